Context: an optimization exercise on an open-source flow, tuned for small area. The choices shown serve that exercise and are no tape-out recipe. Where RTL was checked, it was by simulation tests only, not by an equivalence proof against the original. The runs stand in the order in which they began. Some may have run side by side, so a run need not build on the results above it, and the first need not be the original design. The series may have gaps, and a smaller design here may also do less where the tests do not look. Function not checked in run 11: the RTL went through the layout flow alone.

--- flow/design.v ---
module chip_to_symbol 
(
input logic         i_clk,
input logic         i_rst_n,
input logic         i_stream,
input logic         i_stream_valid,
output logic [3:0]  o_symbol,
output logic        o_symbol_valid       
);
logic [4:0] r_bit_counter;
logic [31:0] r_received_chip;
logic [5:0] s_ones_counter[15:0];
logic	[31:0]	chip_values [15:0];  
initial 
begin
	chip_values[0] 		=  32'b11011001110000110101001000101110;
	chip_values[8] 		=  32'b11101101100111000011010100100010;
	chip_values[4] 		=  32'b00101110110110011100001101010010;
	chip_values[12] 	=  32'b00100010111011011001110000110101;
	chip_values[2] 		=  32'b01010010001011101101100111000011;
	chip_values[10] 	=  32'b00110101001000101110110110011100;
	chip_values[6] 		=  32'b11000011010100100010111011011001;
	chip_values[14] 	=  32'b10011100001101010010001011101101;
	chip_values[1] 		=  32'b10001100100101100000011101111011;
	chip_values[9] 		=  32'b10111000110010010110000001110111;
	chip_values[5] 		=  32'b01111011100011001001011000000111;
	chip_values[13] 	=  32'b01110111101110001100100101100000;
	chip_values[3]		=  32'b00000111011110111000110010010110;
	chip_values[11]		=  32'b01100000011101111011100011001001;
	chip_values[7] 		=  32'b10010110000001110111101110001100;
	chip_values[15] 	=  32'b11001001011000000111011110111000;
end
always_ff@(posedge i_clk , negedge i_rst_n)
begin
    if(!i_rst_n)
    begin
        r_bit_counter <= 'd0;
    end
    else if(r_bit_counter=='d31) 
    begin
        r_bit_counter <= 'd0;
    end
    else if(i_stream_valid)
    begin
        r_bit_counter <= r_bit_counter + 'd1;
    end
end
always_ff@(posedge i_clk , negedge i_rst_n)
begin
    if(!i_rst_n)
    begin
        r_received_chip <= 'd0;
		for(int i = 0 ; i<16 ; i++)
        begin
			s_ones_counter[i] <= 'd0;
		end
    end
	else if (r_bit_counter==31)
	begin
		for(int i = 0 ; i<16 ; i++)
        begin
			s_ones_counter[i] <= 'd0;
		end
	end
    else if(i_stream_valid)
    begin
        r_received_chip[r_bit_counter]<= i_stream;
        for(int i = 0 ; i<16 ; i++)
        begin
            s_ones_counter[i] <= s_ones_counter[i] + (i_stream ~^ chip_values[i][r_bit_counter]);
        end
    end    
end
	always@(*)
		begin
			if((s_ones_counter[0]>=s_ones_counter[1]) && (s_ones_counter[0]>=s_ones_counter[2]) && (s_ones_counter[0]>=s_ones_counter[3]) && (s_ones_counter[0]>=s_ones_counter[4]) && (s_ones_counter[0]>=s_ones_counter[5]) && (s_ones_counter[0]>=s_ones_counter[6]) && (s_ones_counter[0]>=s_ones_counter[7]) && (s_ones_counter[0]>=s_ones_counter[8]) && (s_ones_counter[0]>=s_ones_counter[9]) && (s_ones_counter[0]>=s_ones_counter[10]) && (s_ones_counter[0]>=s_ones_counter[11]) && (s_ones_counter[0]>=s_ones_counter[12]) && (s_ones_counter[0]>=s_ones_counter[13]) && (s_ones_counter[0]>=s_ones_counter[14]) && (s_ones_counter[0]>=s_ones_counter[15]) ) 
			begin
				o_symbol = 'd0;
			end
			else if((s_ones_counter[1]>=s_ones_counter[0]) && (s_ones_counter[1]>=s_ones_counter[2]) && (s_ones_counter[1]>=s_ones_counter[3]) && (s_ones_counter[1]>=s_ones_counter[4]) && (s_ones_counter[1]>=s_ones_counter[5]) && (s_ones_counter[1]>=s_ones_counter[6]) && (s_ones_counter[1]>=s_ones_counter[7]) && (s_ones_counter[1]>=s_ones_counter[8]) && (s_ones_counter[1]>=s_ones_counter[9]) && (s_ones_counter[1]>=s_ones_counter[10]) && (s_ones_counter[1]>=s_ones_counter[11]) && (s_ones_counter[1]>=s_ones_counter[12]) && (s_ones_counter[1]>=s_ones_counter[13]) && (s_ones_counter[1]>=s_ones_counter[14]) && (s_ones_counter[1]>=s_ones_counter[15]) ) 
			begin
				o_symbol = 'd1;
			end
			else if((s_ones_counter[2]>=s_ones_counter[0]) && (s_ones_counter[2]>=s_ones_counter[1]) && (s_ones_counter[2]>=s_ones_counter[3]) && (s_ones_counter[2]>=s_ones_counter[4]) && (s_ones_counter[2]>=s_ones_counter[5]) && (s_ones_counter[2]>=s_ones_counter[6]) && (s_ones_counter[2]>=s_ones_counter[7]) && (s_ones_counter[2]>=s_ones_counter[8]) && (s_ones_counter[2]>=s_ones_counter[9]) && (s_ones_counter[2]>=s_ones_counter[10]) && (s_ones_counter[2]>=s_ones_counter[11]) && (s_ones_counter[2]>=s_ones_counter[12]) && (s_ones_counter[2]>=s_ones_counter[13]) && (s_ones_counter[2]>=s_ones_counter[14]) && (s_ones_counter[2]>=s_ones_counter[15]) ) 
			begin
				o_symbol = 'd2;
			end
			else if((s_ones_counter[3]>=s_ones_counter[0]) && (s_ones_counter[3]>=s_ones_counter[1]) && (s_ones_counter[3]>=s_ones_counter[2]) && (s_ones_counter[3]>=s_ones_counter[4]) && (s_ones_counter[3]>=s_ones_counter[5]) && (s_ones_counter[3]>=s_ones_counter[6]) && (s_ones_counter[3]>=s_ones_counter[7]) && (s_ones_counter[3]>=s_ones_counter[8]) && (s_ones_counter[3]>=s_ones_counter[9]) && (s_ones_counter[3]>=s_ones_counter[10]) && (s_ones_counter[3]>=s_ones_counter[11]) && (s_ones_counter[3]>=s_ones_counter[12]) && (s_ones_counter[3]>=s_ones_counter[13]) && (s_ones_counter[3]>=s_ones_counter[14]) && (s_ones_counter[3]>=s_ones_counter[15]) ) 
			begin
				o_symbol = 'd3;
			end
			else if((s_ones_counter[4]>=s_ones_counter[0]) && (s_ones_counter[4]>=s_ones_counter[1]) && (s_ones_counter[4]>=s_ones_counter[2]) && (s_ones_counter[4]>=s_ones_counter[3]) && (s_ones_counter[4]>=s_ones_counter[5]) && (s_ones_counter[4]>=s_ones_counter[6]) && (s_ones_counter[4]>=s_ones_counter[7]) && (s_ones_counter[4]>=s_ones_counter[8]) && (s_ones_counter[4]>=s_ones_counter[9]) && (s_ones_counter[4]>=s_ones_counter[10]) && (s_ones_counter[4]>=s_ones_counter[11]) && (s_ones_counter[4]>=s_ones_counter[12]) && (s_ones_counter[4]>=s_ones_counter[13]) && (s_ones_counter[4]>=s_ones_counter[14]) && (s_ones_counter[4]>=s_ones_counter[15]) ) 
			begin
				o_symbol = 'd4;
			end
			else if((s_ones_counter[5]>=s_ones_counter[0]) && (s_ones_counter[5]>=s_ones_counter[1]) && (s_ones_counter[5]>=s_ones_counter[2]) && (s_ones_counter[5]>=s_ones_counter[3]) && (s_ones_counter[5]>=s_ones_counter[4]) && (s_ones_counter[5]>=s_ones_counter[6]) && (s_ones_counter[5]>=s_ones_counter[7]) && (s_ones_counter[5]>=s_ones_counter[8]) && (s_ones_counter[5]>=s_ones_counter[9]) && (s_ones_counter[5]>=s_ones_counter[10]) && (s_ones_counter[5]>=s_ones_counter[11]) && (s_ones_counter[5]>=s_ones_counter[12]) && (s_ones_counter[5]>=s_ones_counter[13]) && (s_ones_counter[5]>=s_ones_counter[14]) && (s_ones_counter[5]>=s_ones_counter[15]) ) 
			begin
				o_symbol = 'd5;
			end
			else if((s_ones_counter[6]>=s_ones_counter[0]) && (s_ones_counter[6]>=s_ones_counter[1]) && (s_ones_counter[6]>=s_ones_counter[2]) && (s_ones_counter[6]>=s_ones_counter[3]) && (s_ones_counter[6]>=s_ones_counter[4]) && (s_ones_counter[6]>=s_ones_counter[5]) && (s_ones_counter[6]>=s_ones_counter[7]) && (s_ones_counter[6]>=s_ones_counter[8]) && (s_ones_counter[6]>=s_ones_counter[9]) && (s_ones_counter[6]>=s_ones_counter[10]) && (s_ones_counter[6]>=s_ones_counter[11]) && (s_ones_counter[6]>=s_ones_counter[12]) && (s_ones_counter[6]>=s_ones_counter[13]) && (s_ones_counter[6]>=s_ones_counter[14]) && (s_ones_counter[6]>=s_ones_counter[15]) ) 
			begin
				o_symbol = 'd6;
			end
			else if((s_ones_counter[7]>=s_ones_counter[0]) && (s_ones_counter[7]>=s_ones_counter[1]) && (s_ones_counter[7]>=s_ones_counter[2]) && (s_ones_counter[7]>=s_ones_counter[3]) && (s_ones_counter[7]>=s_ones_counter[4]) && (s_ones_counter[7]>=s_ones_counter[5]) && (s_ones_counter[7]>=s_ones_counter[6]) && (s_ones_counter[7]>=s_ones_counter[8]) && (s_ones_counter[7]>=s_ones_counter[9]) && (s_ones_counter[7]>=s_ones_counter[10]) && (s_ones_counter[7]>=s_ones_counter[11]) && (s_ones_counter[7]>=s_ones_counter[12]) && (s_ones_counter[7]>=s_ones_counter[13]) && (s_ones_counter[7]>=s_ones_counter[14]) && (s_ones_counter[7]>=s_ones_counter[15]) ) 
			begin
				o_symbol = 'd7;
			end
			else if((s_ones_counter[8]>=s_ones_counter[0]) && (s_ones_counter[8]>=s_ones_counter[1]) && (s_ones_counter[8]>=s_ones_counter[2]) && (s_ones_counter[8]>=s_ones_counter[3]) && (s_ones_counter[8]>=s_ones_counter[4]) && (s_ones_counter[8]>=s_ones_counter[5]) && (s_ones_counter[8]>=s_ones_counter[6]) && (s_ones_counter[8]>=s_ones_counter[7]) && (s_ones_counter[8]>=s_ones_counter[9]) && (s_ones_counter[8]>=s_ones_counter[10]) && (s_ones_counter[8]>=s_ones_counter[11]) && (s_ones_counter[8]>=s_ones_counter[12]) && (s_ones_counter[8]>=s_ones_counter[13]) && (s_ones_counter[8]>=s_ones_counter[14]) && (s_ones_counter[8]>=s_ones_counter[15]) ) 
			begin
				o_symbol = 'd8;
			end
			else if((s_ones_counter[9]>=s_ones_counter[0]) && (s_ones_counter[9]>=s_ones_counter[1]) && (s_ones_counter[9]>=s_ones_counter[2]) && (s_ones_counter[9]>=s_ones_counter[3]) && (s_ones_counter[9]>=s_ones_counter[4]) && (s_ones_counter[9]>=s_ones_counter[5]) && (s_ones_counter[9]>=s_ones_counter[6]) && (s_ones_counter[9]>=s_ones_counter[7]) && (s_ones_counter[9]>=s_ones_counter[8]) && (s_ones_counter[9]>=s_ones_counter[10]) && (s_ones_counter[9]>=s_ones_counter[11]) && (s_ones_counter[9]>=s_ones_counter[12]) && (s_ones_counter[9]>=s_ones_counter[13]) && (s_ones_counter[9]>=s_ones_counter[14]) && (s_ones_counter[9]>=s_ones_counter[15]) ) 
			begin
				o_symbol = 'd9;
			end
			else if((s_ones_counter[10]>=s_ones_counter[0]) && (s_ones_counter[10]>=s_ones_counter[1]) && (s_ones_counter[10]>=s_ones_counter[2]) && (s_ones_counter[10]>=s_ones_counter[3]) && (s_ones_counter[10]>=s_ones_counter[4]) && (s_ones_counter[10]>=s_ones_counter[5]) && (s_ones_counter[10]>=s_ones_counter[6]) && (s_ones_counter[10]>=s_ones_counter[7]) && (s_ones_counter[10]>=s_ones_counter[8]) && (s_ones_counter[10]>=s_ones_counter[9]) && (s_ones_counter[10]>=s_ones_counter[11]) && (s_ones_counter[10]>=s_ones_counter[12]) && (s_ones_counter[10]>=s_ones_counter[13]) && (s_ones_counter[10]>=s_ones_counter[14]) && (s_ones_counter[10]>=s_ones_counter[15]) ) 
			begin
				o_symbol = 'd10;
			end
			else if((s_ones_counter[11]>=s_ones_counter[0]) && (s_ones_counter[11]>=s_ones_counter[1]) && (s_ones_counter[11]>=s_ones_counter[2]) && (s_ones_counter[11]>=s_ones_counter[3]) && (s_ones_counter[11]>=s_ones_counter[4]) && (s_ones_counter[11]>=s_ones_counter[5]) && (s_ones_counter[11]>=s_ones_counter[6]) && (s_ones_counter[11]>=s_ones_counter[7]) && (s_ones_counter[11]>=s_ones_counter[8]) && (s_ones_counter[11]>=s_ones_counter[9]) && (s_ones_counter[11]>=s_ones_counter[10]) && (s_ones_counter[11]>=s_ones_counter[12]) && (s_ones_counter[11]>=s_ones_counter[13]) && (s_ones_counter[11]>=s_ones_counter[14]) && (s_ones_counter[11]>=s_ones_counter[15]) ) 
			begin
				o_symbol = 'd11;
			end
			else if((s_ones_counter[12]>=s_ones_counter[0]) && (s_ones_counter[12]>=s_ones_counter[1]) && (s_ones_counter[12]>=s_ones_counter[2]) && (s_ones_counter[12]>=s_ones_counter[3]) && (s_ones_counter[12]>=s_ones_counter[4]) && (s_ones_counter[12]>=s_ones_counter[5]) && (s_ones_counter[12]>=s_ones_counter[6]) && (s_ones_counter[12]>=s_ones_counter[7]) && (s_ones_counter[12]>=s_ones_counter[8]) && (s_ones_counter[12]>=s_ones_counter[9]) && (s_ones_counter[12]>=s_ones_counter[10]) && (s_ones_counter[12]>=s_ones_counter[11]) && (s_ones_counter[12]>=s_ones_counter[13]) && (s_ones_counter[12]>=s_ones_counter[14]) && (s_ones_counter[12]>=s_ones_counter[15]) ) 
			begin
				o_symbol = 'd12;
			end
			else if((s_ones_counter[13]>=s_ones_counter[0]) && (s_ones_counter[13]>=s_ones_counter[1]) && (s_ones_counter[13]>=s_ones_counter[2]) && (s_ones_counter[13]>=s_ones_counter[3]) && (s_ones_counter[13]>=s_ones_counter[4]) && (s_ones_counter[13]>=s_ones_counter[5]) && (s_ones_counter[13]>=s_ones_counter[6]) && (s_ones_counter[13]>=s_ones_counter[7]) && (s_ones_counter[13]>=s_ones_counter[8]) && (s_ones_counter[13]>=s_ones_counter[9]) && (s_ones_counter[13]>=s_ones_counter[10]) && (s_ones_counter[13]>=s_ones_counter[11]) && (s_ones_counter[13]>=s_ones_counter[12]) && (s_ones_counter[13]>=s_ones_counter[15]) && (s_ones_counter[13]>=s_ones_counter[14]) ) 
			begin
				o_symbol = 'd13;
			end
			else if((s_ones_counter[14]>=s_ones_counter[0]) && (s_ones_counter[14]>=s_ones_counter[1]) && (s_ones_counter[14]>=s_ones_counter[2]) && (s_ones_counter[14]>=s_ones_counter[3]) && (s_ones_counter[14]>=s_ones_counter[4]) && (s_ones_counter[14]>=s_ones_counter[5]) && (s_ones_counter[14]>=s_ones_counter[6]) && (s_ones_counter[14]>=s_ones_counter[7]) && (s_ones_counter[14]>=s_ones_counter[8]) && (s_ones_counter[14]>=s_ones_counter[9]) && (s_ones_counter[14]>=s_ones_counter[10]) && (s_ones_counter[14]>=s_ones_counter[11]) && (s_ones_counter[14]>=s_ones_counter[12]) && (s_ones_counter[14]>=s_ones_counter[13]) && (s_ones_counter[14]>=s_ones_counter[15]) ) 
			begin
				o_symbol = 'd14;
			end
			else
				begin
				o_symbol = 'd15;
				end
			end
assign o_symbol_valid = (r_bit_counter==31);  
endmodule
--- flow/run.sh ---
#!/bin/bash
# synth_recipe.tcl (not shown) runs the flow's synth.tcl, then flattens the netlist and writes it again
# the make line also repeats each setting of config.mk as NAME=value (left out here)
make -C /OpenROAD-flow-scripts/flow DESIGN_CONFIG=/design/flow/config.mk WORK_HOME=/design/flow/orfs CLKGATE_MAP_FILE= SYNTH_SCRIPT=/design/flow/synth_recipe.tcl finish
--- flow/config.mk ---
export PLATFORM = sky130hd
export DESIGN_NAME = chip_to_symbol
export DESIGN_NICKNAME = chip_to_symbol
export VERILOG_FILES = /design/flow/design.v
export SDC_FILE = /design/flow/constraint.sdc
export NUM_CORES = 4
export LEC_CHECK = 0
export CAP_MARGIN = 20
export CORE_MARGIN = 2
export CORE_UTILIZATION = 40
export SLEW_MARGIN = 20
--- flow/constraint.sdc ---
create_clock -name core_clock -period 10.0 [get_ports {i_clk}]
set_input_delay 2.0000 -clock core_clock [delete_from_list [all_inputs] [get_ports {i_clk}]]
set_output_delay 2.0000 -clock core_clock [all_outputs]
set_load 0.01 [all_outputs]
==> implementation parameters, run 1 <==
Parameter                              Value

Status
  Run status ... no timing/DRC/antenna violations

Yosys
  Ranking of synthesized cells by area ... ha_1 (40%), dfrtp_1 (11%), a21oi_1 (6.0%), o21ai_0 (3.4%), nor2_1 (3.0%)
  Synthesized netlist cell count ... 2887
  Netlist Area Pre-Place ... 23800 sq um
  Number of register bits inferred by synthesis ... approximately 100
  Count of cell types in the netlist ... 72
  Sequential area share after synthesis ... 10.6%
  Yosys top cell area share ... 40.0%
  Synthesized area per cell ... 8.26 sq um
  Synth warnings ... 2
  Proportion of register bits with asynchronous set or reset after synthesis ... 100%
  Number of enable-type register cells in the synthesized netlist ... 0
  Nets in the synthesized netlist ... 3652
  Most area-hungry cell type in the Yosys netlist ... ha_1
  Leading register cell type out of synthesis ... dfrtp_1

STA
  RSZ-0062 raised after global routing ... no
  Total negative setup slack ... 0 ns
  Post-route fraction of the period consumed by the critical path ... 71.6%
  Final worst clock skew ... 0.0115 ns
  Count of final hold-check violations ... 0
  Setup-failing EPs final ... 0
  Final critical delay including setup and external delays ... roughly 7 ns
  Max-slew headroom at the worst pin ... between 20% and 30%
  Pins Over Slew Limit ... 0
  Achievable clock frequency ... 140 MHz
  Slew at the pin closest to its max-slew limit ... between 1 and 1.5 ns

Floorplanning
  Row Count ... 89
  Die width ... 248 um
  Boundary pin count ... 9
  Floorplan core area ... between 50000 and 60000 sq um
  Total Die Area ... 61600 sq um
  Die span in y ... around 250 um
  Effective utilization at floorplan ... 40.5%

Cells and area
  Commonest cells after routing, fill and taps aside ... ha_1 (760), a21oi_1 (285), nor2_1 (189), inv_1 (178), nand2_1 (172)
  Share of cells above drive strength 1 ... under 10%
  Final layout net count ... 3689
  Multi-input gate area in the final layout ... 20500 sq um
  Most common cell after layout, fill and taps aside ... ha_1
  Count of filler cells inserted in the layout ... 5774
  FF/Latch Area ... 2530 sq um
  Area delta synth->final ... 6.78%

GRT
  Pin count of the biggest net entering global routing ... between 60 and 70
  Number of antenna violations at the first check in global routing ... 1
  Overall fraction of global-route tracks in use ... 31.9%
  First-pass GRT wire length ... 146000 um
  Vias in the first global route ... 23477
  Sum of overflow across all layers after global routing ... 0

Setup path
  Worst Path Required ... 8.00 ns
  Worst setup EP type ... output port
  Largest driver fanout on the critical path ... 14
  Kind of launch point of the worst setup path ... flip-flop
  WS Path Type ... reg2out
  Data arrival time at the worst-slack endpoint ... 5.16 ns

Place
  DP HPWL ... about 73000 um
  Global placer's final weighted congestion ... 1.02
  Count of input and output buffers ... 8

Run
  Number of max-capacitance violations reported ... 0

Clocking
  Number of buffers on the longest clock path ... 2
  Post-CTS repair timing setup buffer count ... 0
  TritonCTS clock tree ... yes
  Clk sinks ... around 100
  Skew-Pair Late Insertion Delay ... 0.41 ns
  # H-tree levels ... 3
  Number of buffers inserted by hold repair at cts ... 0
  Clock Pin Slew Worst Setup and Hold Paths ... 0.09 ns
  Cell at the root of the clock tree ... clkbuf_16
  Number of buffers created by CTS ... 9
  Count of instances resized after the clock tree is built ... 0

Detailed routing
  Drc violations ... 0
  Router iterations before antenna repair ... 8
  Final wirelength ... 98400 um
  Drt first-iter violations ... 2012
  Post-detailed-route wirelength per cell ... 26.6 um
  Avg Vias per Cell ... 6.50
  Routed via count ... 24080
  Number of antenna-violating nets in the routed design ... 0

Min path
  HP Class ... reg2reg
-- synthesized netlist by cell type (all sizes together), types with 11 or more instances --
cell type and number:
o21bai 19, o21a 70, or2 11, a21o 60, ha 761, nor2b 93
nor3 59, and3 12, a21boi 28, nand2 174, nor2 189, a32oi 50
nor4 19, mux2i 35, clkbuf 26, a21oi 285, nand3 33, o31ai 18
a31oi 11, and4 60, o22ai 15, a211oi 39, o2111ai 14, nand2b 86
xnor2 70, dfrtp 101, nor4b 13, nand4 69, o21ai 173, inv 178
a22oi 12
-- state kept, by name (all words and copies together) (netlist names) --
name	cells
s_ones_counter	96
r_bit_counter	5
-- path summary, 6_finish.rpt --
kind	from	slack (ns)	cells past startpoint	endpoint
max in group asynchronous	i_rst_n	6.95	2	s_ones_counter[5][4]$_DFFE_PN0P_
min reg2reg	s_ones_counter[15][4]$_DFFE_PN0P_	0.55	2	s_ones_counter[15][4]$_DFFE_PN0P_
max reg2reg	r_bit_counter[1]$_DFFE_PN0P_	6.12	15	s_ones_counter[8][4]$_DFFE_PN0P_
max	s_ones_counter[1][5]$_DFFE_PN0P_	2.84	12	o_symbol[0]
min in group asynchronous	i_rst_n	1.61	1	s_ones_counter[12][4]$_DFFE_PN0P_
min	s_ones_counter[15][4]$_DFFE_PN0P_	0.55	2	s_ones_counter[15][4]$_DFFE_PN0P_
-- worst max-delay path: stages, from the launching register on --
cell and delay [ns]:
dfrtp_1 0.42, inv_1 0.74, ha_1 0.28, and3_1 0.17, nand3_1 0.11, o21ai_0 0.70, and4_1 0.36, o2111ai_1 0.14
nor4b_1 0.77, nand2b_1 0.12, a31o_2 0.27, nand2_1 0.11, clkdlybuf4s50_1 0.55
-- kinds of logic (layout without fill, tap and decap cells) --
group                    after synthesis  in the layout  synth area share, %
buffers and inverters                212            254                 3.34
flip-flops                           101            101                 10.6
adder cells (fa/ha/maj)              761            761                 40.0
XOR/XNOR                              76             76                 2.79
other                                  0              1                    0
multiplexers                          37             37                 1.56
AO/OA/AOI/OAI                        846            846                 22.5
AND/OR/NAND/NOR                      854            854                 19.3
-- cell type report --
class,instances,area share (%)
multi-input cells,2574,80.6
flip-flops and latches,101,9.93
well taps,773,3.80
inverters,179,2.64
repair buffers,59,1.80
clock buffers,10,0.939
clock inverters,6,0.241
diodes,1,0.00983
-- metrics by stage --
step / hold WS (ns) / instances / instance area [sq um] / util, % / setup slack, ns
finish: 0.548 / 3703 / 25400 / 43.2 / 2.84
global route: 0.584 / 3702 / 25400 / 43.2 / 2.76
CTS: 0.553 / 3702 / 25400 / 43.2 / 3.02
detailed placement: 0.535 / 3686 / 25100 / 42.7 / 3.50
global placement: 0.531 / 3686 / 25100 / 42.7 / 3.59
floorplan: 0.510 / 2887 / 23800 / - / 5.20
-- routing by layer --
layer / global-route usage (%) / wire, um
met1: 40.1 / 40900
met2: 49.8 / 42100
met5: 0 / 10
met3: 7.04 / 8650
met4: 18.9 / 6750
Power of run 1 is not shown: default switching activity piles up to over one toggle a cycle in this logic, so the estimate is an artifact.
==> run 2: changes to the inputs <==
==> flow/design.v (replaced) <==
module chip_to_symbol
(
input  logic        i_clk,
input  logic        i_rst_n,
input  logic        i_stream,
input  logic        i_stream_valid,
output logic [3:0]  o_symbol,
output logic        o_symbol_valid
);
function automatic logic chip(input int s, input logic [4:0] k);
    logic [31:0] c;
    case (s)
     0: c = 32'b11011001110000110101001000101110;
     1: c = 32'b10001100100101100000011101111011;
     2: c = 32'b01010010001011101101100111000011;
     3: c = 32'b00000111011110111000110010010110;
     4: c = 32'b00101110110110011100001101010010;
     5: c = 32'b01111011100011001001011000000111;
     6: c = 32'b11000011010100100010111011011001;
     7: c = 32'b10010110000001110111101110001100;
     8: c = 32'b11101101100111000011010100100010;
     9: c = 32'b10111000110010010110000001110111;
    10: c = 32'b00110101001000101110110110011100;
    11: c = 32'b01100000011101111011100011001001;
    12: c = 32'b00100010111011011001110000110101;
    13: c = 32'b01110111101110001100100101100000;
    14: c = 32'b10011100001101010010001011101101;
    15: c = 32'b11001001011000000111011110111000;
    default: c = '0;
    endcase
    chip = c[k];
endfunction
logic [4:0] r_pos;
wire last  = &r_pos;
wire first = ~|r_pos;
always_ff @(posedge i_clk, negedge i_rst_n)
    if (!i_rst_n)
        r_pos <= '0;
    else if (i_stream_valid || last)
        r_pos <= r_pos + 5'd1;
logic [4:0] r_cnt [16];
wire clr = i_stream_valid & first;
always_ff @(posedge i_clk)
    for (int s = 0; s < 16; s++)
        r_cnt[s] <= (r_cnt[s] & {5{~clr}}) + {4'd0, i_stream_valid & (i_stream ~^ chip(s, r_pos))};
logic [15:0] alive, hit;
always_comb begin
    alive = '1;
    for (int b = 4; b >= 0; b--) begin
        for (int s = 0; s < 16; s++)
            hit[s] = alive[s] & r_cnt[s][b];
        if (|hit)
            alive = hit;
    end
    o_symbol = 4'd15;
    for (int s = 14; s >= 0; s--)
        if (alive[s])
            o_symbol = s[3:0];
end
assign o_symbol_valid = last;
endmodule
==> run 2 against run 1 <==
Compared with the run above: still clean; via count down 81%; setup slack worse by 2.3 ns; critical path depth up 8; final area down 76%; clock-buffer cell count down 1; sequential share of layout area up 19 points; global-route usage down 11 points; non-clock buffer count down 47; critical endpoint unchanged.
==> implementation parameters, run 2 <==
Parameter                              Value

Yosys
  Netlist Area Pre-Place ... 5490 sq um
  Proportion of register bits with asynchronous set or reset after synthesis ... 5.88%
  Most area-hungry cell type in the Yosys netlist ... dfxtp_1
  Synthesized netlist cell count ... 639
  Leading register cell type out of synthesis ... dfxtp_1
  Synth warnings ... 2
  Sequential area share after synthesis ... around a third
  Most common cell in the netlist ... dfxtp_1
  Nets in the synthesized netlist ... 685
  Synthesized area per cell ... 8.59 sq um
  Number of enable-type register cells in the synthesized netlist ... 0
  Ranking of synthesized cells by area ... dfxtp_1 (29%), ha_1 (9.6%), xor2_1 (5.7%), nor2_1 (5.4%), xnor2_1 (4.9%)
  Number of register bits inferred by synthesis ... 85
  Count of cell types in the netlist ... 60
  Most frequent cells after synthesis ... dfxtp_1 (80), nor2_1 (79), ha_1 (42)
  Yosys top cell area share ... 29.2%

GRT
  Overall fraction of global-route tracks in use ... 21.2%
  Pin count of the biggest net entering global routing ... just under 50
  Number of antenna violations at the first check in global routing ... 0
  Vias in the first global route ... between 4000 and 5000
  Sum of overflow across all layers after global routing ... 0
  First-pass GRT wire length ... 23900 um

STA
  Post-route fraction of the period consumed by the critical path ... 94.5%
  Minimum setup slack in the final design ... 0.550 ns
  Slew at the pin closest to its max-slew limit ... 1.12 ns
  Setup-failing EPs final ... 0
  Max-slew headroom at the worst pin ... 25.0%
  Total negative setup slack ... 0 ns
  Pins Over Slew Limit ... 0
  Final critical delay including setup and external delays ... 9.45 ns
  Achievable clock frequency ... 106 MHz
  RSZ-0062 raised after global routing ... no
  Final worst clock skew ... 0.00822 ns
  Count of final hold-check violations ... 0

Floorplanning
  Die span in y ... between 100 and 150 um
  Row Count ... 42
  Boundary pin count ... 9
  Effective utilization at floorplan ... 41.1%
  Floorplan core area ... 13300 sq um
  Total Die Area ... 14700 sq um
  Die width ... 121 um

Cells and area
  Final layout net count ... between 600 and 700
  Largest registers ranked by flip-flop count ... r_cnt (80), r_pos (5)
  Share of cells above drive strength 1 ... 7.22%
  Inserted Diodes ... 0
  Most common cell after layout, fill and taps aside ... dfxtp_1
  Area delta synth->final ... 9.51%
  Register name with the most flops ... r_cnt
  Number of flip-flops in the largest register ... 80
  Commonest cells after routing, fill and taps aside ... dfxtp_1 (80), nor2_1 (79), ha_1 (42)

Setup path
  WS Path Type ... reg2out
  Largest driver fanout on the critical path ... 44
  Kind of launch point of the worst setup path ... flip-flop
  Worst setup EP type ... output port
  Worst Path Required ... 8.00 ns
  Data arrival time at the worst-slack endpoint ... about 7.5 ns

Clocking
  Clk sinks ... between 80 and 90
  # H-tree levels ... 3
  Skew-Pair Late Insertion Delay ... 0.36 ns
  TritonCTS clock tree ... yes
  Post-CTS repair timing setup buffer count ... 0
  Clock Pin Slew Worst Setup and Hold Paths ... 0.07 ns
  Number of buffers created by CTS ... 9
  Cell at the root of the clock tree ... clkbuf_16
  Number of buffers on the longest clock path ... 2
  Number of buffers inserted by hold repair at cts ... 0
  Count of instances resized after the clock tree is built ... 0

Place
  Post-place setup slack ... 0.433 ns
  DP HPWL ... between 10000 and 15000 um
  Count of input and output buffers ... 8
  Global placer's final weighted congestion ... 0.956

Detailed routing
  Post-detailed-route wirelength per cell ... 18.1 um
  Avg Vias per Cell ... 5.73
  Final wirelength ... 14700 um
  Routed via count ... 4661
  Drt first-iter violations ... 329
  Number of antenna-violating nets in the routed design ... 0
  Drc violations ... 0
  Router iterations before antenna repair ... 6

Run
  Number of max-capacitance violations reported ... 0

Status
  Run status ... no timing/DRC/antenna violations

Min path
  HP Class ... reg2reg
[run 2: changes by cell type after synthesis, sizes merged, moves of 80 or more]
cell | before | now
nand2 | 174 | 36
nor2b | 93 | 3
o21ai | 173 | 44
ha | 761 | 42
dfxtp | 0 | 80
dfrtp | 101 | 5
nor2 | 189 | 79
nand2b | 86 | 1
a21oi | 285 | 11
inv | 178 | 30
[run 2: worst paths after layout]
kind,startpoint,end,slack [ns],cells after the start
max in group asynchronous,i_rst_n,r_pos[4]$_DFFE_PN0P_,7.92,1
min reg2reg,r_cnt[5][2]$_DFF_P_,r_cnt[5][2]$_DFF_P_,0.55,2
min,r_cnt[5][2]$_DFF_P_,r_cnt[5][2]$_DFF_P_,0.55,2
max reg2reg,r_pos[3]$_DFFE_PN0P_,r_cnt[9][4]$_DFF_P_,6.79,8
max,r_cnt[5][4]$_DFF_P_,o_symbol[0],0.55,20
min in group asynchronous,i_rst_n,r_pos[3]$_DFFE_PN0P_,1.87,1
[run 2: layer usage]
layer | track usage (%) | up-vias | share of wire (%)
li1 | - | 2275 | -
met1 | 30.1 | 2204 | 47
met2 | 32.4 | 161 | 45
met3 | 3.67 | 21 | 5.8
met4 | 7.61 | 0 | 2.1
met5 | 0 | - | 0
[run 2: worst max-delay path: stages (launching register included)]
cell	delay (ns)
dfxtp_1	0.43
nor4_1	0.08
and4_2	0.47
o21ai_0	0.27
nand4_1	0.19
nor4_4	0.71
buf_6	0.26
o22ai_1	0.15
o2111ai_1	0.31
nor4_2	0.08
buf_4	0.23
o21ai_1	0.26
o2111ai_1	0.21
nor4_4	0.99
o221ai_2	0.35
o2111ai_4	0.42
nor3_2	0.14
o221a_1	0.32
a2111oi_0	0.49
a221oi_1	0.18
clkdlybuf4s50_1	0.51
[run 2: cells by family (layout without fill, tap and decap cells)]
group,count (synthesis),in the layout,synth area share [%]
DFF,85,85,31.5
adders and majority gates,42,42,9.57
xor gates and xnor gates,67,67,10.7
buffers and inverters,60,58,4.65
and+or+nand+nor,215,215,19.2
AOI/OAI and AO/OA,153,153,21.2
muxes,17,17,3.26
[run 2: layout make-up]
type / count / area [sq um]
clock buffers: 9 / 225
clock inverters: 7 / 96.3
fillers: 1380 / 7340
inverters: 30 / 113
multi-input cells: 494 / 3520
flip-flops and latches: 85 / 1730
well taps: 176 / 220
repair buffers: 12 / 114
[run 2: through the flow]
step                      util, %  area (sq um)  std cells  hold slack [ns]
after floorplan                 -          5490        639            0.489
after global placement       42.5          5680        796            0.536
after detailed placement     42.5          5680        796            0.536
after CTS                    44.9          6000        812            0.545
after global routing         45.0          6010        813            0.570
final                        45.0          6010        813            0.545
Power of run 2 is left out for the same reason.
==> run 3: changes to the inputs <==
==> flow/design.v (replaced) <==
module chip_to_symbol
(
input  logic        i_clk,
input  logic        i_rst_n,
input  logic        i_stream,
input  logic        i_stream_valid,
output logic [3:0]  o_symbol,
output logic        o_symbol_valid
);
localparam logic [31:0] C0 = 32'b11011001110000110101001000101110;
logic [4:0] r_pos;
wire last  = &r_pos;
wire first = ~|r_pos;
always_ff @(posedge i_clk, negedge i_rst_n)
    if (!i_rst_n)
        r_pos <= '0;
    else if (i_stream_valid || last)
        r_pos <= r_pos + 5'd1;
logic [7:0] bm, mb, r1, r2, r3;
always_comb
    for (int i = 0; i < 8; i++)
        bm[i] = C0[4*i + r_pos[1:0]];
assign mb = ~(bm ^ {8{i_stream}});
assign r1 = r_pos[2] ? {mb[0],   mb[7:1]} : mb;
assign r2 = r_pos[3] ? {r1[1:0], r1[7:2]} : r1;
assign r3 = r_pos[4] ? {r2[3:0], r2[7:4]} : r2;
logic [7:0] m;
assign m = {r3[7], r3[3], r3[5], r3[1], r3[6], r3[2], r3[4], r3[0]};
wire clr = first;
wire odd = r_pos[0];
wire par = r_pos[1];    
logic [3:0] r_h  [8];
logic [3:0] r_dd [8];
logic [3:0] h    [8];
logic [3:0] dd   [8];
logic [3:0] th   [8];
logic [3:0] tdd  [8];
logic [7:0] inc, zero;
logic       any;
always_comb begin
    for (int j = 0; j < 8; j++) begin
        logic g, t, l;
        h[j]  = r_h[j]  & {4{~clr}};
        dd[j] = r_dd[j] & {4{~clr}};
        l = h[j][3];
        t = (h[j] == 4'd0) & ~par;
        g = ~l & ~t;
        inc[j]  = i_stream_valid & (odd ? m[j] : (t | (m[j] ? g : l)));
        zero[j] = dd[j] == 4'd0;
    end
    any = |(zero & inc);
end
always_comb
    for (int j = 0; j < 8; j++) begin
        logic eh, edd, c;
        eh = i_stream_valid & ~odd & (m[j] ~^ par);
        c  = eh;
        for (int k = 0; k < 4; k++) begin
            th[j][k] = c;
            c = c & (h[j][k] ~^ par);
        end
        th[j][3] = th[j][3] & (h[j][3] | ~par);
        edd = (any ^ inc[j]) & ~(any & (&dd[j]));
        c   = edd;
        for (int k = 0; k < 4; k++) begin
            tdd[j][k] = c;
            c = c & (dd[j][k] ~^ any);
        end
    end
always_ff @(posedge i_clk)
    for (int j = 0; j < 8; j++) begin
        r_h[j]  <= h[j]  ^ th[j];
        r_dd[j] <= dd[j] ^ tdd[j];
    end
logic [2:0] win;
always_comb begin
    win = 3'd7;
    for (int j = 6; j >= 0; j--)
        if (r_dd[j] == 4'd0)
            win = j[2:0];
    o_symbol = {win, r_h[win][3]};
end
assign o_symbol_valid = last;
endmodule
--- a/flow/config.mk
+++ b/flow/config.mk
@@ -5,6 +5,7 @@
 export SDC_FILE = /design/flow/constraint.sdc
 export NUM_CORES = 4
 export LEC_CHECK = 0
+export ABC_AREA = 1
 export CAP_MARGIN = 20
 export CORE_MARGIN = 2
 export CORE_UTILIZATION = 40
==> run 3 against run 2 <==
Compared with the run above: area after synthesis decreased by 13%; final cell count increased by 8.1%; global-route usage decreased by 1.9 points.
==> implementation parameters, run 3 <==
Parameter                              Value

Cells and area
  Commonest cells after routing, fill and taps aside ... nand2_1 (250), nand3_1 (126), dfxtp_1 (64), inv_1 (51), xor2_1 (45)
  Most common cell after layout, fill and taps aside ... nand2_1
  FF/Latch Area ... 1410 sq um
  Inserted Diodes ... 0
  Share of cells above drive strength 1 ... 5.84%
  Largest registers ranked by flip-flop count ... r_dd (32), r_h (32), r_pos (5)
  Count of filler cells inserted in the layout ... around 1200
  Multi-input gate area in the final layout ... 2990 sq um
  Final layout net count ... 741
  Area delta synth->final ... 8.17%

Yosys
  Synthesized netlist cell count ... 738
  Proportion of register bits with asynchronous set or reset after synthesis ... 7.25%
  Synth warnings ... 7
  Most common cell in the netlist ... nand2_1
  Netlist Area Pre-Place ... roughly 4800 sq um
  Nets in the synthesized netlist ... 747
  Synthesized area per cell ... between 6 and 7 sq um
  Sequential area share after synthesis ... 29.4%
  Ranking of synthesized cells by area ... dfxtp_1 (27%), nand2_1 (20%), nand3_1 (13%), xor2_1 (8.2%), nand4_1 (4.8%)
  Yosys top cell area share ... around 27%
  Number of enable-type register cells in the synthesized netlist ... 0
  Count of cell types in the netlist ... 31
  Leading register cell type out of synthesis ... dfxtp_1
  Number of register bits inferred by synthesis ... a little under 70
  Most area-hungry cell type in the Yosys netlist ... dfxtp_1
  Most frequent cells after synthesis ... nand2_1 (250), nand3_1 (126), dfxtp_1 (64)

Clocking
  Post-CTS repair timing setup buffer count ... 0
  Number of buffers on the longest clock path ... 2
  Skew-Pair Late Insertion Delay ... 0.34 ns
  Cell at the root of the clock tree ... clkbuf_16
  Clock Pin Slew Worst Setup and Hold Paths ... ~0.05 ns
  Number of buffers created by CTS ... 9
  TritonCTS clock tree ... yes
  # H-tree levels ... 3
  Count of instances resized after the clock tree is built ... 0
  Clk sinks ... 69
  Number of buffers inserted by hold repair at cts ... 0

Floorplanning
  Total Die Area ... 12800 sq um
  Die span in y ... approximately 110 um
  Boundary pin count ... 9
  Floorplan core area ... 11500 sq um
  Die width ... 113 um
  Row Count ... 39
  Effective utilization at floorplan ... 41.5%

Min path
  End point of the most critical hold path ... r_h[1][2]$_DFF_P_
  HP Class ... reg2reg
  Hold Crit Depth ... 2
  Worst hold path startpoint ... r_h[1][2]$_DFF_P_

Run
  Number of max-capacitance violations reported ... 0

Setup path
  Largest driver fanout on the critical path ... 36
  Worst Reg-to-Reg Cells ... 22
  Most Frequent Cell on Critical Path ... nand2_1
  Worst reg2reg setup slack ... roughly 5.4 ns
  Critical-path top delay cell ... clkdlybuf4s50_1
  Cell Chain, Critical Path ... clkdlybuf4s50_1, inv_2, nand2_1, nand3_1, nand3_1, nand2_1, nand2_1, nand2_1, inv_1, nand2_1, nand4_1, nand2_1, nor2_4, nand2_4, inv_2, nand2_1, nand2_1, nand2_1, inv_1, nand3_1, nand2_1
  Kind of launch point of the worst setup path ... input pin
  Worst Path Required ... 10.29 ns
  Data arrival time at the worst-slack endpoint ... approximately 5.0 ns
  Max incr delay on CP ... 0.61 ns
  WS Path Type ... in2reg
  Worst setup EP type ... flip-flop
  Critical R2R Launch ... r_pos[0]$_DFFE_PN0P_
  RR Endpoint ... r_dd[2][2]$_DFF_P_

Detailed routing
  Drt first-iter violations ... 278
  Post-detailed-route wirelength per cell ... between 10 and 15 um
  Final wirelength ... 11400 um
  Number of antenna-violating nets in the routed design ... 0
  Avg Vias per Cell ... 5.26
  Routed via count ... roughly 4600
  Router iterations before antenna repair ... 4
  Drc violations ... 0

GRT
  Number of antenna violations at the first check in global routing ... 0
  Sum of overflow across all layers after global routing ... 0
  Vias in the first global route ... 4389
  Overall fraction of global-route tracks in use ... 19.3%
  First-pass GRT wire length ... 20000 um
  Pin count of the biggest net entering global routing ... 46

STA
  RSZ-0062 raised after global routing ... no
  Achievable clock frequency ... 211 MHz
  Slew at the pin closest to its max-slew limit ... 0.681 ns
  Total negative setup slack ... 0 ns
  Pins Over Slew Limit ... 0
  Minimum setup slack in the final design ... 5.25 ns
  Count of final hold-check violations ... 0
  Setup-failing EPs final ... 0
  Final critical delay including setup and external delays ... 4.75 ns
  Max-slew headroom at the worst pin ... 54.5%
  Post-route fraction of the period consumed by the critical path ... ~47%
  Hold slack final ... about 0.52 ns
  Final worst clock skew ... 0.00490 ns

Place
  Global placer's final weighted congestion ... 0.983
  DP HPWL ... 8310 um
  Count of input and output buffers ... 8
  Post-place setup slack ... 4.96 ns

Status
  Run status ... no timing/DRC/antenna violations
## run 3: cell types whose count changed after synthesis, sizes merged, moves of 27 or more
cell and delta:
nand2 +224, inv +30, o21ai -27, nand4 +31
ha -37, nor2 -46, and2 -34, nand3 +95
## run 3: worst max path at each step
stage	start	endpoint	slack, ns	depth (start not counted)
6_report	i_stream	r_dd[2][2]$_DFF_P_	5.25	21
5_1_grt	r_pos[0]$_DFFE_PN0P_	r_dd[2][2]$_DFF_P_	4.77	22
2_1_floorplan	r_dd[3][1]$_DFF_P_	o_symbol[0]	6.30	10
3_3_place_gp	i_stream	r_dd[2][1]$_DFF_P_	5.04	18
3_5_place_dp	i_stream	r_dd[2][2]$_DFF_P_	4.96	21
4_1_cts	r_dd[3][0]$_DFF_P_	o_symbol[0]	5.24	11
## run 3: through the flow
step / instances / utilization (%) / instance area (sq um)
3_5_place_dp: 864 / 42.5 / 4890
2_1_floorplan: 738 / - / 4780
4_1_cts: 879 / 44.9 / 5170
5_1_grt: 879 / 44.9 / 5170
6_report: 879 / 44.9 / 5170
3_3_place_gp: 864 / 42.5 / 4890
## run 3: cell type report
cell class | instances | area share (%)
well taps | 143 | 3.46
clock inverters | 1 | 0.0968
multi-input cells | 582 | 57.7
clock buffers | 14 | 5.30
flip-flops and latches | 69 | 27.2
inverters | 60 | 4.36
repair buffers | 10 | 1.84
## run 3: critical path: cells and delay by family
| kind | cells | cell delay, ns |
|---|---|---|
| buffers and inverters | 5 | 1.18 |
| and+or+nand+nor | 16 | 1.86 |
## run 3: logic make-up (layout without fill, tap and decap cells)
logic type	after synthesis	count (layout)	share of synthesized area, %
buffers and inverters	87	85	8.11
adders and majority gates	5	5	1.31
and+or+nand+nor	476	476	45.2
DFF	69	69	29.4
xor gates and xnor gates	67	67	12.3
AOI/OAI and AO/OA	34	34	3.66
## run 3: metal layers
| layer | track usage (%) | up-vias | share of wire [%] |
|---|---|---|---|
| li1 | - | 2405 | - |
| met1 | 25.0 | 2131 | 48 |
| met2 | 31.5 | 68 | 47 |
| met3 | 4.28 | 20 | 3.2 |
| met4 | 7.24 | 0 | 1.9 |
| met5 | 0 | - | 0 |
Power of run 3 is not shown: the default activity estimate is doubtful for this run.
==> run 4: changes to the inputs <==
==> flow/flow/run.sh (new file) <==
#!/bin/bash
# Layout flow: the standard synthesis, then its combinational logic
# re-mapped for area by ABC (registers untouched, proven equal), then the standard flow's
# standard layout from floorplan to finish. Each tool writes its own log here.
set -euo pipefail
W=$PWD
R=$W/orfs/results/$FLOW_PLATFORM/chip_to_symbol/base
LIB=$FLOW_HOME/platforms/$FLOW_PLATFORM/lib/sky130_fd_sc_hd__tt_025C_1v80.lib

# 1. standard synthesis, netlist only
bash standard.sh $R/1_2_yosys.v > synth_standard.log 2>&1
cp $R/1_2_yosys.v $W/std_1_2_yosys.v

# 2. re-map combinational logic (dont-use list as the standard synthesis used it)
DU=$(grep -o -- "-dont_use [^ ]*" $W/orfs/logs/$FLOW_PLATFORM/chip_to_symbol/base/1_2_yosys.log | sort -u | tr '\n' ' ')
export REABC_LIB=$LIB REABC_DONTUSE="$DU" REABC_TOP=$FLOW_TOP \
       REABC_IN=$W/std_1_2_yosys.v REABC_OUT=$W/reabc_1_2_yosys.v \
       REABC_SCRIPT=$W/flow/area.abc
yosys -c $W/flow/reabc.tcl > reabc.log 2>&1

# 3. prove it equal to the standard netlist; keep the standard one otherwise
if EQ_A=$W/std_1_2_yosys.v EQ_B=$W/reabc_1_2_yosys.v yosys -c $W/flow/equiv.tcl > equiv.log 2>&1; then
  cp $W/reabc_1_2_yosys.v $R/1_2_yosys.v
  echo "re-mapped netlist used" > netlist_choice.log
else
  echo "equivalence failed: standard netlist kept" > netlist_choice.log
fi

# 4. standard layout from the (newer) netlist on
bash standard.sh > layout.log 2>&1
==> flow/flow/area.abc (new file) <==
strash
&get -n
&deepsyn -T 60
&put
dch
map -a
amap
topo
==> flow/flow/equiv.tcl (new file) <==
# Prove the re-mapped netlist equal to the standard one: registers are paired
# by name, so this is a combinational proof of every register input and output.
yosys -import
read_liberty -ignore_miss_func $::env(REABC_LIB)
read_verilog $::env(EQ_A)
yosys rename $::env(REABC_TOP) gold
read_verilog $::env(EQ_B)
yosys rename $::env(REABC_TOP) gate
hierarchy -check
flatten gold gate
opt_clean
async2sync
yosys rename -hide w:_*
opt_clean -purge
equiv_make gold gate equiv
hierarchy -top equiv
equiv_simple -seq 2
equiv_induct
equiv_status -assert
==> flow/flow/reabc.tcl (new file) <==
# Re-map the combinational logic of the standard synthesis netlist with a
# stronger, area-oriented ABC script. Sequential cells and tie cells are kept
# as they are (same instances, names and cell types), so the registers are
# exactly the standard synthesis's.
yosys -import
set lib    $::env(REABC_LIB)
set du     $::env(REABC_DONTUSE)

read_liberty -ignore_miss_func $lib
foreach pat {sky130_fd_sc_hd__df* sky130_fd_sc_hd__edf* sky130_fd_sc_hd__sdf* sky130_fd_sc_hd__sedf* sky130_fd_sc_hd__dl* sky130_fd_sc_hd__conb*} {
  catch { blackbox $pat }
}
read_verilog $::env(REABC_IN)
hierarchy -top $::env(REABC_TOP)
flatten
opt_clean -purge
tee -o reabc_before.txt stat -liberty $lib
abc -script $::env(REABC_SCRIPT) -liberty $lib {*}$du
read_liberty -lib -ignore_redef $lib
opt_clean -purge
hilomap -singleton -hicell sky130_fd_sc_hd__conb_1 HI -locell sky130_fd_sc_hd__conb_1 LO
splitnets
opt_clean -purge
tee -o reabc_after.txt stat -liberty $lib
check -assert -mapped
write_verilog -noattr -nohex -nodec $::env(REABC_OUT)
==> flow/standard.sh (new file) <==
#!/bin/bash
# synth_recipe.tcl (not shown) runs the flow's synth.tcl, then flattens the netlist and writes it again
# the make line also repeats each setting of config.mk as NAME=value (left out here)
make -C /OpenROAD-flow-scripts/flow DESIGN_CONFIG=/design/flow/config.mk WORK_HOME=/design/flow/orfs CLKGATE_MAP_FILE= SYNTH_SCRIPT=/design/flow/synth_recipe.tcl "${@:-finish}"
removed: flow/run.sh
==> run 4 against run 3 <==
Compared with the run above: highest routed layer unchanged; first-iteration DRC count fell by 19%; non-clock buffer count rose by 1; clock-buffer cell count did not move; setup slack got worse by 2.0 ns; critical path depth fell by 3; clock skew rose by 0.0044 ns; maximum frequency fell by 30%; final cell count fell by 14%; utilization rose by 1.3 points; hold slack got worse by 0.017 ns.
==> implementation parameters, run 4 <==
Parameter                              Value

Setup path
  Data arrival time at the worst-slack endpoint ... 7.09 ns
  Largest driver fanout on the critical path ... 25
  Critical-path top delay cell ... o311ai_0
  Max incr delay on CP ... 0.70 ns
  Source of the critical timing path ... i_stream
  Kind of launch point of the worst setup path ... input pin
  Dominant delay contributor by cell family on the critical path ... compound AO/OA/AOI/OAI gates
  Worst Path Required ... 10.30 ns
  Critical R2R Launch ... r_pos[0]$_DFFE_PN0P_
  Bufs and invs on worst path ... 5
  Cell Chain, Critical Path ... clkdlybuf4s50_1, clkinv_1, o22ai_1, nand2_1, a31o_1, o22a_1, o22ai_1, clkinv_1, o311ai_0, o221ai_1, a2111oi_0, o21ai_1, buf_4, and3_1, o32ai_1, clkinv_1, o21ai_0, xor2_1
  Most Frequent Cell on Critical Path ... clkinv_1
  Worst setup EP type ... flip-flop
  WS Path Type ... in2reg

Detailed routing
  Routed via count ... 4008
  Drc violations ... 0
  Final wirelength ... 9770 um
  Avg Vias per Cell ... ~5.3
  Drt first-iter violations ... between 200 and 250
  Number of antenna-violating nets in the routed design ... 0
  Post-detailed-route wirelength per cell ... 13.0 um
  Router iterations before antenna repair ... 5

Clocking
  Post-CTS repair timing setup buffer count ... 0
  # H-tree levels ... 3
  Count of instances resized after the clock tree is built ... 0
  Number of buffers inserted by hold repair at cts ... 0
  Cell at the root of the clock tree ... clkbuf_8
  Number of buffers created by CTS ... 9
  TritonCTS clock tree ... yes
  Clock Pin Slew Worst Setup and Hold Paths ... about 0.080 ns
  Skew-Pair Late Insertion Delay ... 0.36 ns
  Clk sinks ... between 60 and 70
  Number of buffers on the longest clock path ... 2

STA
  Slew at the pin closest to its max-slew limit ... 1.00 ns
  RSZ-0062 raised after global routing ... no
  Setup-failing EPs final ... 0
  Post-route fraction of the period consumed by the critical path ... 68.0%
  Count of final hold-check violations ... 0
  Pins Over Slew Limit ... 0
  Achievable clock frequency ... roughly 150 MHz
  Total negative setup slack ... 0 ns
  Final worst clock skew ... 0.00927 ns
  Final critical delay including setup and external delays ... 6.80 ns
  Max-slew headroom at the worst pin ... 32.8%

Cells and area
  Commonest cells after routing, fill and taps aside ... nor2_1 (108), clkinv_1 (93), nand2_1 (85), o21ai_0 (83), dfxtp_1 (64)
  Largest registers ranked by flip-flop count ... r_dd (32), r_h (32), r_pos (5)
  Share of cells above drive strength 1 ... between 3 and 4%
  Most common cell after layout, fill and taps aside ... nor2_1
  Area delta synth->final ... 12.9%
  Inserted Diodes ... 0
  Final layout net count ... 620

GRT
  Vias in the first global route ... 3500
  Pin count of the biggest net entering global routing ... 46
  Number of antenna violations at the first check in global routing ... 0
  First-pass GRT wire length ... 16400 um
  Sum of overflow across all layers after global routing ... 0
  Overall fraction of global-route tracks in use ... 18.8%

Floorplanning
  Total Die Area ... roughly 11000 sq um
  Effective utilization at floorplan ... 40.9%
  Die span in y ... around 100 um
  Floorplan core area ... about 9700 sq um
  Row Count ... 36
  Die width ... 104 um
  Boundary pin count ... 9

Yosys
  Synthesized area per cell ... approximately 6.7 sq um
  Synthesized netlist cell count ... 594
  Synth warnings ... 7
  Netlist Area Pre-Place ... ~4000 sq um
  Nets in the synthesized netlist ... about 600

Min path
  HP Class ... reg2reg
  Worst hold path startpoint ... r_dd[6][3]$_DFF_P_

Place
  Global placer's final weighted congestion ... 0.841
  Count of input and output buffers ... 8
  DP HPWL ... approximately 6900 um

Status
  Run status ... no timing/DRC/antenna violations

Run
  Number of max-capacitance violations reported ... 0
==> run 4: metal layers <==
layer | routed length, um | track usage (%) | share of wire [%] | up-vias
li1 | - | - | - | 2134
met1 | 4810 | 25.2 | 49 | 1767
met2 | 4290 | 29.5 | 44 | 91
met3 | 501 | 2.96 | 5.1 | 16
met4 | 160 | 9.17 | 1.6 | 0
met5 | 0 | 0 | 0 | -
==> run 4: stage by stage <==
stage	cells	setup slack (ns)	utilization, %	area [sq um]	hold WS, ns
after floorplan	594	0.228	-	3980	0.470
after global placement	738	3.22	43.8	4260	0.485
after detailed placement	738	2.93	43.8	4260	0.489
after CTS	754	3.30	46.2	4500	0.506
after global routing	754	2.66	46.2	4500	0.531
final	754	3.20	46.2	4500	0.506
==> run 4: layout make-up <==
class | instances | area [sq um]
Clock buffer | 14 | 204
Clock inverter | 2 | 35.0
Fill cell | 1027 | 5230
Inverter | 93 | 349
Multi-Input combinational cell | 432 | 2230
Sequential cell | 69 | 1410
Tap cell | 133 | 166
Timing Repair Buffer | 11 | 103
==> run 4: worst paths after layout <==
| check | cells past startpoint | endpoint | slack (ns) |
|---|---|---|---|
| max in group asynchronous | 1 | r_pos[4]$_DFFE_PN0P_ | 7.94 |
| min in group asynchronous | 1 | r_pos[2]$_DFFE_PN0P_ | 1.87 |
| worst min register to register | 2 | r_dd[6][3]$_DFF_P_ | 0.51 |
| worst min-delay path | 2 | r_dd[6][3]$_DFF_P_ | 0.51 |
| worst max register to register | 21 | r_dd[2][2]$_DFF_P_ | 4.14 |
| worst max-delay path | 18 | r_dd[4][2]$_DFF_P_ | 3.20 |
==> run 4: worst min-delay path, stage by stage (launching register included) <==
cell	delay, ns
dfxtp_1	0.32
nand2_1	0.07
o21ai_0	0.08
Power of run 4 is not shown: the default activity estimate is doubtful for this run.
==> run 5: changes to the inputs <==
--- a/flow/flow/run.sh
+++ b/flow/flow/run.sh
@@ -26,5 +26,9 @@
   echo "equivalence failed: standard netlist kept" > netlist_choice.log
 fi
 
-# 4. standard layout from the (newer) netlist on
+# 4. standard layout from the (newer) netlist on; clock tree options from
+#    cts_args.txt when present
+if [[ -f $W/flow/cts_args.txt ]]; then
+  export CTS_ARGS="$(cat $W/flow/cts_args.txt)"
+fi
 bash standard.sh > layout.log 2>&1
==> flow/flow/cts_args.txt (new file) <==
-sink_clustering_enable -repair_clock_nets -dont_use_dummy_load -buf_list sky130_fd_sc_hd__clkbuf_4 -sink_clustering_size 24
==> run 5 against run 4 <==
Compared with the run above: still clean on timing, DRC and antenna; sequential share of layout area grew 1.2 points; setup slack better by 0.11 ns; non-clock buffer count is the same; maximum frequency increased by 1.7%; utilization shrank 1.8 points; clock-buffer cell count fell by 5; die area is the same; synthesized cell count unchanged; critical path depth stayed put; global-route usage is 0.11 points lower; critical path type unchanged.
==> implementation parameters, run 5 <==
Parameter                              Value

Floorplanning
  Floorplan core area ... between 9000 and 10000 sq um
  Die width ... approximately 100 um
  Die span in y ... 104 um
  Boundary pin count ... 9
  Row Count ... 36
  Effective utilization at floorplan ... 40.9%
  Total Die Area ... 10800 sq um

Place
  Count of input and output buffers ... 8
  Global placer's final weighted congestion ... 0.841
  DP HPWL ... between 6000 and 7000 um

Setup path
  Dominant delay contributor by cell family on the critical path ... compound AO/OA/AOI/OAI gates
  Critical-path top delay cell ... o311ai_0
  Most Frequent Cell on Critical Path ... clkinv_1
  Capture point of the worst path ... r_dd[4][2]$_DFF_P_
  Worst path depth ... 18
  Cell Chain, Critical Path ... clkdlybuf4s50_1, clkinv_1, o22ai_1, nand2_1, a31o_1, o22a_1, o22ai_1, clkinv_1, o311ai_0, o221ai_1, a2111oi_0, o21ai_1, buf_4, and3_1, o32ai_1, clkinv_1, o21ai_0, xor2_1
  Largest driver fanout on the critical path ... 25
  WS Path Type ... in2reg
  Worst reg2reg setup slack ... 4.18 ns
  Bufs and invs on worst path ... 5
  Worst setup EP type ... flip-flop
  RR Endpoint ... r_dd[2][2]$_DFF_P_
  Data arrival time at the worst-slack endpoint ... 7.06 ns
  Kind of launch point of the worst setup path ... input pin
  Worst Reg-to-Reg Cells ... 21
  Source of the critical timing path ... i_stream
  Worst Path Required ... 10.37 ns
  Max incr delay on CP ... 0.69 ns
  Critical R2R Launch ... r_pos[0]$_DFFE_PN0P_

STA
  Pins Over Slew Limit ... 0
  Final worst clock skew ... 0.0292 ns
  Total negative setup slack ... 0 ns
  Max-slew headroom at the worst pin ... 33.7%
  Slew at the pin closest to its max-slew limit ... 0.988 ns
  Post-route fraction of the period consumed by the critical path ... 66.8%
  Setup-failing EPs final ... 0
  Final critical delay including setup and external delays ... approximately 6.7 ns
  RSZ-0062 raised after global routing ... no
  Count of final hold-check violations ... 0
  Achievable clock frequency ... 150 MHz

Clocking
  # H-tree levels ... 3
  Skew-Pair Late Insertion Delay ... 0.43 ns
  Number of buffers created by CTS ... 9
  Clock Pin Slew Worst Setup and Hold Paths ... roughly 0.12 ns
  Count of instances resized after the clock tree is built ... 0
  Number of buffers inserted by hold repair at cts ... 0
  Clk sinks ... 69
  Post-CTS repair timing setup buffer count ... 0
  TritonCTS clock tree ... yes
  Number of buffers on the longest clock path ... 2
  Cell at the root of the clock tree ... clkbuf_4

Detailed routing
  Router iterations before antenna repair ... 5
  Avg Vias per Cell ... 5.37
  Drt first-iter violations ... 260
  Drc violations ... 0
  Number of antenna-violating nets in the routed design ... 0
  Post-detailed-route wirelength per cell ... 13.1 um
  Final wirelength ... roughly 10000 um
  Routed via count ... 4015

GRT
  Number of antenna violations at the first check in global routing ... 0
  Overall fraction of global-route tracks in use ... a little under a fifth
  Sum of overflow across all layers after global routing ... 0
  Pin count of the biggest net entering global routing ... 46
  First-pass GRT wire length ... 16400 um
  Vias in the first global route ... 3500

Cells and area
  Commonest cells after routing, fill and taps aside ... nor2_1 (108), clkinv_1 (93), nand2_1 (85), o21ai_0 (83), dfxtp_1 (64)
  Count of filler cells inserted in the layout ... 1046
  Most common cell after layout, fill and taps aside ... nor2_1
  Largest registers ranked by flip-flop count ... r_dd (32), r_h (32), r_pos (5)
  Share of cells above drive strength 1 ... 2.12%
  Area delta synth->final ... 8.61%
  FF/Latch Area ... 1410 sq um
  Final layout net count ... a little over 600
  Inserted Diodes ... 0
  Multi-input gate area in the final layout ... 2230 sq um

Yosys
  Nets in the synthesized netlist ... 598
  Synthesized area per cell ... about 6.7 sq um
  Synth warnings ... 7
  Synthesized netlist cell count ... 594
  Netlist Area Pre-Place ... 3980 sq um

Min path
  HP Class ... reg2reg

Run
  Number of max-capacitance violations reported ... 0

Status
  Run status ... no timing/DRC/antenna violations
[run 5: how the worst min path moves through the flow]
stage / from / endpoint / slack [ns] / depth (start not counted)
2_1_floorplan: r_dd[6][3]$_DFF_P_ / r_dd[6][3]$_DFF_P_ / 0.47 / 3
3_3_place_gp: r_dd[6][3]$_DFF_P_ / r_dd[6][3]$_DFF_P_ / 0.49 / 3
3_5_place_dp: r_dd[6][3]$_DFF_P_ / r_dd[6][3]$_DFF_P_ / 0.49 / 3
4_1_cts: r_dd[6][3]$_DFF_P_ / r_dd[6][3]$_DFF_P_ / 0.51 / 2
5_1_grt: r_dd[6][3]$_DFF_P_ / r_dd[6][3]$_DFF_P_ / 0.54 / 2
6_report: r_dd[6][3]$_DFF_P_ / r_dd[6][3]$_DFF_P_ / 0.51 / 2
[run 5: layout make-up]
class                   count  area share, %
flip-flops and latches     69           32.5
repair buffers             11           2.37
inverters                  93           8.07
multi-input cells         432           51.6
well taps                 133           3.85
clock buffers               9           1.56
[run 5: worst min-delay path: stages, from the launching register on]
cell and delay, ns:
dfxtp_1 0.33, nand2_1 0.07, o21ai_0 0.08
[run 5: layer usage]
metal	share of wire, %	vias up	GRT usage, %
met5	0	-	0
met4	2.6	0	9.07
met3	4.4	19	2.71
li1	-	2127	-
met1	50	1780	25.3
met2	43	89	29.3
[run 5: stage by stage]
step                      hold slack (ns)  std cells  utilization [%]  setup WS (ns)  area (sq um)
final                               0.513        747             44.5           3.32          4330
after global routing                0.537        747             44.5           2.72          4330
after CTS                           0.513        747             44.5           3.39          4330
after detailed placement            0.489        738             43.8           2.93          4260
after global placement              0.485        738             43.8           3.22          4260
after floorplan                     0.470        594                -          0.228          3980
Power of run 5 is not shown: the default activity estimate is doubtful for this run.
==> run 6: changes to the inputs <==
==> flow/flow/cts_args.txt (replaced) <==
-sink_clustering_enable -repair_clock_nets -dont_use_dummy_load -buf_list sky130_fd_sc_hd__clkbuf_8
--- a/flow/config.mk
+++ b/flow/config.mk
@@ -8,5 +8,6 @@
 export ABC_AREA = 1
 export CAP_MARGIN = 20
 export CORE_MARGIN = 2
-export CORE_UTILIZATION = 40
+export CORE_UTILIZATION = 65
+export PLACE_DENSITY = 0.8
 export SLEW_MARGIN = 20
==> run 6 against run 5 <==
Compared with the run above: via count grew 2.4%; utilization grew 28 points; clock-buffer cell count is the same; hold slack gained 0.0012 ns; setup slack lost 0.019 ns; final area shrank 0.20%; global-route usage grew 12 points; critical path type unchanged; area after synthesis is the same; largest cell class unchanged; first-iteration DRC count shrank 8.5%; synthesized cell count is the same; final cell count shrank 7.6%; register-to-register slack gained 0.18 ns.
==> implementation parameters, run 6 <==
Parameter                              Value

Setup path
  Worst Reg-to-Reg Cells ... 21
  WS Path Type ... in2reg
  Kind of launch point of the worst setup path ... input pin
  Worst reg2reg setup slack ... approximately 4.4 ns
  Worst Path Required ... 10.28 ns
  Data arrival time at the worst-slack endpoint ... 6.99 ns
  Largest driver fanout on the critical path ... 25
  Critical R2R Launch ... r_pos[1]$_DFFE_PN0P_
  RR Endpoint ... r_dd[4][2]$_DFF_P_
  Source of the critical timing path ... i_stream
  Worst setup EP type ... flip-flop

GRT
  Overall fraction of global-route tracks in use ... 30.6%
  Number of antenna violations at the first check in global routing ... 0
  Sum of overflow across all layers after global routing ... 0
  First-pass GRT wire length ... 15800 um
  Vias in the first global route ... 3635
  Pin count of the biggest net entering global routing ... 31

Detailed routing
  Avg Vias per Cell ... 5.96
  Drc violations ... 0
  Router iterations before antenna repair ... 6
  Post-detailed-route wirelength per cell ... 14.0 um
  Number of antenna-violating nets in the routed design ... 0
  Final wirelength ... ~9600 um
  Routed via count ... 4110
  Drt first-iter violations ... 238

Run
  Number of max-capacitance violations reported ... 0

Yosys
  Netlist Area Pre-Place ... 3980 sq um
  Synth warnings ... 7
  Nets in the synthesized netlist ... 598
  Synthesized area per cell ... 6.70 sq um
  Synthesized netlist cell count ... 594

Min path
  End point of the most critical hold path ... r_dd[6][3]$_DFF_P_
  HP Class ... reg2reg
  Hold Crit Depth ... 2
  Worst hold path startpoint ... r_dd[6][3]$_DFF_P_

Clocking
  Number of buffers on the longest clock path ... 2
  Number of buffers created by CTS ... 9
  Clock Pin Slew Worst Setup and Hold Paths ... 0.07 ns
  Clk sinks ... 69
  TritonCTS clock tree ... yes
  Post-CTS repair timing setup buffer count ... 0
  Number of buffers inserted by hold repair at cts ... 0
  Count of instances resized after the clock tree is built ... 0
  # H-tree levels ... 3
  Skew-Pair Late Insertion Delay ... 0.35 ns
  Cell at the root of the clock tree ... clkbuf_8

STA
  RSZ-0062 raised after global routing ... no
  Total negative setup slack ... 0 ns
  Slew at the pin closest to its max-slew limit ... about 0.96 ns
  Max-slew headroom at the worst pin ... 35.3%
  Achievable clock frequency ... 149 MHz
  Count of final hold-check violations ... 0
  Pins Over Slew Limit ... 0
  Final critical delay including setup and external delays ... 6.70 ns
  Setup-failing EPs final ... 0
  Final worst clock skew ... 0.0144 ns
  Post-route fraction of the period consumed by the critical path ... between 60% and 70%
  Minimum setup slack in the final design ... 3.30 ns

Floorplanning
  Floorplan core area ... 5920 sq um
  Effective utilization at floorplan ... 67.3%
  Row Count ... 28
  Total Die Area ... 6770 sq um
  Die width ... 82.3 um
  Boundary pin count ... 9
  Die span in y ... 82.3 um

Cells and area
  Most common cell after layout, fill and taps aside ... nor2_1
  Final layout net count ... 621
  Share of cells above drive strength 1 ... 2.28%
  Largest registers ranked by flip-flop count ... r_dd (32), r_h (32), r_pos (5)
  Inserted Diodes ... 0
  Commonest cells after routing, fill and taps aside ... nor2_1 (108), clkinv_1 (93), nand2_1 (85), o21ai_0 (83), dfxtp_1 (64)
  Final std cell area, no fill ... 4320 sq um
  Area delta synth->final ... 8.39%

Place
  Post-place setup slack ... 3.09 ns
  Count of input and output buffers ... 8
  Global placer's final weighted congestion ... 0.929
  Placed cell area ... 4190 sq um
  DP HPWL ... 7030 um

Status
  Run status ... no timing/DRC/antenna violations
run 6: how the worst max path moves through the flow:
stage | end | slack (ns)
after CTS | r_dd[4][2]$_DFF_P_ | 3.43
after floorplan | r_dd[5][3]$_DFF_P_ | 0.23
after detailed placement | r_dd[4][2]$_DFF_P_ | 3.09
after global placement | r_dd[4][2]$_DFF_P_ | 3.36
final | r_dd[4][2]$_DFF_P_ | 3.30
after global routing | r_dd[4][2]$_DFF_P_ | 2.86
run 6: layout make-up:
cell class	instances	area, sq um
Multi-Input combinational cell	432	2230
Tap cell	75	93.8
Sequential cell	69	1410
Clock buffer	9	124
Inverter	93	349
Fill cell	507	1600
Timing Repair Buffer	12	110
run 6: per-stage QoR:
stage,hold WS [ns],utilization (%),std cells
after CTS,0.515,72.9,690
final,0.514,72.9,690
after floorplan,0.470,-,594
after global placement,0.486,70.8,681
after global routing,0.548,72.9,690
after detailed placement,0.503,70.8,681
run 6: metal layers:
layer  track usage, %  up-vias  share of wire, %
met4             13.2        0               1.9
li1                 -     2131                 -
met3             6.20       16               5.4
met5                0        -                 0
met2             52.3      102                48
met1             37.2     1861                45
run 6: worst max-delay path: stages:
cell and delay [ns]:
clkdlybuf4s50_1 0.52, clkinv_1 0.10, o22ai_1 0.29, nor2_1 0.11, clkinv_1 0.11, nand3_1 0.11
a21boi_0 0.18, nand2_1 0.11, o21ai_0 0.12, o22ai_1 0.24, clkinv_1 0.15, o311ai_0 0.62
o22ai_1 0.18, a2111oi_0 0.64, o21ai_1 0.20, buf_4 0.28, and3_1 0.23, o32ai_1 0.37
clkinv_1 0.15, o21ai_0 0.12, xor2_1 0.17
Power of run 6 is not shown: the default activity estimate is doubtful for this run.
==> run 7: changes to the inputs <==
--- a/flow/config.mk
+++ b/flow/config.mk
@@ -9,5 +9,6 @@
 export CAP_MARGIN = 20
 export CORE_MARGIN = 2
 export CORE_UTILIZATION = 65
+export GPL_TIMING_DRIVEN = 0
 export PLACE_DENSITY = 0.8
 export SLEW_MARGIN = 20
==> run 7 against run 6 <==
Compared with the run above: sequential cell count unchanged; hold slack got worse by 0.015 ns; register-to-register slack got worse by 1.1 ns; maximum frequency decreased by 7.3%; clock skew increased by 0.0033 ns; first-iteration DRC count increased by 18%; sequential share of layout area decreased by 0.16 points; via count about the same; synthesized cell count unchanged; die area unchanged; setup slack got worse by 0.53 ns; critical path type unchanged; largest cell class unchanged.
==> implementation parameters, run 7 <==
Parameter                              Value

Clocking
  # H-tree levels ... 3
  Cell at the root of the clock tree ... clkbuf_8
  Number of buffers inserted by hold repair at cts ... 0
  Skew-Pair Late Insertion Delay ... roughly 0.35 ns
  Clk sinks ... 69
  Post-CTS repair timing setup buffer count ... 0
  Clock Pin Slew Worst Setup and Hold Paths ... approximately 0.070 ns
  TritonCTS clock tree ... yes
  Number of buffers on the longest clock path ... 2
  Count of instances resized after the clock tree is built ... 0
  Number of buffers created by CTS ... 9

Floorplanning
  Total Die Area ... 6770 sq um
  Die width ... ~82 um
  Floorplan core area ... 5920 sq um
  Boundary pin count ... 9
  Row Count ... 28
  Die span in y ... a little over 80 um
  Effective utilization at floorplan ... between 60% and 70%

Yosys
  Nets in the synthesized netlist ... 598
  Synthesized netlist cell count ... 594
  Synth warnings ... 7
  Netlist Area Pre-Place ... 3980 sq um
  Synthesized area per cell ... roughly 6.7 sq um

Min path
  HP Class ... reg2reg

STA
  RSZ-0062 raised after global routing ... no
  Max-slew headroom at the worst pin ... 27.0%
  Setup-failing EPs final ... 0
  Final critical delay including setup and external delays ... around 7.2 ns
  Slew at the pin closest to its max-slew limit ... between 1 and 1.5 ns
  Post-route fraction of the period consumed by the critical path ... 72.3%
  Achievable clock frequency ... between 100 and 150 MHz
  Hold slack final ... 0.499 ns
  Final worst clock skew ... 0.0176 ns
  Pins Over Slew Limit ... 0
  Count of final hold-check violations ... 0

Detailed routing
  Avg Vias per Cell ... 5.92
  Final wirelength ... 9510 um
  Routed via count ... approximately 4000
  Router iterations before antenna repair ... 4
  Drt first-iter violations ... 281
  Number of antenna-violating nets in the routed design ... 0
  Post-detailed-route wirelength per cell ... approximately 14 um
  Drc violations ... 0

Cells and area
  Area delta synth->final ... 8.92%
  Multi-input gate area in the final layout ... 2240 sq um
  Most common cell after layout, fill and taps aside ... nor2_1
  Share of cells above drive strength 1 ... 2.91%
  Largest registers ranked by flip-flop count ... r_dd (32), r_h (32), r_pos (5)
  Commonest cells after routing, fill and taps aside ... nor2_1 (108), clkinv_1 (93), nand2_1 (85), o21ai_0 (83), dfxtp_1 (64)
  Final layout net count ... 624
  Inserted Diodes ... 0
  Post-route non-filler standard cell count ... about 690
  Count of filler cells inserted in the layout ... a little under 500
  FF/Latch Area ... around 1400 sq um

Setup path
  Kind of launch point of the worst setup path ... input pin
  Cell Chain, Critical Path ... clkdlybuf4s50_1, clkinv_1, o22ai_1, nand2_1, a31o_1, o22a_1, o22ai_1, clkinv_1, o311ai_0, o221ai_1, a2111oi_0, o21ai_2, buf_8, clkinv_1, nor3_1, o32ai_1, clkinv_1, o21ai_0, o21ai_0
  Worst Path Required ... 10.24 ns
  Data arrival time at the worst-slack endpoint ... 7.47 ns
  Most Frequent Cell on Critical Path ... clkinv_1
  Bufs and invs on worst path ... 6
  Max incr delay on CP ... 0.88 ns
  WS Path Type ... in2reg
  Largest driver fanout on the critical path ... 19
  Worst setup EP type ... flip-flop
  Dominant delay contributor by cell family on the critical path ... compound AO/OA/AOI/OAI gates
  Critical-path top delay cell ... a2111oi_0

Run
  Number of max-capacitance violations reported ... 0

Place
  DP HPWL ... roughly 7000 um
  Global placer's final weighted congestion ... 0.859
  Cell count after placement ... 684
  Count of input and output buffers ... 8

Status
  Run status ... no timing/DRC/antenna violations

GRT
  Overall fraction of global-route tracks in use ... 30.1%
  Pin count of the biggest net entering global routing ... 31
  Sum of overflow across all layers after global routing ... 0
  First-pass GRT wire length ... 15600 um
  Number of antenna violations at the first check in global routing ... 0
  Vias in the first global route ... around 3700
run 7: stage by stage:
stage               setup TNS, ns  cell area, sq um  worst slack, ns  util, %
floorplan                       0              3980            0.228        -
global placement          -163.40              4160            -5.09     70.2
detailed placement              0              4210             2.53     71.2
CTS                             0              4340             2.90     73.3
global route                    0              4340             2.27     73.3
finish                          0              4340             2.77     73.3
run 7: worst min-delay path: stages (launching register included):
cell,delay (ns)
dfxtp_1,0.31
nand2_1,0.06
o21ai_0,0.07
run 7: worst paths after layout:
| kind | endpoint | startpoint | slack, ns | depth (start not counted) |
|---|---|---|---|---|
| max in group asynchronous | r_pos[4]$_DFFE_PN0P_ | i_rst_n | 7.94 | 1 |
| hold reg to reg | r_dd[6][3]$_DFF_P_ | r_dd[6][3]$_DFF_P_ | 0.50 | 2 |
| setup reg to reg | r_dd[1][2]$_DFF_P_ | r_pos[1]$_DFFE_PN0P_ | 3.27 | 18 |
| hold / removal | r_dd[6][3]$_DFF_P_ | r_dd[6][3]$_DFF_P_ | 0.50 | 2 |
| setup / recovery | r_dd[1][2]$_DFF_P_ | i_stream | 2.77 | 19 |
| min in group asynchronous | r_pos[1]$_DFFE_PN0P_ | i_rst_n | 1.86 | 1 |
run 7: final cells by class:
type | count | area share [%]
multi-input cells | 432 | 51.6
flip-flops and latches | 69 | 32.4
inverters | 93 | 8.05
repair buffers | 15 | 2.94
clock buffers | 9 | 2.86
well taps | 75 | 2.16
run 7: metal layers:
layer  GRT usage, %  routed length [um]
met1           36.3                4440
met3           9.02                 463
met2           51.9                4500
met4           8.33                 112
met5              0                   0
Power of run 7 is not shown: the default activity estimate is doubtful for this run.
==> run 8: changes to the inputs <==
--- a/flow/config.mk
+++ b/flow/config.mk
@@ -8,7 +8,5 @@
 export ABC_AREA = 1
 export CAP_MARGIN = 20
 export CORE_MARGIN = 2
-export CORE_UTILIZATION = 65
-export GPL_TIMING_DRIVEN = 0
-export PLACE_DENSITY = 0.8
+export CORE_UTILIZATION = 40
 export SLEW_MARGIN = 20
==> run 8 against run 7 <==
Compared with the run above: register-to-register slack improved by 0.87 ns; maximum frequency grew 6.7%; clock-buffer cell count did not move; hold slack improved by 0.0075 ns; first-iteration DRC count shrank 24%; critical path depth down 1; final area up 1.0%; die area up 59%; area after synthesis stayed put; routed wire length grew 3.1%.
==> implementation parameters, run 8 <==
Parameter                              Value

Status
  Run status ... no timing/DRC/antenna violations

Detailed routing
  Final wirelength ... 9800 um
  Router iterations before antenna repair ... 5
  Post-detailed-route wirelength per cell ... between 10 and 15 um
  Drt first-iter violations ... 214
  Number of antenna-violating nets in the routed design ... 0
  Drc violations ... 0
  Avg Vias per Cell ... 5.33
  Routed via count ... about 4000

STA
  Slew at the pin closest to its max-slew limit ... 1.01 ns
  Count of final hold-check violations ... 0
  RSZ-0062 raised after global routing ... no
  Final critical delay including setup and external delays ... 6.78 ns
  Max-slew headroom at the worst pin ... 32.0%
  Total negative setup slack ... 0 ns
  Final worst clock skew ... ~0.016 ns
  Post-route fraction of the period consumed by the critical path ... 67.8%
  Pins Over Slew Limit ... 0
  Achievable clock frequency ... 147 MHz
  Setup-failing EPs final ... 0

Min path
  HP Class ... reg2reg

GRT
  Pin count of the biggest net entering global routing ... 46
  Number of antenna violations at the first check in global routing ... 0
  Overall fraction of global-route tracks in use ... 18.7%
  Sum of overflow across all layers after global routing ... 0
  First-pass GRT wire length ... roughly 16000 um
  Vias in the first global route ... 3510

Cells and area
  Final layout net count ... 620
  Share of cells above drive strength 1 ... 2.12%
  Largest registers ranked by flip-flop count ... r_dd (32), r_h (32), r_pos (5)
  Inserted Diodes ... 0
  Area delta synth->final ... 10.0%
  Count of filler cells inserted in the layout ... roughly 1000
  Most common cell after layout, fill and taps aside ... nor2_1
  Commonest cells after routing, fill and taps aside ... nor2_1 (108), clkinv_1 (93), nand2_1 (85), o21ai_0 (83), dfxtp_1 (64)

Floorplanning
  Boundary pin count ... 9
  Die span in y ... approximately 100 um
  Total Die Area ... 10800 sq um
  Floorplan core area ... 9730 sq um
  Row Count ... 36
  Die width ... 104 um
  Effective utilization at floorplan ... 40.9%

Clocking
  Number of buffers created by CTS ... 9
  Count of instances resized after the clock tree is built ... 0
  Post-CTS repair timing setup buffer count ... 0
  Skew-Pair Late Insertion Delay ... 0.36 ns
  # H-tree levels ... 3
  Clock Pin Slew Worst Setup and Hold Paths ... 0.08 ns
  Number of buffers on the longest clock path ... 2
  Clk sinks ... 69
  TritonCTS clock tree ... yes
  Number of buffers inserted by hold repair at cts ... 0
  Cell at the root of the clock tree ... clkbuf_8

Yosys
  Synth warnings ... 7
  Synthesized netlist cell count ... approximately 590
  Netlist Area Pre-Place ... between 3000 and 4000 sq um
  Synthesized area per cell ... approximately 6.7 sq um
  Nets in the synthesized netlist ... between 500 and 600

Setup path
  Worst Path Required ... roughly 10 ns
  WS Path Type ... in2reg
  Data arrival time at the worst-slack endpoint ... 7.07 ns
  Critical-path top delay cell ... o311ai_0
  Worst setup EP type ... flip-flop
  Cell Chain, Critical Path ... clkdlybuf4s50_1, clkinv_1, o22ai_1, nand2_1, a31o_1, o22a_1, o22ai_1, clkinv_1, o311ai_0, o221ai_1, a2111oi_0, o21ai_1, buf_4, and3_1, o32ai_1, clkinv_1, o21ai_0, xor2_1
  Dominant delay contributor by cell family on the critical path ... compound AO/OA/AOI/OAI gates
  Kind of launch point of the worst setup path ... input pin
  Bufs and invs on worst path ... 5
  Max incr delay on CP ... 0.69 ns
  Most Frequent Cell on Critical Path ... clkinv_1
  Largest driver fanout on the critical path ... 25

Place
  DP HPWL ... 6940 um
  Global placer's final weighted congestion ... roughly 0.84
  Count of input and output buffers ... 8

Run
  Number of max-capacitance violations reported ... 0
-- run 8: changes by cell type in the layout (fill, tap and decap cells not counted), sizes merged --
cell	change
buf	-4
-- run 8: path summary, 6_finish.rpt --
check	start	endpoint	slack (ns)	cells past startpoint
setup / recovery	i_stream	r_dd[4][2]$_DFF_P_	3.22	18
setup reg to reg	r_pos[0]$_DFFE_PN0P_	r_dd[2][2]$_DFF_P_	4.14	21
hold reg to reg	r_dd[6][3]$_DFF_P_	r_dd[6][3]$_DFF_P_	0.51	2
min in group asynchronous	i_rst_n	r_pos[2]$_DFFE_PN0P_	1.88	1
hold / removal	r_dd[6][3]$_DFF_P_	r_dd[6][3]$_DFF_P_	0.51	2
max in group asynchronous	i_rst_n	r_pos[4]$_DFFE_PN0P_	7.92	1
-- run 8: layout make-up --
class                           count  area, sq um  share of cell area (%)
Tap cell                          133          166                    3.80
Timing Repair Buffer               11          103                    2.34
Multi-Input combinational cell    432         2230                    51.0
Sequential cell                    69         1410                    32.1
Inverter                           93          349                    7.97
Clock buffer                        9          124                    2.83
-- run 8: layer usage --
metal  global-route usage, %  routed length [um]  vias up
met2                    29.4                4240       56
met5                       0                   0        -
li1                        -                   -     2129
met4                    9.17                 215        0
met3                    2.83                 286       16
met1                    25.2                5060     1778
-- run 8: metrics by stage --
stage / area (sq um) / std cells / utilization, % / hold WS (ns) / setup WS [ns]
2_1_floorplan: 3980 / 594 / - / 0.470 / 0.228
3_3_place_gp: 4260 / 738 / 43.8 / 0.485 / 3.22
3_5_place_dp: 4260 / 738 / 43.8 / 0.489 / 2.93
4_1_cts: 4380 / 747 / 45.0 / 0.506 / 3.29
5_1_grt: 4380 / 747 / 45.0 / 0.531 / 2.64
6_report: 4380 / 747 / 45.0 / 0.506 / 3.22
-- run 8: worst min-delay path: cells and delay by family, from the launching register on --
family             cells  cell delay (ns)
AOI/OAI and AO/OA      1             0.08
and+or+nand+nor        1             0.07
DFF                    1             0.32
Power of run 8 is not shown: the default activity estimate is doubtful for this run.
==> run 9: changes to the inputs <==
--- a/flow/flow/run.sh
+++ b/flow/flow/run.sh
@@ -31,4 +31,8 @@
 if [[ -f $W/flow/cts_args.txt ]]; then
   export CTS_ARGS="$(cat $W/flow/cts_args.txt)"
 fi
+# port buffer cell from buffer_ports_args.txt when present
+if [[ -f $W/flow/buffer_ports_args.txt ]]; then
+  export BUFFER_PORTS_ARGS="$(cat $W/flow/buffer_ports_args.txt)"
+fi
 bash standard.sh > layout.log 2>&1
==> flow/flow/buffer_ports_args.txt (new file) <==
-buffer_cell sky130_fd_sc_hd__buf_1
==> flow/flow/cts_args.txt (replaced) <==
-sink_clustering_enable -repair_clock_nets -dont_use_dummy_load -buf_list sky130_fd_sc_hd__clkbuf_4
--- a/flow/config.mk
+++ b/flow/config.mk
@@ -8,5 +8,5 @@
 export ABC_AREA = 1
 export CAP_MARGIN = 20
 export CORE_MARGIN = 2
-export CORE_UTILIZATION = 40
+export CORE_UTILIZATION = 60
 export SLEW_MARGIN = 20
==> run 9 against run 8 <==
Compared with the run above: via count rose by 0.63%; critical path type unchanged; synthesized cell count stayed put; maximum frequency is 6.1% higher; final area fell by 3.9%; first-iteration DRC count decreased by 1.4%; register-to-register slack improved by 0.10 ns; hold slack is essentially flat; clock skew rose by 0.018 ns; routed wire length is 3.8% lower; utilization is 21 points higher; highest routed layer unchanged; non-clock buffer count grew 1.
==> implementation parameters, run 9 <==
Parameter                              Value

Clocking
  Clk sinks ... 69
  Number of buffers on the longest clock path ... 2
  Count of instances resized after the clock tree is built ... 0
  Post-CTS repair timing setup buffer count ... 0
  Clock Pin Slew Worst Setup and Hold Paths ... 0.12 ns
  Number of buffers created by CTS ... 9
  Cell at the root of the clock tree ... clkbuf_4
  TritonCTS clock tree ... yes
  # H-tree levels ... 3
  Number of buffers inserted by hold repair at cts ... 0
  Skew-Pair Late Insertion Delay ... about 0.4 ns

Min path
  HP Class ... reg2reg
  Worst hold path startpoint ... r_dd[6][3]$_DFF_P_

Cells and area
  Inserted Diodes ... 0
  Area delta synth->final ... 5.78%
  Commonest cells after routing, fill and taps aside ... nor2_1 (108), clkinv_1 (93), nand2_1 (85), o21ai_0 (83), dfxtp_1 (64)
  Core occupancy in the finished layout ... 66.0%
  Share of cells above drive strength 1 ... 2.28%
  Most common cell after layout, fill and taps aside ... nor2_1
  Final layout net count ... around 620
  Largest registers ranked by flip-flop count ... r_dd (32), r_h (32), r_pos (5)

Run
  Number of max-capacitance violations reported ... 0

Detailed routing
  Drc violations ... 0
  Max Used Layer ... met4
  Metal3 WL ... 476 um
  Drt first-iter violations ... 211
  Post-detailed-route wirelength per cell ... approximately 14 um
  Avg Vias per Cell ... slightly below 6
  Metal1 wirelength ... 4560 um
  Final wirelength ... 9430 um
  Routed via count ... between 4000 and 5000
  Met2 wire length ... 4280 um
  Number of antenna-violating nets in the routed design ... 0
  Router iterations before antenna repair ... 5

STA
  RSZ-0062 raised after global routing ... no
  Total negative setup slack ... 0 ns
  Setup-failing EPs final ... 0
  Pins Over Slew Limit ... 0
  Post-route fraction of the period consumed by the critical path ... 63.9%
  Final critical delay including setup and external delays ... 6.39 ns
  Count of final hold-check violations ... 0
  Achievable clock frequency ... 156 MHz
  Minimum setup slack in the final design ... roughly 3.6 ns
  Slew at the pin closest to its max-slew limit ... around 0.8 ns
  Max-slew headroom at the worst pin ... a little under half
  Final worst clock skew ... 0.0339 ns

Floorplanning
  Die span in y ... roughly 85 um
  Boundary pin count ... 9
  Floorplan core area ... around 6400 sq um
  Row Count ... 29
  Total Die Area ... 7310 sq um
  Die width ... about 85 um
  Effective utilization at floorplan ... between 60% and 70%

Setup path
  Critical R2R Launch ... r_pos[1]$_DFFE_PN0P_
  Bufs and invs on worst path ... 6
  Cell Chain, Critical Path ... buf_1, clkinv_1, o22ai_1, nor2_1, clkinv_1, nand2_1, o22ai_1, o21ai_0, o22ai_1, clkinv_1, o311ai_0, o22ai_1, a2111oi_0, o21ai_1, buf_4, and3_1, o32ai_1, clkinv_1, o21ai_0, xor2_1
  Worst setup EP type ... flip-flop
  Kind of launch point of the worst setup path ... input pin
  Source of the critical timing path ... i_stream
  Worst reg2reg setup slack ... between 4 and 5 ns
  RR Endpoint ... r_dd[4][2]$_DFF_P_
  Largest driver fanout on the critical path ... 23
  Max incr delay on CP ... approximately 0.67 ns
  WS Path Type ... in2reg
  Worst path depth ... 20
  Capture point of the worst path ... r_dd[4][2]$_DFF_P_
  Worst Reg-to-Reg Cells ... 20
  Dominant delay contributor by cell family on the critical path ... compound AO/OA/AOI/OAI gates
  Worst Path Required ... around 10 ns
  Critical-path top delay cell ... a2111oi_0
  Data arrival time at the worst-slack endpoint ... 6.75 ns

Yosys
  Synth warnings ... 7
  Netlist Area Pre-Place ... 3980 sq um
  Nets in the synthesized netlist ... 598
  Synthesized area per cell ... 6.70 sq um
  Synthesized netlist cell count ... 594

Place
  DP HPWL ... 6830 um
  Post-place setup slack ... 3.32 ns
  Count of input and output buffers ... 8
  Global placer's final weighted congestion ... a little under 0.9

GRT
  Vias in the first global route ... 3639
  Overall fraction of global-route tracks in use ... 27.3%
  Pin count of the biggest net entering global routing ... 45
  First-pass GRT wire length ... 16100 um
  Number of antenna violations at the first check in global routing ... 0
  Sum of overflow across all layers after global routing ... 0

Status
  Run status ... no timing/DRC/antenna violations
-- run 9: area by class of cell --
class / instances / area (sq um)
fill: 570 / 2170
sequential: 69 / 1410
inverter: 93 / 349
multi-input combinational: 432 / 2230
clock buffer: 9 / 67.6
timing repair buffer: 12 / 60.1
tap: 77 / 96.3
-- run 9: routing by layer --
layer  vias to the layer above  GRT usage [%]
li1                       2128              -
met1                      1778           36.7
met2                        89           44.6
met3                         9           3.50
met4                         0           9.81
met5                         -           4.20
-- run 9: worst min-delay path by stage --
stage,endpoint,cells after the start
3_5_place_dp,r_dd[6][3]$_DFF_P_,3
5_1_grt,r_dd[6][3]$_DFF_P_,2
2_1_floorplan,r_dd[6][3]$_DFF_P_,3
6_report,r_dd[6][3]$_DFF_P_,2
3_3_place_gp,r_dd[6][3]$_DFF_P_,3
4_1_cts,r_dd[6][3]$_DFF_P_,2
-- run 9: worst min-delay path, cell delays in order, from the launching register on --
cell and delay, ns:
dfxtp_1 0.33, nand2_1 0.06, o21ai_0 0.07
-- run 9: through the flow --
step	cells	hold WS [ns]	area, sq um
finish	692	0.507	4210
floorplan	594	0.470	3980
CTS	692	0.511	4210
global placement	683	0.482	4150
global route	692	0.538	4210
detailed placement	683	0.490	4150
Power of run 9 is not shown: the default activity estimate is doubtful for this run.
==> run 10: changes to the inputs <==
==> flow/flow/cts_args.txt (replaced) <==
-sink_clustering_enable -repair_clock_nets -dont_use_dummy_load -buf_list sky130_fd_sc_hd__clkbuf_8
--- a/flow/config.mk
+++ b/flow/config.mk
@@ -8,5 +8,5 @@
 export ABC_AREA = 1
 export CAP_MARGIN = 20
 export CORE_MARGIN = 2
-export CORE_UTILIZATION = 60
+export CORE_UTILIZATION = 40
 export SLEW_MARGIN = 20
==> run 10 against run 9 <==
Compared with the run above: synthesized cell count did not move; maximum frequency down 3.0%; global-route usage is 8.4 points lower; first-iteration DRC count is 35% higher; final cell count grew 8.1%; non-clock buffer count unchanged; register-to-register slack got worse by 0.39 ns; die area increased by 47%; hold slack gained 0.0035 ns; via count fell by 1.3%; final area rose by 3.1%.
==> implementation parameters, run 10 <==
Parameter                              Value

Detailed routing
  Drt first-iter violations ... roughly 290
  Router iterations before antenna repair ... 4
  Avg Vias per Cell ... 5.28
  Routed via count ... slightly below 4000
  Number of antenna-violating nets in the routed design ... 0
  Final wirelength ... approximately 9600 um
  Post-detailed-route wirelength per cell ... 12.8 um
  Drc violations ... 0

Cells and area
  Area delta synth->final ... 9.05%
  Commonest cells after routing, fill and taps aside ... nor2_1 (108), clkinv_1 (93), nand2_1 (85), o21ai_0 (83), dfxtp_1 (64)
  Largest registers ranked by flip-flop count ... r_dd (32), r_h (32), r_pos (5)
  Inserted Diodes ... 0
  Final layout net count ... 621
  Share of cells above drive strength 1 ... 2.44%
  Most common cell after layout, fill and taps aside ... nor2_1

GRT
  Busiest grt layer ... met2
  Met1 track utilization from global routing ... 25.3%
  Pin count of the biggest net entering global routing ... 46
  Global routing usage on met2 ... between 30% and 40%
  Sum of overflow across all layers after global routing ... 0
  Overall fraction of global-route tracks in use ... between 10% and 20%
  First-pass GRT wire length ... 16600 um
  Number of antenna violations at the first check in global routing ... 0
  Routing usage on met3 ... under 10%
  Vias in the first global route ... 3586

Setup path
  WS Path Type ... in2reg
  Kind of launch point of the worst setup path ... input pin
  Largest driver fanout on the critical path ... 18
  Source of the critical timing path ... i_stream
  Max incr delay on CP ... 0.71 ns
  Worst Path Required ... 10.24 ns
  Critical-path top delay cell ... o311ai_0
  Critical R2R Launch ... r_pos[1]$_DFFE_PN0P_
  Most Frequent Cell on Critical Path ... clkinv_1
  Worst setup EP type ... flip-flop
  Data arrival time at the worst-slack endpoint ... 6.83 ns
  Cell Chain, Critical Path ... buf_1, clkinv_1, o22ai_1, nor2_1, clkinv_1, nand3_1, a21boi_0, nand2_1, o21ai_0, o22ai_1, clkinv_1, o311ai_0, o22ai_1, a2111oi_0, o21ai_2, buf_4, clkinv_1, nor3_1, o32ai_1, clkinv_1, o21ai_0, o21ai_0
  Worst Reg-to-Reg Cells ... 22

STA
  Setup-failing EPs final ... 0
  Final worst clock skew ... 0.0192 ns
  Pins Over Slew Limit ... 0
  Slew at the pin closest to its max-slew limit ... 0.842 ns
  Total negative setup slack ... 0 ns
  Achievable clock frequency ... ~150 MHz
  Count of final hold-check violations ... 0
  RSZ-0062 raised after global routing ... no
  Final critical delay including setup and external delays ... 6.59 ns
  Post-route fraction of the period consumed by the critical path ... 65.9%
  Max-slew headroom at the worst pin ... 43.1%

Floorplanning
  Boundary pin count ... 9
  Die width ... 104 um
  Die span in y ... between 100 and 150 um
  Effective utilization at floorplan ... between 40% and 50%
  Floorplan core area ... a little under 10000 sq um
  Total Die Area ... 10800 sq um
  Row Count ... 36

Clocking
  Count of instances resized after the clock tree is built ... 0
  # H-tree levels ... 3
  Post-CTS repair timing setup buffer count ... 0
  Number of buffers on the longest clock path ... 2
  Cell at the root of the clock tree ... clkbuf_8
  Skew-Pair Late Insertion Delay ... 0.36 ns
  Number of buffers created by CTS ... 9
  TritonCTS clock tree ... yes
  Number of buffers inserted by hold repair at cts ... 0
  Clk sinks ... 69
  Clock Pin Slew Worst Setup and Hold Paths ... 0.07 ns

Yosys
  Synth warnings ... 7
  Netlist Area Pre-Place ... 3980 sq um
  Synthesized netlist cell count ... 594
  Synthesized area per cell ... 6.70 sq um
  Nets in the synthesized netlist ... 598

Min path
  Hold Crit Depth ... 2
  Worst hold path startpoint ... r_dd[6][3]$_DFF_P_
  HP Class ... reg2reg

Place
  Global placer's final weighted congestion ... 0.866
  Count of input and output buffers ... 8
  DP HPWL ... 7000 um

Status
  Run status ... no timing/DRC/antenna violations

Run
  Number of max-capacitance violations reported ... 0
run 10: area by class of cell:
| class | instances | area (sq um) |
|---|---|---|
| timing repair buffer | 12 | 60.1 |
| sequential | 69 | 1410 |
| clock buffer | 9 | 124 |
| tap | 133 | 166 |
| inverter | 93 | 349 |
| fill | 1048 | 5390 |
| multi-input combinational | 432 | 2240 |
run 10: routing by layer:
| metal | vias to the layer above | share of wire [%] |
|---|---|---|
| met2 | 52 | 44 |
| met3 | 11 | 3.1 |
| met4 | 0 | 1.5 |
| li1 | 2119 | - |
| met1 | 1768 | 52 |
| met5 | - | 0 |
run 10: per-stage QoR:
step                area (sq um)  worst slack (ns)  utilization (%)  cells  hold WS (ns)
floorplan                   3980             0.228                -    594         0.470
global placement            4220              3.33             43.4    739         0.486
detailed placement          4220              3.10             43.4    739         0.495
CTS                         4340              3.48             44.6    748         0.511
global route                4340              2.64             44.6    748         0.552
finish                      4340              3.41             44.6    748         0.510
run 10: critical path, delay by kind of cell:
family	cells	cell delay, ns
AOI/OAI and AO/OA	11	3.21
and+or+nand+nor	4	0.39
buffers and inverters	7	1.21
run 10: final timing paths:
path	to	slack [ns]
setup / recovery	r_dd[1][2]$_DFF_P_	3.41
hold / removal	r_dd[6][3]$_DFF_P_	0.51
setup reg to reg	r_dd[1][2]$_DFF_P_	3.85
hold reg to reg	r_dd[6][3]$_DFF_P_	0.51
max in group asynchronous	r_pos[3]$_DFFE_PN0P_	8.30
min in group asynchronous	r_pos[0]$_DFFE_PN0P_	1.49
Power of run 10 is not shown: the default activity estimate is doubtful for this run.
==> run 11: changes to the inputs <==
--- a/flow/design.v
+++ b/flow/design.v
@@ -40,8 +40,8 @@
 always_comb begin
     for (int j = 0; j < 8; j++) begin
         logic g, t, l;
-        h[j]  = r_h[j]  & {4{~clr}};
-        dd[j] = r_dd[j] & {4{~clr}};
+        h[j]  = r_h[j];
+        dd[j] = r_dd[j];
         l = h[j][3];
         t = (h[j] == 4'd0) & ~par;
         g = ~l & ~t;
@@ -69,8 +69,8 @@
     end
 always_ff @(posedge i_clk)
     for (int j = 0; j < 8; j++) begin
-        r_h[j]  <= h[j]  ^ th[j];
-        r_dd[j] <= dd[j] ^ tdd[j];
+        r_h[j]  <= clr ? {4{i_stream_valid & ~m[j]}} : (h[j] ^ th[j]);
+        r_dd[j] <= (dd[j] ^ tdd[j]) & {4{~clr}};
     end
 logic [2:0] win;
 always_comb begin
==> flow/flow/run.sh (replaced) <==
#!/bin/bash
# Layout flow: the standard synthesis; then its combinational logic is
# re-mapped for area by ABC with a few scripts (flow/abc/*.abc), registers
# untouched; the smallest result that is proven equal to the standard netlist
# is kept; then the standard layout from floorplan to finish.
# Each tool run writes its own log in this folder.
set -euo pipefail
W=$PWD
R=$W/orfs/results/$FLOW_PLATFORM/chip_to_symbol/base
LIB=$FLOW_HOME/platforms/$FLOW_PLATFORM/lib/sky130_fd_sc_hd__tt_025C_1v80.lib

# 1. standard synthesis, netlist only
bash standard.sh $R/1_2_yosys.v > synth_standard.log 2>&1
cp $R/1_2_yosys.v $W/std_1_2_yosys.v

# 2. re-map combinational logic, one job per ABC script, 4 at a time
DU=$(grep -o -- "-dont_use [^ ]*" $W/orfs/logs/$FLOW_PLATFORM/chip_to_symbol/base/1_2_yosys.log | sort -u | tr '\n' ' ')
export REABC_LIB=$LIB REABC_DONTUSE="$DU" REABC_TOP=$FLOW_TOP REABC_IN=$W/std_1_2_yosys.v
mkdir -p $W/reabc
for s in $W/flow/abc/*.abc; do
  n=$(basename $s .abc)
  mkdir -p $W/reabc/$n
  ( cd $W/reabc/$n && REABC_OUT=$W/reabc/$n/out.v REABC_SCRIPT=$s \
      timeout 900 yosys -c $W/flow/reabc.tcl > $W/reabc/$n/yosys.log 2>&1 || true ) &
  while [[ $(jobs -r | wc -l) -ge 4 ]]; do sleep 1; done
done
wait

# 3. smallest candidate proven equal to the standard netlist; else the standard one
: > $W/reabc/areas.txt
for d in $W/reabc/*/; do
  if [[ -f $d/out.v && -f $d/reabc_after.txt ]]; then
    a=$(grep "Chip area" $d/reabc_after.txt | awk '{print $NF}')
    echo "$a $d" >> $W/reabc/areas.txt
  fi
done
sort -g $W/reabc/areas.txt -o $W/reabc/areas.txt
chosen=""
while read -r a d; do
  if EQ_A=$W/std_1_2_yosys.v EQ_B=$d/out.v yosys -c $W/flow/equiv.tcl > $d/equiv.log 2>&1; then
    chosen=$d; break
  fi
done < $W/reabc/areas.txt
if [[ -n $chosen ]]; then
  cp $chosen/out.v $R/1_2_yosys.v
  echo "re-mapped netlist used: $chosen" > netlist_choice.log
else
  echo "no re-mapped netlist proven equal: standard netlist kept" > netlist_choice.log
fi
cat $W/reabc/areas.txt >> netlist_choice.log

# 4. standard layout from the (newer) netlist on; clock tree options from
#    cts_args.txt and port buffer options from buffer_ports_args.txt
if [[ -f $W/flow/cts_args.txt ]]; then
  export CTS_ARGS="$(cat $W/flow/cts_args.txt)"
fi
if [[ -f $W/flow/buffer_ports_args.txt ]]; then
  export BUFFER_PORTS_ARGS="$(cat $W/flow/buffer_ports_args.txt)"
fi
bash standard.sh > layout.log 2>&1
==> flow/flow/abc/s1.abc (new file) <==
strash
&get -n
&deepsyn -J 100 -S 0
&put
dch
map -a
amap
topo
==> flow/flow/abc/s2.abc (new file) <==
strash
&get -n
&deepsyn -J 100 -S 0
&put
dch
amap -m
topo
==> flow/flow/abc/s3.abc (new file) <==
strash
&get -n
&deepsyn -J 100 -S 0
&dch -f
&nf -R 1000
&put
topo
==> flow/flow/abc/s4.abc (new file) <==
strash
&get -n
&deepsyn -J 100 -S 5
&put
dch
map -a
amap
topo
==> flow/flow/abc/s5.abc (new file) <==
strash
&get -n
&deepsyn -J 100 -S 5
&put
dch
amap -m
topo
==> flow/flow/abc/s6.abc (new file) <==
strash
&get -n
&deepsyn -J 100 -S 5
&dch -f
&nf -R 1000
&put
topo
==> flow/flow/abc/s7.abc (new file) <==
strash
&get -n
&deepsyn -J 100 -S 7
&put
dch
map -a
amap
topo
==> flow/flow/abc/s8.abc (new file) <==
strash
&get -n
&deepsyn -J 100 -S 7
&put
dch
amap -m
topo
==> flow/flow/abc/s9.abc (new file) <==
strash
&get -n
&deepsyn -J 100 -S 7
&dch -f
&nf -R 1000
&put
topo
--- a/flow/flow/reabc.tcl
+++ b/flow/flow/reabc.tcl
@@ -14,7 +14,7 @@
 hierarchy -top $::env(REABC_TOP)
 flatten
 opt_clean -purge
-tee -o reabc_before.txt stat -liberty $lib
+tee -q -o reabc_before.txt stat -liberty $lib
 abc -script $::env(REABC_SCRIPT) -liberty $lib {*}$du
 read_liberty -lib -ignore_redef $lib
 opt_clean -purge
removed: flow/flow/area.abc
==> run 11 against run 10 <==
Compared with the run above: still clean on timing, DRC and antenna; global-route usage is 0.30 points higher; clock-buffer cell count unchanged; hold slack worse by 0.031 ns; utilization increased by 0.88 points; area after synthesis fell by 2.5%; die area is 2.4% lower; via count down 0.61%; non-clock buffer count is 1 higher; critical path depth is 4 higher; synthesized cell count is 6.9% lower; final area is 2.2% lower; largest cell class unchanged; highest routed layer unchanged.
==> implementation parameters, run 11 <==
Parameter                              Value

Clocking
  TritonCTS clock tree ... yes
  Count of instances resized after the clock tree is built ... 0
  Number of buffers created by CTS ... 9
  Number of buffers on the longest clock path ... 2
  Post-CTS repair timing setup buffer count ... 0
  Clock Pin Slew Worst Setup and Hold Paths ... 0.07 ns
  Clk sinks ... 69
  Skew-Pair Late Insertion Delay ... 0.35 ns
  Cell at the root of the clock tree ... clkbuf_8
  # H-tree levels ... 3
  Number of buffers inserted by hold repair at cts ... 0

Place
  Global placer's final weighted congestion ... about 0.88
  Count of input and output buffers ... 8
  DP HPWL ... about 6600 um

STA
  RSZ-0062 raised after global routing ... no
  Post-route fraction of the period consumed by the critical path ... between 70% and 80%
  Pins Over Slew Limit ... 0
  Max-slew headroom at the worst pin ... 41.9%
  Final critical delay including setup and external delays ... 7.00 ns
  Total negative setup slack ... 0 ns
  Setup-failing EPs final ... 0
  Achievable clock frequency ... 143 MHz
  Final worst clock skew ... 0.0200 ns
  Count of final hold-check violations ... 0
  Slew at the pin closest to its max-slew limit ... 0.861 ns

Setup path
  Most Frequent Cell on Critical Path ... nor2_1
  Critical R2R Launch ... r_pos[1]$_DFFE_PN0P_
  Largest driver fanout on the critical path ... 17
  Critical-path top delay cell ... a211oi_1
  Max incr delay on CP ... 0.50 ns
  WS Path Type ... in2reg
  Source of the critical timing path ... i_stream
  Worst setup EP type ... flip-flop
  Kind of launch point of the worst setup path ... input pin
  Data arrival time at the worst-slack endpoint ... roughly 7.3 ns
  Worst Path Required ... ~10 ns

GRT
  Overall fraction of global-route tracks in use ... 19.2%
  First-pass GRT wire length ... 16000 um
  Vias in the first global route ... 3430
  Pin count of the biggest net entering global routing ... 40
  Sum of overflow across all layers after global routing ... 0
  Number of antenna violations at the first check in global routing ... 0

Cells and area
  Most common cell after layout, fill and taps aside ... nor2_1
  Count of filler cells inserted in the layout ... 950
  Core occupancy in the finished layout ... 45.5%
  Final layout net count ... 581
  Share of cells above drive strength 1 ... 2.78%
  Inserted Diodes ... 0
  Commonest cells after routing, fill and taps aside ... nor2_1 (104), clkinv_1 (103), o21ai_0 (68), dfxtp_1 (64), o22ai_1 (38)
  Largest registers ranked by flip-flop count ... r_dd (32), r_h (32), r_pos (5)
  Area delta synth->final ... 9.31%

Yosys
  Netlist Area Pre-Place ... 3880 sq um
  Synthesized netlist cell count ... 553
  Synthesized area per cell ... 7.02 sq um
  Nets in the synthesized netlist ... around 560
  Synth warnings ... 7

Floorplanning
  Die width ... 103 um
  Die span in y ... around 100 um
  Boundary pin count ... 9
  Floorplan core area ... 9330 sq um
  Row Count ... 35
  Total Die Area ... around 11000 sq um
  Effective utilization at floorplan ... 41.6%

Min path
  Worst hold path startpoint ... r_dd[7][2]$_DFF_P_
  HP Class ... reg2reg

Status
  Run status ... no timing/DRC/antenna violations

Detailed routing
  Number of antenna-violating nets in the routed design ... 0
  Router iterations before antenna repair ... 5
  Routed via count ... 3926
  Final wirelength ... ~9400 um
  Post-detailed-route wirelength per cell ... 13.4 um
  Drc violations ... 0
  Drt first-iter violations ... 288
  Avg Vias per Cell ... 5.58

Run
  Number of max-capacitance violations reported ... 0
## run 11: final cells by class
cell class | instances | area [sq um] | area share (%)
Timing Repair Buffer | 13 | 67.6 | 1.59
Multi-Input combinational cell | 381 | 2100 | 49.5
Tap cell | 129 | 161 | 3.80
Sequential cell | 69 | 1410 | 33.1
Inverter | 103 | 387 | 9.11
Clock buffer | 9 | 124 | 2.92
## run 11: worst max-delay path: cells and delay by family
kind,cells,cell delay (ns)
buf+inv,4,0.76
simple gates,7,0.82
mux,1,0.40
compound gates,14,3.24
## run 11: path summary, 6_finish.rpt
path	endpoint	slack, ns	cells after the start
max	r_dd[3][3]$_DFF_P_	3.00	26
min	r_dd[7][2]$_DFF_P_	0.48	2
max reg2reg	r_dd[3][3]$_DFF_P_	3.81	28
min reg2reg	r_dd[7][2]$_DFF_P_	0.48	2
max in group asynchronous	r_pos[3]$_DFFE_PN0P_	8.29	1
min in group asynchronous	r_pos[1]$_DFFE_PN0P_	1.48	1
## run 11: routing by layer
layer / GRT usage (%) / share of wire, % / vias to the layer above
li1: - / - / 2074
met5: 0 / 0 / -
met2: 32.3 / 46 / 83
met1: 25.5 / 49 / 1759
met3: 3.05 / 3.7 / 10
met4: 5.64 / 1.0 / 0
## run 11: per-stage QoR
stage | std cells | cell area, sq um | worst slack (ns) | hold slack, ns
after floorplan | 553 | 3880 | 2.05 | 0.452
final | 704 | 4250 | 3.00 | 0.479
after CTS | 704 | 4250 | 3.12 | 0.483
after global routing | 704 | 4250 | 2.42 | 0.513
after detailed placement | 695 | 4120 | 2.77 | 0.472
after global placement | 695 | 4120 | 2.94 | 0.467
Power of run 11 is not shown: the default activity estimate is doubtful for this run.
==> run 12: changes to the inputs <==
--- a/flow/design.v
+++ b/flow/design.v
@@ -40,8 +40,8 @@
 always_comb begin
     for (int j = 0; j < 8; j++) begin
         logic g, t, l;
-        h[j]  = r_h[j];
-        dd[j] = r_dd[j];
+        h[j]  = r_h[j]  & {4{~clr}};
+        dd[j] = r_dd[j] & {4{~clr}};
         l = h[j][3];
         t = (h[j] == 4'd0) & ~par;
         g = ~l & ~t;
@@ -69,8 +69,8 @@
     end
 always_ff @(posedge i_clk)
     for (int j = 0; j < 8; j++) begin
-        r_h[j]  <= clr ? {4{i_stream_valid & ~m[j]}} : (h[j] ^ th[j]);
-        r_dd[j] <= (dd[j] ^ tdd[j]) & {4{~clr}};
+        r_h[j]  <= h[j]  ^ th[j];
+        r_dd[j] <= dd[j] ^ tdd[j];
     end
 logic [2:0] win;
 always_comb begin
==> run 12 against run 11 <==
Compared with the run above: still clean on timing, DRC and antenna; first-iteration DRC count shrank 51%; routed wire length shrank 9.8%; area after synthesis decreased by 1.4%.
==> implementation parameters, run 12 <==
Parameter                              Value

Status
  Run status ... no timing/DRC/antenna violations

STA
  Achievable clock frequency ... 163 MHz
  Count of final hold-check violations ... 0
  Minimum setup slack in the final design ... between 3 and 4 ns
  Final critical delay including setup and external delays ... between 6 and 7 ns
  RSZ-0062 raised after global routing ... no
  Pins Over Slew Limit ... 0
  Max-slew headroom at the worst pin ... 35.8%
  Slew at the pin closest to its max-slew limit ... 0.964 ns
  Post-route fraction of the period consumed by the critical path ... 61.4%
  Total negative setup slack ... 0 ns
  Final worst clock skew ... 0.0239 ns
  Setup-failing EPs final ... 0

Cells and area
  Count of filler cells inserted in the layout ... 949
  Inserted Diodes ... 0
  Area delta synth->final ... 8.69%
  Most common cell after layout, fill and taps aside ... nand2_1
  Final layout net count ... 508
  Final std cell area, no fill ... 4160 sq um
  Commonest cells after routing, fill and taps aside ... nand2_1 (103), dfxtp_1 (64), xor2_1 (48), nor2_1 (46), a21oi_1 (42)
  Share of cells above drive strength 1 ... around 2.6%
  Largest registers ranked by flip-flop count ... r_dd (32), r_h (32), r_pos (5)

Clocking
  # H-tree levels ... 3
  Post-CTS repair timing setup buffer count ... 0
  Skew-Pair Late Insertion Delay ... about 0.35 ns
  Number of buffers on the longest clock path ... 2
  Clock Pin Slew Worst Setup and Hold Paths ... 0.07 ns
  Number of buffers inserted by hold repair at cts ... 0
  Number of buffers created by CTS ... 9
  Clk sinks ... 69
  Cell at the root of the clock tree ... clkbuf_8
  Count of instances resized after the clock tree is built ... 0
  TritonCTS clock tree ... yes

Yosys
  Synth warnings ... 7
  Netlist Area Pre-Place ... 3830 sq um
  Synthesized area per cell ... just under 8 sq um
  Nets in the synthesized netlist ... just under 500
  Synthesized netlist cell count ... 483

Detailed routing
  Final wirelength ... 8490 um
  Routed via count ... 3381
  Router iterations before antenna repair ... 4
  Number of antenna-violating nets in the routed design ... 0
  Post-detailed-route wirelength per cell ... ~13 um
  Drc violations ... 0
  Avg Vias per Cell ... 5.36
  Drt first-iter violations ... 140

Setup path
  Worst Path Required ... ~10 ns
  Worst setup EP type ... flip-flop
  Kind of launch point of the worst setup path ... input pin
  Data arrival time at the worst-slack endpoint ... 6.41 ns
  Largest driver fanout on the critical path ... 28
  WS Path Type ... in2reg

GRT
  Overall fraction of global-route tracks in use ... 17.3%
  Vias in the first global route ... 3023
  Pin count of the biggest net entering global routing ... 44
  Number of antenna violations at the first check in global routing ... 0
  First-pass GRT wire length ... 14300 um
  Sum of overflow across all layers after global routing ... 0

Floorplanning
  Total Die Area ... 10400 sq um
  Die span in y ... 102 um
  Effective utilization at floorplan ... 41.3%
  Boundary pin count ... 9
  Die width ... 102 um
  Floorplan core area ... 9280 sq um
  Row Count ... 35

Place
  Global placer's final weighted congestion ... 0.860
  Placed cell area ... 4040 sq um
  DP HPWL ... ~6000 um
  Post-place setup slack ... 3.49 ns
  Count of input and output buffers ... 8

Run
  Number of max-capacitance violations reported ... 0

Min path
  HP Class ... reg2reg
-- run 12: cell type report --
cell class | count | area [sq um] | share of cell area (%)
multi-input combinational | 405 | 2390 | 57.5
sequential | 69 | 1410 | 33.8
tap | 129 | 161 | 3.88
clock buffer | 9 | 124 | 2.98
timing repair buffer | 10 | 45.0 | 1.08
inverter | 9 | 33.8 | 0.812
-- run 12: worst max-delay path, cell delays in order --
cell and delay (ns):
buf_1 0.26, xor2_1 0.30, xnor2_1 0.19, o21ai_0 0.14, mux2_1 0.36, nand2_1 0.06, o21ai_0 0.21, o21ai_0 0.14
o311ai_0 0.28, nor2_1 0.23, a21oi_1 0.07, nand3_1 0.11, a21o_1 0.74, clkinv_1 0.42, nor3_1 0.32, a21oi_1 0.16
a211oi_1 0.27, xnor2_1 0.14
-- run 12: metal layers --
| metal | share of wire (%) | global-route usage (%) | vias up |
|---|---|---|---|
| met5 | 0 | 0 | - |
| met2 | 46 | 27.5 | 52 |
| met4 | 2.1 | 6.87 | 0 |
| li1 | - | - | 1734 |
| met3 | 2.7 | 2.39 | 17 |
| met1 | 49 | 24.0 | 1578 |
-- run 12: path summary, 6_finish.rpt --
check | from | endpoint | slack [ns] | cells after the start
setup reg to reg | r_pos[0]$_DFFE_PN0P_ | r_dd[1][3]$_DFF_P_ | 4.55 | 17
setup / recovery | i_stream | r_dd[1][3]$_DFF_P_ | 3.86 | 18
min in group asynchronous | i_rst_n | r_pos[2]$_DFFE_PN0P_ | 1.50 | 1
max in group asynchronous | i_rst_n | r_pos[0]$_DFFE_PN0P_ | 8.28 | 1
hold / removal | r_dd[4][3]$_DFF_P_ | r_dd[4][3]$_DFF_P_ | 0.50 | 2
hold reg to reg | r_dd[4][3]$_DFF_P_ | r_dd[4][3]$_DFF_P_ | 0.50 | 2
-- run 12: through the flow --
step,hold slack [ns],utilization [%],cells
finish,0.496,44.8,631
global route,0.511,44.8,631
CTS,0.498,44.8,631
detailed placement,0.487,43.5,622
global placement,0.478,43.5,622
floorplan,0.464,-,483
Power of run 12 is not shown: the default activity estimate is doubtful for this run.
==> run 13: changes to the inputs <==
==> flow/flow/abc/s10.abc (new file) <==
strash
&get -n
&deepsyn -J 100 -S 11
&put
dch
map -a
amap
topo
==> flow/flow/abc/s11.abc (new file) <==
strash
&get -n
&deepsyn -J 100 -S 11
&put
dch
amap -m
topo
==> flow/flow/abc/s12.abc (new file) <==
strash
&get -n
&deepsyn -J 100 -S 11
&dch -f
&nf -R 1000
&put
topo
==> flow/flow/abc/s13.abc (new file) <==
strash
&get -n
&deepsyn -J 100 -S 17
&put
dch
map -a
amap
topo
==> flow/flow/abc/s14.abc (new file) <==
strash
&get -n
&deepsyn -J 100 -S 17
&put
dch
amap -m
topo
==> flow/flow/abc/s15.abc (new file) <==
strash
&get -n
&deepsyn -J 100 -S 17
&dch -f
&nf -R 1000
&put
topo
==> run 13 against run 12 <==
Compared with the run above: hold slack got worse by 0.0052 ns; final area about the same; sequential share of layout area about the same; first-iteration DRC count increased by 47%; critical endpoint unchanged; highest routed layer unchanged.
==> implementation parameters, run 13 <==
Parameter                              Value

Yosys
  Netlist Area Pre-Place ... 3830 sq um
  Synth warnings ... 7
  Synthesized netlist cell count ... between 400 and 500
  Synthesized area per cell ... a little under 8 sq um
  Nets in the synthesized netlist ... around 490

Status
  Run status ... no timing/DRC/antenna violations

GRT
  Vias in the first global route ... 3024
  Sum of overflow across all layers after global routing ... 0
  First-pass GRT wire length ... 14300 um
  Overall fraction of global-route tracks in use ... roughly 17%
  Pin count of the biggest net entering global routing ... 44
  Number of antenna violations at the first check in global routing ... 0

Clocking
  Skew-Pair Late Insertion Delay ... 0.35 ns
  Number of buffers created by CTS ... 9
  Number of buffers on the longest clock path ... 2
  Count of instances resized after the clock tree is built ... 0
  Cell at the root of the clock tree ... clkbuf_8
  Post-CTS repair timing setup buffer count ... 0
  Clock Pin Slew Worst Setup and Hold Paths ... 0.06 ns
  Clk sinks ... approximately 70
  Number of buffers inserted by hold repair at cts ... 0
  TritonCTS clock tree ... yes
  # H-tree levels ... 3

Detailed routing
  Final wirelength ... 8330 um
  Avg Vias per Cell ... 5.18
  Routed via count ... approximately 3300
  Router iterations before antenna repair ... 7
  Drc violations ... 0
  Number of antenna-violating nets in the routed design ... 0
  Post-detailed-route wirelength per cell ... 13.1 um
  Drt first-iter violations ... roughly 210

Cells and area
  Largest registers ranked by flip-flop count ... r_dd (32), r_h (32), r_pos (5)
  Count of filler cells inserted in the layout ... between 900 and 1000
  Area delta synth->final ... 8.70%
  Inserted Diodes ... 0
  Commonest cells after routing, fill and taps aside ... nand2_1 (103), dfxtp_1 (64), nor2_1 (63), a21oi_1 (51), xor2_1 (45)
  Multi-input gate area in the final layout ... 2410 sq um
  FF/Latch Area ... 1410 sq um
  Most common cell after layout, fill and taps aside ... nand2_1
  Final layout net count ... 512
  Share of cells above drive strength 1 ... 2.37%

Place
  Global placer's final weighted congestion ... between 0.8 and 0.9
  Count of input and output buffers ... 8
  DP HPWL ... 5880 um

Run
  Number of max-capacitance violations reported ... 0

STA
  Post-route fraction of the period consumed by the critical path ... between 50% and 60%
  Max-slew headroom at the worst pin ... ~48%
  Final worst clock skew ... 0.0145 ns
  Total negative setup slack ... 0 ns
  Setup-failing EPs final ... 0
  Slew at the pin closest to its max-slew limit ... ~0.77 ns
  Final critical delay including setup and external delays ... around 6.0 ns
  Achievable clock frequency ... 167 MHz
  RSZ-0062 raised after global routing ... no
  Count of final hold-check violations ... 0
  Pins Over Slew Limit ... 0

Setup path
  WS Path Type ... in2reg
  Data arrival time at the worst-slack endpoint ... 6.25 ns
  Kind of launch point of the worst setup path ... input pin
  Worst setup EP type ... flip-flop
  Largest driver fanout on the critical path ... 20
  Worst Path Required ... 10.27 ns

Floorplanning
  Floorplan core area ... 9280 sq um
  Die span in y ... 102 um
  Die width ... 102 um
  Row Count ... 35
  Boundary pin count ... 9
  Effective utilization at floorplan ... 41.2%
  Total Die Area ... about 10000 sq um

Min path
  HP Class ... reg2reg
[run 13: cell types whose count changed in the layout (fill, tap and decap cells not counted), moves of 5 or more]
cell,change
nor2_1,+17
a21oi_1,+9
o21ai_0,-8
and3_1,-7
a31oi_1,-5
clkinv_1,-5
nor3_1,-5
o221ai_1,+5
[run 13: area by class of cell]
type | instances | area share, %
Multi-Input combinational cell | 414 | 57.9
Inverter | 4 | 0.361
Timing Repair Buffer | 10 | 1.08
Clock buffer | 9 | 2.98
Sequential cell | 69 | 33.8
Tap cell | 129 | 3.88
[run 13: through the flow]
step	hold slack [ns]	setup WS [ns]	util (%)	cell area, sq um	cells
after global placement	0.479	3.95	43.5	4040	626
final	0.491	4.03	44.8	4160	635
after floorplan	0.463	4.69	-	3830	487
after global routing	0.518	3.50	44.8	4160	635
after detailed placement	0.478	3.75	43.5	4040	626
after CTS	0.490	4.10	44.8	4160	635
[run 13: final timing paths]
check,start,to,slack (ns),cells past startpoint
max,i_stream,r_dd[1][3]$_DFF_P_,4.03,19
min,r_dd[4][3]$_DFF_P_,r_dd[4][3]$_DFF_P_,0.49,2
max reg2reg,r_pos[0]$_DFFE_PN0P_,r_dd[1][3]$_DFF_P_,4.69,15
min reg2reg,r_dd[4][3]$_DFF_P_,r_dd[4][3]$_DFF_P_,0.49,2
max in group asynchronous,i_rst_n,r_pos[3]$_DFFE_PN0P_,8.31,1
min in group asynchronous,i_rst_n,r_pos[4]$_DFFE_PN0P_,1.49,1
[run 13: worst max-delay path: stages]
cell and delay, ns:
buf_1 0.23, xor2_1 0.26, o22ai_1 0.10, a31oi_1 0.25
o21ai_0 0.16, nand2_1 0.09, o21ai_0 0.10, a21oi_1 0.30
a311o_1 0.15, nand3_1 0.13, o21ai_0 0.23, a221oi_1 0.09
nand2_1 0.13, a21o_1 0.59, clkinv_1 0.47, nor3_1 0.35
a21oi_1 0.17, a211oi_1 0.29, xnor2_1 0.15
[run 13: layer usage]
metal / routed length [um] / track usage [%]
met5: 0 / 0
met4: 110 / 6.77
met3: 286 / 2.26
met2: 3710 / 27.4
met1: 4230 / 24.5
Power of run 13 is not shown: the default activity estimate is doubtful for this run.

==> port drivers added, routing unchanged <==
In the flow no input, the clock included, has a driving cell. The finished layouts below were timed again as built, in two steps.
Step 1 sets driving cells, clkbuf_16 on the clock port and buf_2 on the other inputs (assumed; they add their load-dependent delay and slew).
Step 2 times the ports against the registers' clock, not the clock port: input delays grow and output delays shrink by t, the midpoint of the rising clock arrivals with the driver on.
Slacks: ideal ports / drivers / drivers and shift; pairs: ideal ports / drivers.
run	t (ns)	slack for setup (ns)	worst setup path after step 2	worst slew at a driven data input, ns	pins driven straight from the clock port
run 1	0.469	2.838 / 2.775 / 3.244	register to output	0.03	1
run 2	0.392	0.550 / 0.515 / 0.907	register to output	0.03	1
run 3	0.379	5.251 / 5.258 / 4.889	input to register	0.03	1
run 4	0.388	3.202 / 3.211 / 2.823	input to register	0.03	1
run 5	0.448	3.316 / 3.323 / 2.875	input to register	0.03	1
run 6	0.377	3.296 / 3.307 / 2.930	input to register	0.03	1
run 7	0.378	2.768 / 2.779 / 2.401	input to register	0.03	1
run 8	0.380	3.219 / 3.228 / 2.848	input to register	0.03	1
run 9	0.429	3.610 / 3.619 / 3.190	input to register	0.03	1
run 10	0.377	3.413 / 3.421 / 3.044	input to register	0.03	1
run 11	0.372	2.997 / 3.008 / 2.636	input to register	0.03	1
run 12	0.364	3.861 / 3.867 / 3.503	input to register	0.03	1
run 13	0.375	4.025 / 4.032 / 3.657	input to register	0.03	1
After both steps setup and hold are still met in every run listed. The setup slack of run 5, which loses most, moves by +0.007 ns with the drivers and by -0.441 ns with both steps.
